What follows belongs to an exercise in optimizing a design on an open flow for small area and a short achievable clock period; a production flow would make more cautious choices. At most, simulation tests tie the RTL to the original design; equivalence was not proved. The runs stand in the order in which they began. Some may have run side by side, so a run need not build on the results above it, and the first need not be the original design. Not every run is shown, and edits may drop behaviour that the tests do not exercise. For runs 3 to 6, only the layout was checked, not whether the RTL still works. Power and IR drop assume default switching activity.

<file path="design/flow/design.v">
module glb_segment #
(
    parameter H_DISP            = 12'd160       ,    
    parameter V_DISP            = 12'd120            
)
(
    input   wire                clk             ,
    input   wire                rst_n           ,
    input   wire                Y_hsync         ,    
    input   wire                Y_vsync         ,    
    input   wire    [ 7:0]      Y_data          ,    
    input   wire                Y_de            ,    
    output  wire                segment_hsync     ,    
    output  wire                segment_vsync     ,    
    output  reg     [ 7:0]      segment_data      ,    
    output  wire                segment_de             
);
reg     [31:0]      sum_pixel;
wire    [31:0]      divisor = H_DISP*V_DISP;
reg     [ 7:0]      mean_pixel;
reg     [ 7:0]      m1_data,m2_data;
reg     [31:0]      under_sum,over_sum;
reg     [23:0]      under_sum_cnt,over_sum_cnt;
reg     [ 7:0]      threshold;
parameter DLY_CYCLE = 2 ;
reg     [DLY_CYCLE-1:0]      Y_de_d                  ;
reg     [DLY_CYCLE-1:0]      Y_hsync_d               ;
reg     [DLY_CYCLE-1:0]      Y_vsync_d               ;
wire Y_vsync_pedge;
wire Y_vsync_nedge;
always @(posedge clk or negedge rst_n) begin
    if(!rst_n) begin
        Y_de_d    <= {(DLY_CYCLE){1'b0}};
        Y_hsync_d <= {(DLY_CYCLE){1'b0}};
        Y_vsync_d <= {(DLY_CYCLE){1'b0}};
    end
    else begin
        Y_de_d    <= {Y_de_d   [(DLY_CYCLE-2):0],    Y_de};
        Y_hsync_d <= {Y_hsync_d[(DLY_CYCLE-2):0], Y_hsync};
        Y_vsync_d <= {Y_vsync_d[(DLY_CYCLE-2):0], Y_vsync};
    end
end
assign segment_de    = Y_de_d   [0];
assign segment_hsync = Y_hsync_d[0];
assign segment_vsync = Y_vsync_d[0];
assign Y_vsync_pedge = Y_vsync_d[0] & ~Y_vsync_d[1];
assign Y_vsync_nedge = ~Y_vsync_d[0] & Y_vsync_d[1];
reg      [1:0]          frame_cnt         ;   
always @(posedge clk or negedge rst_n) begin
    if(!rst_n)
        frame_cnt <= 2'd0;
    else if(frame_cnt == 2'd3)
        frame_cnt <= frame_cnt;
    else if(Y_vsync_nedge)
        frame_cnt <= frame_cnt  + 1'b1;
end
always @(posedge clk or negedge rst_n) begin
    if(!rst_n) begin
        sum_pixel <= 32'd0;
    end
    else if(Y_vsync_nedge)begin
        sum_pixel <= 32'd0;
    end
    else if(Y_de && (frame_cnt == 2'd1))begin
        sum_pixel <= sum_pixel + Y_data;
    end
end
always @(posedge clk or negedge rst_n) begin
    if(!rst_n) begin
        mean_pixel <= 8'h00;
    end
    else if(Y_vsync_nedge && (frame_cnt == 2'd1))begin  
        mean_pixel <= sum_pixel / divisor;
    end
end
always @(posedge clk or negedge rst_n) begin
    if(!rst_n) begin
        under_sum_cnt <= 24'd0;
        over_sum_cnt  <= 24'd0;
    end
    else if(Y_vsync_nedge) begin
        under_sum_cnt <= 24'd0;
        over_sum_cnt  <= 24'd0;
    end
    else if(Y_de && (frame_cnt == 2'd2))begin
        if (Y_data >= mean_pixel)
            over_sum_cnt  <= over_sum_cnt + 1'b1;
        else
            under_sum_cnt <= under_sum_cnt + 1'b1;
    end
end
always @(posedge clk or negedge rst_n) begin
    if(!rst_n) begin
        under_sum <= 32'd0;
        over_sum  <= 32'd0;
    end
    else if(Y_de && (frame_cnt == 2'd2))begin
        if (Y_data >= mean_pixel)
            over_sum  <= over_sum + Y_data;
        else
            under_sum <= under_sum + Y_data;
    end
end
always @(posedge clk or negedge rst_n) begin
    if(!rst_n) begin
        m1_data <= 8'h00;
    end
    else if(Y_vsync_nedge && (frame_cnt == 2'd2))begin  
        m1_data <= (under_sum_cnt == 24'd0) ? 8'h00 : under_sum / under_sum_cnt;
    end
end
always @(posedge clk or negedge rst_n) begin
    if(!rst_n) begin
        m2_data <= 8'h00;
    end
    else if(Y_vsync_nedge && (frame_cnt == 2'd2))begin  
        m2_data <= (over_sum_cnt == 24'd0) ? 8'h00 : over_sum / over_sum_cnt;
    end
end
always @(posedge clk or negedge rst_n) begin
    if(!rst_n) begin
        threshold <= 8'h00;
    end
    else begin  
        threshold <= ({1'b0, m1_data} + {1'b0, m2_data}) >> 1;
    end
end
always @(posedge clk or negedge rst_n) begin
    if(!rst_n) begin
        segment_data <= 8'h00;
    end
    else if(Y_de && (frame_cnt == 2'd3))begin
        segment_data <= (Y_data > threshold) ? 8'h00 : 8'hff;
    end
end
endmodule
</file>
<file path="design/flow/run.sh">
#!/bin/bash
# synth_recipe.tcl (not shown) runs the flow's synth.tcl, then flattens the netlist and writes it again
# the make line also repeats each setting of config.mk as NAME=value (left out here)
make -C /OpenROAD-flow-scripts/flow DESIGN_CONFIG=/design/flow/config.mk WORK_HOME=/design/flow/orfs CLKGATE_MAP_FILE= SYNTH_SCRIPT=/design/flow/synth_recipe.tcl finish
</file>
<file path="design/flow/config.mk">
export PLATFORM = sky130hd
export DESIGN_NAME = glb_segment
export DESIGN_NICKNAME = glb_segment
export VERILOG_FILES = /design/flow/design.v
export SDC_FILE = /design/flow/constraint.sdc
export NUM_CORES = 4
export LEC_CHECK = 0
export CAP_MARGIN = 20
export CORE_MARGIN = 2
export CORE_UTILIZATION = 45
export PLACE_DENSITY = 0.6
export SLEW_MARGIN = 20
</file>
<file path="design/flow/constraint.sdc">
create_clock -name core_clock -period 120.0 [get_ports {clk}]
set_input_delay 24.0000 -clock core_clock [delete_from_list [all_inputs] [get_ports {clk}]]
set_output_delay 24.0000 -clock core_clock [all_outputs]
set_load 0.01 [all_outputs]
</file>
==> run summary, run 1 <==
- Worst Setup Slack, final: around 6500 ps
- Maximum level of the CTS H-tree: 4
- Final cell utilization of the core: 48.90%
- Peak fanout along the critical path: 47
- Clock latency on the worst-skew pair: 500 ps
- Synth cell count leaders: sky130_fd_sc_hd__ha_1 (1,040), sky130_fd_sc_hd__nor3_1 (840), sky130_fd_sc_hd__o21a_1 (811)
- Placeable Area: 125,600 um2
- Routability congestion estimate: 0.8880
- Total I/O pin count: 24
- Flops & latches, synth: between 150 and 200
- Number of CTS-inserted buffers: 17
- Area growth, synth to finish: 7.830%
- Period utilisation layout: 94.54%
- Share of the synthesized area in the top cell type: between 20% and 30%
- Hold Crit Start: Y_vsync_d[0]
- Prevailing post-synth register cell: sky130_fd_sc_hd__dfrtp_1
- Fraction of final layout cells with drive strength greater than 1: between 10% and 20%
- Max Cap Viol: 0
- DRC errors left: 0
- Area enclosed by the die boundary: 129,400 um2
- Total wire length: 170,600 um
- Most Frequent Cell on Critical Path: sky130_fd_sc_hd__o21a_1
- Via count of the first global-routing pass: 53,160
- Final hold violation count: 0
- Chip Height: approximately 360 um
- Final HPWL from detailed placement: 128,400 um
- Max incr delay on CP: 610 ps
- Cell count after synthesis: 7,624
- Setup Crit Path Kind: reg -> reg
- Worst Setup SP: over_sum_cnt[22]
- Count of hold-fix buffers inserted at cts: 0
- Startpoint type of the worst setup path: flop
- FILL cells: 12,480
- Arrival time reported for the critical path endpoint: between 100,000 and 150,000 ps
- Outcome: finished clean
- Count of flip-flops with a built-in enable after synthesis: 0
- Most frequent cell after synthesis: sky130_fd_sc_hd__ha_1
- Wire length of the first global-routing pass: 274,300 um
- Number of setup violations in the final report: 0
- TritonCTS clock tree: yes
- Final worst path period need: around 110,000 ps
- Worst Path Buf+Inv: 21
- Synth async-reset ratio: 100.0%
- Final number of max-transition violations: 0
- Total nets after synthesis: 8,681
- Initial DRC Count: between 3,000 and 4,000
- GRT Util Overall: between 20% and 30%
- RR Startpoint: over_sum_cnt[22]
- Number of warnings reported in the yosys synthesis log: 1
- Cell count along the critical path: 587
- Number of antenna violations at the first check in global routing: 1
- Setup crit end kind: flop
- Worst hold path cell count: 0
- Crit path to: m2_data[0]
- Count of unique library cells instantiated by Yosys: 137
- Root buffer cell: sky130_fd_sc_hd__clkbuf_16
- Average via count per standard cell: 6.141
- Seq/Total Area, Yosys: 8.041%
- Final nets: 8,647
- # rows: 130
- # diodes: 0
- Reg2Reg Depth: about 590
- Die span in x: about 360 um
- Pin count of the biggest net entering global routing: a little over 80
- Worst slack after detailed placement: -1296 ps
- Length of the first detailed-routing pass in iterations: 5
- Kind of cell adding the most delay to the critical path: compound AO/OA/AOI/OAI gates
- Vias: about 57,000
- Measured slew at the worst slew-check pin: 1067 ps
- Most area-consuming cells after synthesis: sky130_fd_sc_hd__ha_1 (23%), sky130_fd_sc_hd__o21a_1 (11%), sky130_fd_sc_hd__dfrtp_1 (8.0%), sky130_fd_sc_hd__nor3_1 (7.4%), sky130_fd_sc_hd__mux2_2 (6.8%)
- Average size of a mapped cell: 7.470 um2
- Post-synthesis instance area: 56,950 um2
- Worst-case clock skew: approximately 18 ps
- Setup slack on the worst flop-to-flop path: 6550 ps
- Library cell occupying the most area in the post-synthesis netlist: sky130_fd_sc_hd__ha_1
- Path type of the worst min-delay path: reg -> reg
- Clock net sink count: between 150 and 200
- Final antenna-violating net count: 0
- Initial Utilization: between 40 and 50%
- WL per Instance: between 15 and 20 um
- Count of port buffers added during placement: 23
- CTS clock-pin slew for the worst setup and hold paths: 80 ps
- Overflow left after global routing: 0
- Hold EP: Y_vsync_d[1]
- Relative slew slack: 28.79%
- End of the worst register-to-register path: m2_data[0]
- Largest buffer count on any clock path: 2
- Cell with the largest stage delay on the worst path: sky130_fd_sc_hd__or4b_2
- Peak clock frequency supported by timing: about 0.0088 GHz
- WP data required: around 120,000 ps
==> sequential cells by signal, summed over array words and instances (netlist names), 8 cells and up <==
name,flops
m1_data,8
over_sum,32
over_sum_cnt,24
mean_pixel,8
threshold,8
under_sum_cnt,24
under_sum,32
m2_data,8
sum_pixel,32
==> metrics by stage <==
stage	setup TNS [ps]	instance area, um2	hold WS [ps]	cells
floorplan	0	56950	435.1	7624
global placement	0	59020	452.7	9113
detailed placement	-1296	59020	447.6	9113
CTS	0	59710	469.8	9148
global route	-564.5	61410	487.3	9253
finish	0	61410	462.9	9253
==> repair_timing <==
action / 4_1_cts / 5_1_grt
pin swaps: 1 / 65
setup buffers: 1 / 96
gates cloned: 2 / 9
resized for setup: 6 / 227
setup endpoints to repair: 1 / 4
==> logic make-up (layout without fill, tap and decap cells) <==
group | count (synthesis) | count (layout) | synth area share, %
buf+inv | 464 | 436 | 3.249
fa+ha+maj | 1051 | 1051 | 23.12
xor+xnor | 302 | 302 | 4.820
compound gates | 2290 | 2293 | 28.24
flops | 183 | 183 | 8.041
mux | 416 | 416 | 8.145
simple gates | 2918 | 2922 | 24.39
==> metal layers <==
metal  track usage, %  vias up  wire [um]
met5                0        -          0
met3            1.599      223       5481
met4            6.187        0       3765
met2            44.23     1052      81090
met1            33.59    26740      80220
li1                 -    28810          -
==> placed cells by master, fill, tap and decap left out, types with 62 or more instances in the layout <==
cell | Yosys | routed
sky130_fd_sc_hd__dfrtp_1 | 183 | 181
sky130_fd_sc_hd__nand2b_1 | 63 | 63
sky130_fd_sc_hd__nand2_1 | 583 | 582
sky130_fd_sc_hd__o31ai_1 | 294 | 293
sky130_fd_sc_hd__or2_2 | 120 | 120
sky130_fd_sc_hd__nor2b_1 | 66 | 62
sky130_fd_sc_hd__xnor2_1 | 232 | 232
sky130_fd_sc_hd__a21oi_1 | 364 | 343
sky130_fd_sc_hd__ha_1 | 1040 | 1040
sky130_fd_sc_hd__nor2_1 | 759 | 743
sky130_fd_sc_hd__buf_4 | 12 | 181
sky130_fd_sc_hd__nor3_1 | 840 | 834
sky130_fd_sc_hd__nand4_1 | 127 | 127
sky130_fd_sc_hd__o21a_1 | 811 | 811
sky130_fd_sc_hd__o21ai_0 | 270 | 228
sky130_fd_sc_hd__a21o_1 | 157 | 156
sky130_fd_sc_hd__mux2_2 | 343 | 343
sky130_fd_sc_hd__nand3_1 | 108 | 106
sky130_fd_sc_hd__inv_1 | 163 | 163
==> final cells by class <==
type	count	area, um2	area share (%)
Tap cell	1650	2064	3.362
Multi-Input combinational cell	6984	51400	83.70
Timing Repair Buffer	232	2085	3.395
Clock buffer	19	452.9	0.7376
Inverter	172	645.6	1.051
Sequential cell	183	4582	7.461
Clock inverter	13	181.4	0.2954
Power of run 1 is not shown: the default activity estimate is doubtful for this run.
==> run 2: changes to the inputs <==
==> design/flow/design.v (replaced) <==
module glb_segment #
(
    parameter H_DISP            = 12'd160       ,
    parameter V_DISP            = 12'd120
)
(
    input   wire                clk             ,
    input   wire                rst_n           ,
    input   wire                Y_hsync         ,
    input   wire                Y_vsync         ,
    input   wire    [ 7:0]      Y_data          ,
    input   wire                Y_de            ,
    output  wire                segment_hsync     ,
    output  wire                segment_vsync     ,
    output  wire    [ 7:0]      segment_data      ,
    output  wire                segment_de
);
localparam [22:0] NPIX = H_DISP*V_DISP;
reg             vs0, vs1, hs0, de0;
reg     [ 1:0]  fc;
reg             seg;
reg     [ 7:0]  yd;
reg     [ 7:0]  mq;
reg     [22:0]  us, os;
reg     [14:0]  uc, oc;
assign segment_hsync = hs0;
assign segment_vsync = vs0;
assign segment_de    = de0;
assign segment_data  = {8{seg}};
wire nedge = vs1 & ~vs0;
wire f1 = (fc == 2'd1);
wire f2 = (fc == 2'd2);
wire f3 = (fc == 2'd3);
wire dv = f3 & ~mq[3];
wire [ 7:0] p     = yd & {8{de0}};
wire        under = (yd < mq);
wire        uen   = f1 | (f2 & under);
wire        oen   = f2 & ~under;
wire [22:0] ua    = us + (uen ? p : 8'd0);
wire        wrap  = f1 & (ua >= NPIX);
wire [22:0] uacc  = wrap ? ua - NPIX : ua;
wire [22:0] oacc  = os + (oen ? p : 8'd0);
wire [16:0] ut    = {1'b0, us[22:7]} + {2'b01, ~uc};
wire [16:0] ot    = {1'b0, os[22:7]} + {2'b01, ~oc};
wire [22:0] ustep = ut[16] ? {ut[14:0], us[6:0], 1'b1} : {us[21:0], 1'b0};
wire [22:0] ostep = ot[16] ? {ot[14:0], os[6:0], 1'b1} : {os[21:0], 1'b0};
wire [ 8:0] msum  = {1'b0, us[7:0]} + {1'b0, os[7:0]};
wire [ 7:0] thr   = msum[8:1];
always @(posedge clk or negedge rst_n) begin
    if (!rst_n) begin
        vs0 <= 1'b0; vs1 <= 1'b0; hs0 <= 1'b0; de0 <= 1'b0;
    end else begin
        vs0 <= Y_vsync; vs1 <= vs0; hs0 <= Y_hsync; de0 <= Y_de;
    end
end
always @(posedge clk)
    yd <= Y_data;
always @(posedge clk or negedge rst_n) begin
    if (!rst_n)
        fc <= 2'd0;
    else if (nedge & ~f3)
        fc <= fc + 2'd1;
end
always @(posedge clk or negedge rst_n) begin
    if (!rst_n)
        mq <= 8'd0;
    else if (nedge & f2)
        mq <= 8'd0;
    else
        mq <= mq + {7'd0, wrap | dv};
end
always @(posedge clk or negedge rst_n) begin
    if (!rst_n)
        us <= 23'd0;
    else if (nedge & f1)
        us <= 23'd0;
    else if (dv)
        us <= ustep;
    else
        us <= uacc;
end
always @(posedge clk or negedge rst_n) begin
    if (!rst_n)
        os <= 23'd0;
    else if (dv)
        os <= ostep;
    else
        os <= oacc;
end
always @(posedge clk or negedge rst_n) begin
    if (!rst_n) begin
        uc <= 15'h7fff;
        oc <= 15'h7fff;
    end else begin
        uc <= uc + {14'd0, f2 & de0 & under};
        oc <= oc + {14'd0, f2 & de0 & ~under};
    end
end
always @(posedge clk or negedge rst_n) begin
    if (!rst_n)
        seg <= 1'b0;
    else if (Y_de & f3)
        seg <= ~(Y_data > thr);
end
endmodule
==> run summary, run 2 <==
- Xor and xnor area share after synthesis: 11.46% (+6.6 points)
- Sw Share: 46.65%
- CTS clock-pin slew for the worst setup and hold paths: 70 ps (about the same)
- Post-CTS repair timing setup buffer count: 0 (-1)
- Combinational cell fraction of total power: 61.4%
- Kind of cell adding the most delay to the critical path: compound AO/OA/AOI/OAI gates
- Register area: 2475 um2 (-46%)
- Final cell utilization of the core: 50.01% (+1.1 points)
- Worst Setup SP: Y_data[1]
- GRT Util Overall: 20.60% (-4.6 points)
- Path type of the worst min-delay path: reg -> reg
- Switching power of the nets: 0.0001101 W
- Setup slack on the worst flop-to-flop path: 112,890 ps (+106,340 ps)
- Die span in x: 137.6 um (-62%)
- Count of flip-flops with a built-in enable after synthesis: 0 (unchanged)
- Count of hold-fix buffers inserted at cts: 0 (unchanged)
- Most area-consuming cells after synthesis: sky130_fd_sc_hd__dfrtp_1 (19%), sky130_fd_sc_hd__ha_1 (12%), sky130_fd_sc_hd__dfstp_2 (9.8%), sky130_fd_sc_hd__xnor2_1 (8.5%), sky130_fd_sc_hd__nor2_1 (3.9%)
- # rows: 48 (-63%)
- Peak clock frequency supported by timing: 0.03929 GHz (+350%)
- Share of the synthesized area in compound gates (AO/OA/AOI/OAI): 18.33% (-9.9 points)
- Arrival time reported for the critical path endpoint: 25,730 ps (-88,120 ps)
- Number of CTS-inserted buffers: 9 (-8)
- Total wire length: 18,040 um (-89%)
- Initial Utilization: 46.25% (+0.90 points)
- Placeable Area: 17,360 um2 (-86%)
- Final worst path period need: 25,450 ps (-88,000 ps)
- Fraction of power consumed by the clock network: 12.1%
- Number of setup violations in the final report: 0 (unchanged)
- Worst Path Buf+Inv: 1 (-95%)
- Via count of the first global-routing pass: 6,204 (-88%)
- WP data required: 120,270 ps (-130 ps)
- Simple-gate portion of the synthesized area: 19.54% (-4.8 points)
- Proportion of synthesized area in mux cells: 1.418% (-6.7 points)
- Maximum level of the CTS H-tree: 3 (-1)
- Root buffer cell: sky130_fd_sc_hd__clkbuf_16
- Outcome: finished clean
- Wire length of the first global-routing pass: 30,550 um (-89%)
- Initial DRC Count: 373 (-90%)
- Clock latency on the worst-skew pair: 360 ps (-140 ps)
- Cells along the critical path: clkdlybuf4s50_1 > ha_1 > nor2b_1 > o21a_1 > o21ai_0 > nand2b_1 > a21oi_1 > o21ai_0 > a41oi_1
- Sequential share of power: 26.5%
- RR Startpoint: yd[1]
- Peak fanout along the critical path: 2 (-96%)
- Highest-count cells in the layout ignoring fill and taps: sky130_fd_sc_hd__nor2_1 (84), sky130_fd_sc_hd__xnor2_1 (78), sky130_fd_sc_hd__ha_1 (78)
- Largest buffer count on any clock path: 2 (unchanged)
- Overflow left after global routing: 0 (unchanged)
- Synth async-reset ratio: 91.92% (-8.1 points)
- Most Frequent Cell on Critical Path: sky130_fd_sc_hd__o21ai_0
- Seq/Total Area, Yosys: 30.83% (+23 points)
- Post-synthesis instance area: 8028 um2 (-86%)
- Vias: 6,327 (-89%)
- Pin count of the biggest net entering global routing: 60 (-27%)
- Average size of a mapped cell: 8.802 um2 (+18%)
- FILL cells: 1,707 (-86%)
- Count of port buffers added during placement: 23 (unchanged)
- Length of the first detailed-routing pass in iterations: 5 (unchanged)
- Library cell occupying the most area in the post-synthesis netlist: sky130_fd_sc_hd__dfrtp_1
- Leading cell type in the layout, fill and taps excluded: sky130_fd_sc_hd__nor2_1
- Max incr delay on CP: 420 ps (-190 ps)
- Area growth, synth to finish: 8.120%
- TritonCTS clock tree: yes
- Cell count along the critical path: 9 (-98%)
- Chip Height: 137.6 um (-62%)
- Synth cell count leaders: sky130_fd_sc_hd__nor2_1 (84), sky130_fd_sc_hd__ha_1 (78), sky130_fd_sc_hd__xnor2_1 (78)
- Total I/O pin count: 24 (unchanged)
- Startpoint type of the worst setup path: input pin
- Count of unique library cells instantiated by Yosys: 76 (-45%)
- WL per Instance: 15.75 um (-15%)
- Combinational family with the most area after synthesis: simple AND/OR/NAND/NOR gates
- Total nets after synthesis: 1,008 (-88%)
- Number of warnings reported in the yosys synthesis log: 1 (unchanged)
- Flops & latches, synth: 99 (-46%)
- Synthesized-area fraction occupied by adder cells: 13.40% (-9.7 points)
- Final number of max-transition violations: 0 (unchanged)
- Setup repair after global routing missed its margin: no
- Post-cts repair resize count: 0 (-6)
- Clock net sink count: 99 (-46%)
- Routability congestion estimate: 0.8310 (-6.4%)
- Cell with the largest stage delay on the worst path: sky130_fd_sc_hd__clkdlybuf4s50_1
- Relative slew slack: 33.29% (+4.5 points)
- Worst-case clock skew: 10.79 ps (-6.869 ps)
- Final HPWL from detailed placement: 13,660 um (-89%)
- Final antenna-violating net count: 0 (unchanged)
- Prevailing post-synth register cell: sky130_fd_sc_hd__dfrtp_1
- Power density normalized to cell area: approximately 27 nW/um2
- Share of the synthesized area in the top cell type: 19.01% (-3.8 points)
- Measured slew at the worst slew-check pin: 1001 ps (-66.38 ps)
- Fraction of final layout cells with drive strength greater than 1: 8.804% (-3.5 points)
- Setup Crit Path Kind: in -> reg
- Worst ir drop on vdd: 0.01666 mV
- Registers with the most flip-flops: os (23), us (23)
- Reg2Reg Depth: 30 (-95%)
- # diodes: 0 (unchanged)
- Number of antenna violations at the first check in global routing: 0 (-1)
- Cell count after synthesis: 912 (-88%)
- Internal Pwr Total: 0.0001259 W
- DRC errors left: 0 (unchanged)
- Period utilisation layout: 21.21% (-73 points)
- End of the worst register-to-register path: mq[6]
- Accumulated negative setup slack: 0 ps (unchanged)
- Final hold violation count: 0 (unchanged)
- Leakage power summed over all cells: around 3.5 nW
- Area enclosed by the die boundary: 18,920 um2 (-85%)
- Most frequent cell after synthesis: sky130_fd_sc_hd__nor2_1
- Area occupied by multi-input gates: 5155 um2 (-90%)
- Crit path to: seg
- Final nets: 1,011 (-88%)
- Average via count per standard cell: 5.526 (-10%)
- Setup crit end kind: flop
- Max Cap Viol: 0 (unchanged)
run 2: changes by cell type after synthesis, moves of 200 or more:
| cell | delta |
|---|---|
| sky130_fd_sc_hd__ha_1 | -962 |
| sky130_fd_sc_hd__nor3_1 | -820 |
| sky130_fd_sc_hd__o21a_1 | -801 |
| sky130_fd_sc_hd__nor2_1 | -675 |
| sky130_fd_sc_hd__nand2_1 | -528 |
| sky130_fd_sc_hd__mux2_2 | -340 |
| sky130_fd_sc_hd__a21oi_1 | -304 |
| sky130_fd_sc_hd__o31ai_1 | -291 |
| sky130_fd_sc_hd__o21ai_0 | -240 |
| sky130_fd_sc_hd__clkbuf_1 | -200 |
run 2: stage by stage:
| step | setup slack [ps] | area [um2] | power [W] | instances | hold slack [ps] |
|---|---|---|---|---|---|
| after global placement | 94180 | 8398 | 0.0002070 | 1129 | 379.4 |
| after CTS | 94530 | 8680 | 0.0002381 | 1145 | 413.8 |
| final | 94550 | 8680 | 0.0002359 | 1145 | 405.1 |
| after detailed placement | 94170 | 8398 | 0.0002079 | 1129 | 389.1 |
| after global routing | 94390 | 8680 | 0.0002607 | 1145 | 424.0 |
| after floorplan | 94790 | 8028 | 0.0001769 | 912 | 435.1 |
run 2: final cells by class:
class	instances	area share (%)
clock buffers	12	2.840
well taps	225	3.243
inverters	63	2.725
repair buffers	26	2.883
clock inverters	4	0.4036
flip-flops and latches	99	28.51
multi-input cells	716	59.39
run 2: power groups by stage:
stage               sequential [W]  combinational [W]  clock (W)
finish                   0.0000625           0.000145  0.0000285
global route             0.0000644           0.000165  0.0000311
CTS                      0.0000625           0.000146  0.0000295
detailed placement       0.0000631           0.000145          0
global placement         0.0000630           0.000144          0
floorplan                0.0000555           0.000121          0
run 2: kinds of logic after synthesis:
| logic type | after synthesis |
|---|---|
| AOI/OAI and AO/OA | 212 |
| DFF | 99 |
| muxes | 11 |
| adders and majority gates | 83 |
| and+or+nand+nor | 305 |
| buffers and inverters | 97 |
| xor gates and xnor gates | 105 |
run 2: worst min path at each step:
stage,from,to,slack [ps],depth (start not counted)
3_3_place_gp,vs0,vs1,380,0
3_5_place_dp,vs0,vs1,390,0
2_1_floorplan,vs0,vs1,440,0
4_1_cts,vs0,vs1,410,0
6_report,vs0,vs1,410,0
5_1_grt,vs0,vs1,420,0
run 2: layer usage:
| layer | vias up | share of wire [%] | track usage, % |
|---|---|---|---|
| li1 | 3239 | - | - |
| met1 | 2990 | 50 | 28.77 |
| met2 | 79 | 45 | 33.14 |
| met3 | 19 | 2.6 | 2.796 |
| met4 | 0 | 1.8 | 6.300 |
| met5 | - | 0 | 0 |
==> run 3: changes to the inputs <==
--- a/design/flow/design.v
+++ b/design/flow/design.v
@@ -15,13 +15,13 @@
     output  wire    [ 7:0]      segment_data      ,
     output  wire                segment_de
 );
-localparam [22:0] NPIX = H_DISP*V_DISP;
+localparam [14:0] NPIX = H_DISP*V_DISP;
 reg             vs0, vs1, hs0, de0;
 reg     [ 1:0]  fc;
 reg             seg;
 reg     [ 7:0]  yd;
 reg     [ 7:0]  mq;
-reg     [22:0]  us, os;
+reg     [23:0]  us, os;
 reg     [14:0]  uc, oc;
 assign segment_hsync = hs0;
 assign segment_vsync = vs0;
@@ -36,14 +36,17 @@
 wire        under = (yd < mq);
 wire        uen   = f1 | (f2 & under);
 wire        oen   = f2 & ~under;
-wire [22:0] ua    = us + (uen ? p : 8'd0);
-wire        wrap  = f1 & (ua >= NPIX);
-wire [22:0] uacc  = wrap ? ua - NPIX : ua;
-wire [22:0] oacc  = os + (oen ? p : 8'd0);
-wire [16:0] ut    = {1'b0, us[22:7]} + {2'b01, ~uc};
-wire [16:0] ot    = {1'b0, os[22:7]} + {2'b01, ~oc};
-wire [22:0] ustep = ut[16] ? {ut[14:0], us[6:0], 1'b1} : {us[21:0], 1'b0};
-wire [22:0] ostep = ot[16] ? {ot[14:0], os[6:0], 1'b1} : {os[21:0], 1'b0};
+wire        wrap  = f1 & (us[14:8] == NPIX[14:8]);
+wire        uclr  = nedge & f1;
+wire        su    = us[23];
+wire        so    = os[23];
+wire [23:0] ua    = dv ? {us[22:0], 1'b0}
+                       : {us[23:15] & {9{~uclr}}, us[14:8] & {7{~(uclr | wrap)}}, us[7:0] & {8{~uclr}}};
+wire [23:0] ub    = dv ? {~su, uc ^ {15{~su}}, {8{su}}} : {16'd0, uen ? p : 8'd0};
+wire [23:0] usum  = ua + ub + {23'd0, dv & su};
+wire [23:0] oa    = dv ? {os[22:0], 1'b0} : os;
+wire [23:0] ob    = dv ? {~so, oc ^ {15{~so}}, {8{so}}} : {16'd0, oen ? p : 8'd0};
+wire [23:0] osum  = oa + ob + {23'd0, dv & so};
 wire [ 8:0] msum  = {1'b0, us[7:0]} + {1'b0, os[7:0]};
 wire [ 7:0] thr   = msum[8:1];
 always @(posedge clk or negedge rst_n) begin
@@ -70,22 +73,16 @@
         mq <= mq + {7'd0, wrap | dv};
 end
 always @(posedge clk or negedge rst_n) begin
-    if (!rst_n)
-        us <= 23'd0;
-    else if (nedge & f1)
-        us <= 23'd0;
-    else if (dv)
-        us <= ustep;
-    else
-        us <= uacc;
-end
-always @(posedge clk or negedge rst_n) begin
-    if (!rst_n)
-        os <= 23'd0;
-    else if (dv)
-        os <= ostep;
-    else
-        os <= oacc;
+    if (!rst_n) begin
+        us <= 24'd0;
+        os <= 24'd0;
+    end else if (dv) begin
+        us <= {usum[23:1], ~usum[23]};
+        os <= {osum[23:1], ~osum[23]};
+    end else begin
+        us <= usum;
+        os <= osum;
+    end
 end
 always @(posedge clk or negedge rst_n) begin
     if (!rst_n) begin
==> run summary, run 3 <==
- Synth cell count leaders: sky130_fd_sc_hd__nand2_1 (146), sky130_fd_sc_hd__ha_1 (75), sky130_fd_sc_hd__nor2_1 (66)
- Fraction of final layout cells with drive strength greater than 1: 7.488% (-1.3 points)
- Xor and xnor area share after synthesis: 13.59% (+2.1 points)
- Setup repair after global routing missed its margin: no
- Cell count after synthesis: 867 (-4.9%)
- Overflow left after global routing: 0 (unchanged)
- Setup crit end kind: flop
- # diodes: 0 (unchanged)
- Setup Crit Path Kind: in -> reg
- Combinational family with the most area after synthesis: simple AND/OR/NAND/NOR gates
- Routability congestion estimate: 0.8396 (+1.0%)
- Count of hold-fix buffers inserted at cts: 0 (unchanged)
- # rows: 47 (-2.1%)
- Clock net sink count: 101 (+2.0%)
- Maximum level of the CTS H-tree: 3 (unchanged)
- Initial DRC Count: 364 (-2.4%)
- Number of warnings reported in the yosys synthesis log: 1 (unchanged)
- Final HPWL from detailed placement: 11,950 um (-13%)
- Flops & latches, synth: 101 (+2.0%)
- Count of port buffers added during placement: 23 (unchanged)
- Final hold violation count: 0 (unchanged)
- Initial Utilization: 45.58% (-0.67 points)
- Synth async-reset ratio: 92.08% (+0.16 points)
- Largest buffer count on any clock path: 2 (unchanged)
- Seq/Total Area, Yosys: 33.76% (+2.9 points)
- Wire length of the first global-routing pass: 28,090 um (-8.0%)
- Final nets: 956 (-5.4%)
- Average via count per standard cell: 5.356 (-3.1%)
- Non-filler instance count after layout: 1,088 (-5.0%)
- Number of setup violations in the final report: 0 (unchanged)
- Share of the synthesized area in compound gates (AO/OA/AOI/OAI): 16.70% (-1.6 points)
- Area enclosed by the die boundary: 17,670 um2 (-6.6%)
- Final antenna-violating net count: 0 (unchanged)
- Most area-consuming cells after synthesis: sky130_fd_sc_hd__dfrtp_1 (21%), sky130_fd_sc_hd__ha_1 (13%), sky130_fd_sc_hd__dfstp_2 (11%), sky130_fd_sc_hd__nand2_1 (7.3%), sky130_fd_sc_hd__xnor2_1 (7.1%)
- Peak fanout along the critical path: 2 (unchanged)
- Total wire length: 16,340 um (-9.4%)
- Count of unique library cells instantiated by Yosys: 58 (-24%)
- Post-CTS repair timing setup buffer count: 0 (unchanged)
- Placeable Area: 16,410 um2 (-5.5%)
- Peak clock frequency supported by timing: 0.03926 GHz (about the same)
- Highest-count cells in the layout ignoring fill and taps: sky130_fd_sc_hd__nand2_1 (145), sky130_fd_sc_hd__ha_1 (75), sky130_fd_sc_hd__nor2_1 (66)
- Average size of a mapped cell: 8.626 um2 (-2.0%)
- Period utilisation layout: 21.23% (about the same)
- Number of CTS-inserted buffers: 9 (unchanged)
- Most Frequent Cell on Critical Path: sky130_fd_sc_hd__o21ai_0
- Library cell occupying the most area in the post-synthesis netlist: sky130_fd_sc_hd__dfrtp_1
- Max Cap Viol: 0 (unchanged)
- Area growth, synth to finish: 9.202%
- Arrival time reported for the critical path endpoint: 25,750 ps (+20 ps)
- WP data required: 120,280 ps (about the same)
- Die span in x: 132.9 um (-3.4%)
- Prevailing post-synth register cell: sky130_fd_sc_hd__dfrtp_1
- Measured slew at the worst slew-check pin: 976.7 ps (-23.86 ps)
- DRC errors left: 0 (unchanged)
- Leading cell type in the layout, fill and taps excluded: sky130_fd_sc_hd__nand2_1
- Count of flip-flops with a built-in enable after synthesis: 0 (unchanged)
- FILL cells: 1,562 (-8.5%)
- Clock latency on the worst-skew pair: 360 ps (about the same)
- Post-synthesis instance area: 7478 um2 (-6.8%)
- Outcome: finished clean
- Worst Setup Slack, final: 94,530 ps (-18.10 ps)
- Chip Height: 132.9 um (-3.4%)
- Startpoint type of the worst setup path: input pin
- Total I/O pin count: 24 (unchanged)
- Final number of max-transition violations: 0 (unchanged)
- Synthesized-area fraction occupied by adder cells: 13.89% (+0.48 points)
- Cell with the largest stage delay on the worst path: sky130_fd_sc_hd__clkdlybuf4s50_1
- Post-cts repair resize count: 0 (unchanged)
- Share of the synthesized area in the top cell type: 21.08% (+2.1 points)
- Cell Area, Placed: 7821 um2 (-6.9%)
- Number of placed cells counting well taps: 1,072 (-5.0%)
- Proportion of synthesized area in mux cells: 0.2677% (-1.2 points)
- Total nets after synthesis: 960 (-4.8%)
- WL per Instance: 15.02 um (-4.7%)
- GRT Util Overall: 19.73% (-0.87 points)
- Number of antenna violations at the first check in global routing: 0 (unchanged)
- Cells along the critical path: clkdlybuf4s50_1 > ha_1 > nor2b_1 > o21a_1 > o21ai_0 > nand2b_1 > a21oi_1 > o21ai_0 > o31a_1 > a31oi_1
- Final non-filler cell area: 8167 um2 (-5.9%)
- Most frequent cell after synthesis: sky130_fd_sc_hd__nand2_1
- Simple-gate portion of the synthesized area: 17.92% (-1.6 points)
- CTS clock-pin slew for the worst setup and hold paths: 70 ps (about the same)
- Length of the first detailed-routing pass in iterations: 5 (unchanged)
- Registers with the most flip-flops: os (24), us (24)
- Relative slew slack: 34.88% (+1.6 points)
- Path type of the worst min-delay path: reg -> reg
- Worst slack after detailed placement: 94,140 ps (-25.60 ps)
- Root buffer cell: sky130_fd_sc_hd__clkbuf_16
- TritonCTS clock tree: yes
- Vias: 5,827 (-7.9%)
- Worst-case clock skew: 10.17 ps (-0.6131 ps)
- Pin count of the biggest net entering global routing: 75 (+25%)
- Max incr delay on CP: 420 ps (about the same)
- Accumulated negative setup slack: 0 ps (unchanged)
- Via count of the first global-routing pass: 5,602 (-9.7%)
- Final worst path period need: 25,470 ps (+18.10 ps)
run 3: worst paths after layout:
check / startpoint / to / slack (ps) / cells after the start
setup / recovery: Y_data[1] / seg / 94530 / 10
hold / removal: vs0 / vs1 / 410 / 0
setup reg to reg: mq[1] / os[16] / 115120 / 20
hold reg to reg: vs0 / vs1 / 410 / 0
max in group asynchronous: rst_n / us[23] / 95230 / 2
min in group asynchronous: rst_n / mq[3] / 23510 / 1
run 3: layout make-up:
type                    instances  area, um2  share of cell area, %
clock buffers                   9      225.2                  2.758
well taps                     220      275.3                  3.371
inverters                      26      97.59                  1.195
flip-flops and latches        101       2525                  30.92
multi-input cells             699       4673                  57.22
clock inverters                 7      120.1                  1.471
repair buffers                 26      250.2                  3.064
run 3: critical path: cells and delay by family:
kind	cells	cell delay, ps
buf+inv	1	420
simple gates	2	200
compound gates	6	810
fa+ha+maj	1	310
run 3: per-layer routing:
layer	routed length [um]	part of all wire [%]	vias to the layer above	GRT usage, %
met1	8174	50	2757	27.81
met5	0	0	-	0
li1	-	-	2971	-
met4	268	1.6	0	6.810
met3	472	2.9	14	2.375
met2	7426	45	85	31.43
run 3: kinds of logic after synthesis:
| logic type | count (synthesis) |
|---|---|
| xor+xnor | 116 |
| mux | 2 |
| compound gates | 197 |
| buf+inv | 67 |
| flops | 101 |
| fa+ha+maj | 80 |
| simple gates | 304 |
run 3: stage by stage:
step,utilization [%],hold slack [ps]
floorplan,-,435.1
global placement,47.67,380.2
detailed placement,47.67,398.6
CTS,49.78,415.5
global route,49.78,432.4
finish,49.78,412.9
Power of run 3 is not shown: the default activity estimate is doubtful for this run.
==> run 4: changes to the inputs <==
--- a/design/flow/design.v
+++ b/design/flow/design.v
@@ -31,24 +31,24 @@
 wire f1 = (fc == 2'd1);
 wire f2 = (fc == 2'd2);
 wire f3 = (fc == 2'd3);
-wire dv = f3 & ~mq[3];
+wire dv = f3 & ~mq[3];                   
+wire fin = f3 & mq[3] & ~mq[0];          
 wire [ 7:0] p     = yd & {8{de0}};
 wire        under = (yd < mq);
 wire        uen   = f1 | (f2 & under);
 wire        oen   = f2 & ~under;
 wire        wrap  = f1 & (us[14:8] == NPIX[14:8]);
-wire        uclr  = nedge & f1;
+wire        sclr  = nedge & ~fc[1];
 wire        su    = us[23];
 wire        so    = os[23];
 wire [23:0] ua    = dv ? {us[22:0], 1'b0}
-                       : {us[23:15] & {9{~uclr}}, us[14:8] & {7{~(uclr | wrap)}}, us[7:0] & {8{~uclr}}};
-wire [23:0] ub    = dv ? {~su, uc ^ {15{~su}}, {8{su}}} : {16'd0, uen ? p : 8'd0};
+                       : {us[23:15] & {9{~(sclr | fin)}}, us[14:8] & {7{~(sclr | fin | wrap)}}, us[7:0] & {8{~sclr}}};
+wire [23:0] ub    = dv ? {~su, uc ^ {15{su}}, {8{su}}}
+                       : {16'd0, fin ? os[7:0] : uen ? p : 8'd0};
 wire [23:0] usum  = ua + ub + {23'd0, dv & su};
-wire [23:0] oa    = dv ? {os[22:0], 1'b0} : os;
-wire [23:0] ob    = dv ? {~so, oc ^ {15{~so}}, {8{so}}} : {16'd0, oen ? p : 8'd0};
+wire [23:0] oa    = dv ? {os[22:0], 1'b0} : os & {24{~sclr}};
+wire [23:0] ob    = dv ? {~so, oc ^ {15{so}}, {8{so}}} : {16'd0, oen ? p : 8'd0};
 wire [23:0] osum  = oa + ob + {23'd0, dv & so};
-wire [ 8:0] msum  = {1'b0, us[7:0]} + {1'b0, os[7:0]};
-wire [ 7:0] thr   = msum[8:1];
 always @(posedge clk or negedge rst_n) begin
     if (!rst_n) begin
         vs0 <= 1'b0; vs1 <= 1'b0; hs0 <= 1'b0; de0 <= 1'b0;
@@ -70,13 +70,10 @@
     else if (nedge & f2)
         mq <= 8'd0;
     else
-        mq <= mq + {7'd0, wrap | dv};
+        mq <= mq + {7'd0, wrap | dv | fin};
 end
-always @(posedge clk or negedge rst_n) begin
-    if (!rst_n) begin
-        us <= 24'd0;
-        os <= 24'd0;
-    end else if (dv) begin
+always @(posedge clk) begin
+    if (dv) begin
         us <= {usum[23:1], ~usum[23]};
         os <= {osum[23:1], ~osum[23]};
     end else begin
@@ -86,17 +83,17 @@
 end
 always @(posedge clk or negedge rst_n) begin
     if (!rst_n) begin
-        uc <= 15'h7fff;
-        oc <= 15'h7fff;
+        uc <= 15'h0000;
+        oc <= 15'h0000;
     end else begin
-        uc <= uc + {14'd0, f2 & de0 & under};
-        oc <= oc + {14'd0, f2 & de0 & ~under};
+        uc <= uc - {14'd0, f2 & de0 & under};
+        oc <= oc - {14'd0, f2 & de0 & ~under};
     end
 end
 always @(posedge clk or negedge rst_n) begin
     if (!rst_n)
         seg <= 1'b0;
     else if (Y_de & f3)
-        seg <= ~(Y_data > thr);
+        seg <= ~(Y_data > us[8:1]);
 end
 endmodule
==> design/flow/flow/run.sh (new file) <==
#!/bin/bash
# Standard ORFS layout (standard.sh) with two changes:
#  - ports are buffered with buf_2 instead of the default delay buffer;
#  - CTS inserts no dummy loads.
set -euo pipefail
bash standard.sh \
  "BUFFER_PORTS_ARGS=-buffer_cell sky130_fd_sc_hd__buf_2" \
  "CTS_ARGS=-sink_clustering_enable -repair_clock_nets -dont_use_dummy_load" \
  finish > flow_make.log 2>&1
==> design/flow/standard.sh (new file) <==
#!/bin/bash
# synth_recipe.tcl (not shown) runs the flow's synth.tcl, then flattens the netlist and writes it again
# the make line also repeats each setting of config.mk as NAME=value (left out here)
make -C /OpenROAD-flow-scripts/flow DESIGN_CONFIG=/design/flow/config.mk WORK_HOME=/design/flow/orfs CLKGATE_MAP_FILE= SYNTH_SCRIPT=/design/flow/synth_recipe.tcl "${@:-finish}"
removed: design/flow/run.sh
==> run summary, run 4 <==
- Outcome: finished clean
- Root buffer cell: sky130_fd_sc_hd__clkbuf_16
- Post-CTS repair timing setup buffer count: 0 (unchanged)
- RR Startpoint: fc[1]
- Final worst path period need: 25,400 ps (-70.80 ps)
- Pin count of the biggest net entering global routing: 46 (-39%)
- Hold Crit Start: vs0
- Number of setup violations in the final report: 0 (unchanged)
- Setup crit end kind: output port
- Chip Height: 128.9 um (-3.0%)
- Average via count per standard cell: 5.658 (+5.6%)
- Setup slack on the worst flop-to-flop path: 115,520 ps (+400 ps)
- Measured slew at the worst slew-check pin: 733.8 ps (-243.0 ps)
- Die span in x: 128.9 um (-3.0%)
- Path type of the worst min-delay path: reg -> reg
- Placeable Area: 15,200 um2 (-7.3%)
- CTS clock-pin slew for the worst setup and hold paths: 70 ps (about the same)
- Highest-count cells in the layout ignoring fill and taps: sky130_fd_sc_hd__nor2_1 (84), sky130_fd_sc_hd__xnor2_1 (70), sky130_fd_sc_hd__ha_1 (68)
- Vias: 5,607 (-3.8%)
- Hold EP: vs1
- Synth cell count leaders: sky130_fd_sc_hd__nor2_1 (85), sky130_fd_sc_hd__xnor2_1 (70), sky130_fd_sc_hd__ha_1 (68)
- Worst hold path cell count: 0 (unchanged)
- Leading cell type in the layout, fill and taps excluded: sky130_fd_sc_hd__nor2_1
- Relative slew slack: 50.87% (+16 points)
- Area enclosed by the die boundary: 16,610 um2 (-6.0%)
- Setup repair after global routing missed its margin: no
- Registers with the most flip-flops: os (24), us (24)
- Area growth, synth to finish: 6.577%
- Clock net sink count: 101 (unchanged)
- Overflow left after global routing: 0 (unchanged)
- Number of warnings reported in the yosys synthesis log: 1 (unchanged)
- TritonCTS clock tree: yes
- Flops & latches, synth: 101 (unchanged)
- Final hold violation count: 0 (unchanged)
- Accumulated negative setup slack: 0 ps (unchanged)
- # rows: 45 (-4.3%)
- Arrival time reported for the critical path endpoint: 1400 ps (-24,350 ps)
- Final antenna-violating net count: 0 (unchanged)
- Peak clock frequency supported by timing: 0.03937 GHz (+0.28%)
- Cell count after synthesis: 799 (-7.8%)
- End of the worst register-to-register path: us[20]
- Maximum level of the CTS H-tree: 3 (unchanged)
- Max incr delay on CP: 790 ps (+370 ps)
- Worst Setup SP: de0
- Count of flip-flops with a built-in enable after synthesis: 0 (unchanged)
- Final nets: 890 (-6.9%)
- Share of the synthesized area in the top cell type: 16.04% (-5.0 points)
- Number of CTS-inserted buffers: 9 (unchanged)
- Post-synthesis instance area: 7019 um2 (-6.1%)
- Seq/Total Area, Yosys: 32.01% (-1.7 points)
- Post-cts repair resize count: 0 (unchanged)
- Peak fanout along the critical path: 26 (+24)
- Setup Crit Path Kind: reg -> out
- Kind of cell adding the most delay to the critical path: flip-flops
- Fraction of final layout cells with drive strength greater than 1: 6.476% (-1.0 points)
- DRC errors left: 0 (unchanged)
- Number of antenna violations at the first check in global routing: 0 (unchanged)
- Cells along the critical path: buf_2
- Most frequent cell after synthesis: sky130_fd_sc_hd__nor2_1
- Count of hold-fix buffers inserted at cts: 0 (unchanged)
- Total nets after synthesis: 884 (-7.9%)
- Count of port buffers added during placement: 23 (unchanged)
- WL per Instance: 16.01 um (+6.6%)
- WP data required: 96,000 ps (-24,280 ps)
- Wire length of the first global-routing pass: 26,740 um (-4.8%)
- Average size of a mapped cell: 8.785 um2 (+1.8%)
- Total wire length: 15,860 um (-2.9%)
- Period utilisation layout: 21.17% (-0.059 points)
- # diodes: 0 (unchanged)
- Clock latency on the worst-skew pair: 350 ps (about the same)
- Max Cap Viol: 0 (unchanged)
- Final number of max-transition violations: 0 (unchanged)
- Cell with the largest stage delay on the worst path: sky130_fd_sc_hd__dfrtp_1
- Total I/O pin count: 24 (unchanged)
- Non-filler instance count after layout: 991 (-8.9%)
- Most area-consuming cells after synthesis: sky130_fd_sc_hd__dfrtp_1 (16%), sky130_fd_sc_hd__dfxtp_1 (16%), sky130_fd_sc_hd__ha_1 (12%), sky130_fd_sc_hd__xnor2_1 (8.7%), sky130_fd_sc_hd__a22o_1 (4.6%)
- Worst-case clock skew: 18.50 ps (+8.326 ps)
- Largest buffer count on any clock path: 2 (unchanged)
- Via count of the first global-routing pass: 5,592 (-0.18%)
- Startpoint type of the worst setup path: flop
- Number of placed cells counting well taps: 982 (-8.4%)
- Initial Utilization: 46.17% (+0.59 points)
- Worst Path Buf+Inv: 1 (unchanged)
- Initial DRC Count: 271 (-26%)
- Synth async-reset ratio: 44.55% (-48 points)
- Reg2Reg Depth: 16 (-20%)
- Count of unique library cells instantiated by Yosys: 63 (+8.6%)
- GRT Util Overall: 20.07% (+0.34 points)
- Routability congestion estimate: 0.8701 (+3.6%)
- Library cell occupying the most area in the post-synthesis netlist: sky130_fd_sc_hd__dfrtp_1
- Prevailing post-synth register cell: sky130_fd_sc_hd__dfxtp_1
- Final HPWL from detailed placement: 12,170 um (+1.8%)
- Length of the first detailed-routing pass in iterations: 5 (unchanged)
run 4: cell count changes in the layout (fill, tap and decap cells not counted), moves of 20 or more:
cell                              previous run  this run
sky130_fd_sc_hd__nand2_1                   145        48
sky130_fd_sc_hd__o21ai_0                    58        38
sky130_fd_sc_hd__buf_2                       0        22
sky130_fd_sc_hd__dfstp_2                    30         0
sky130_fd_sc_hd__xor2_1                     55        33
sky130_fd_sc_hd__clkdlybuf4s50_1            22         0
sky130_fd_sc_hd__dfxtp_1                     8        56
sky130_fd_sc_hd__a22o_1                      4        37
run 4: metal layers:
metal  vias up  routed length (um)  GRT usage [%]
met5         -                   0              0
met4         0                 279          6.905
met3        17                 363          2.370
met2        66                7497          33.86
met1      2675                7722          26.72
li1       2849                   -              -
run 4: layout make-up:
class,count,area [um2]
Fill cell,1459,7721
Multi-Input combinational cell,625,4468
Sequential cell,101,2247
Tap cell,188,235.2
Clock buffer,9,225.2
Timing Repair Buffer,28,155.1
Inverter,40,150.1
run 4: worst max-delay path by stage:
| stage | cells after the start | end | slack [ps] |
|---|---|---|---|
| 3_5_place_dp | 9 | seg | 94450 |
| 4_1_cts | 1 | segment_de | 94610 |
| 5_1_grt | 1 | segment_de | 94530 |
| 6_report | 1 | segment_de | 94600 |
| 2_1_floorplan | 8 | seg | 94630 |
| 3_3_place_gp | 9 | seg | 94430 |
run 4: cells by family after synthesis:
kind of cell             count (synthesis)  share of synthesized area, %
AO/OA/AOI/OAI                          222                         21.73
adder cells (fa/ha/maj)                 72                         13.26
AND/OR/NAND/NOR                        227                         15.53
multiplexers                             1                        0.1426
flip-flops                             101                         32.01
XOR/XNOR                               103                         12.85
buffers and inverters                   73                         4.474
run 4: metrics by stage:
stage	cell area (um2)	hold WS, ps	util, %	setup slack (ps)
4_1_cts	7478	443.6	49.19	94610
2_1_floorplan	7019	427.2	-	94630
6_report	7481	445.6	49.21	94600
3_3_place_gp	7253	417.7	47.71	94430
3_5_place_dp	7253	430.3	47.71	94450
5_1_grt	7481	448.9	49.21	94530
Power of run 4 is not shown: the default activity estimate is doubtful for this run.
==> run 5: changes to the inputs <==
--- a/design/flow/design.v
+++ b/design/flow/design.v
@@ -16,16 +16,17 @@
     output  wire                segment_de
 );
 localparam [14:0] NPIX = H_DISP*V_DISP;
-reg             vs0, vs1, hs0, de0;
+reg             vs0, vs1, de0;
+reg             hso, vso, deo;                   
 reg     [ 1:0]  fc;
 reg             seg;
 reg     [ 7:0]  yd;
 reg     [ 7:0]  mq;
 reg     [23:0]  us, os;
 reg     [14:0]  uc, oc;
-assign segment_hsync = hs0;
-assign segment_vsync = vs0;
-assign segment_de    = de0;
+assign segment_hsync = hso;
+assign segment_vsync = vso;
+assign segment_de    = deo;
 assign segment_data  = {8{seg}};
 wire nedge = vs1 & ~vs0;
 wire f1 = (fc == 2'd1);
@@ -51,9 +52,11 @@
 wire [23:0] osum  = oa + ob + {23'd0, dv & so};
 always @(posedge clk or negedge rst_n) begin
     if (!rst_n) begin
-        vs0 <= 1'b0; vs1 <= 1'b0; hs0 <= 1'b0; de0 <= 1'b0;
+        vs0 <= 1'b0; vs1 <= 1'b0; de0 <= 1'b0;
+        hso <= 1'b0; vso <= 1'b0; deo <= 1'b0;
     end else begin
-        vs0 <= Y_vsync; vs1 <= vs0; hs0 <= Y_hsync; de0 <= Y_de;
+        vs0 <= Y_vsync; vs1 <= vs0; de0 <= Y_de;
+        hso <= Y_hsync; vso <= Y_vsync; deo <= Y_de;
     end
 end
 always @(posedge clk)
@@ -64,10 +67,8 @@
     else if (nedge & ~f3)
         fc <= fc + 2'd1;
 end
-always @(posedge clk or negedge rst_n) begin
-    if (!rst_n)
-        mq <= 8'd0;
-    else if (nedge & f2)
+always @(posedge clk) begin
+    if (nedge & ~fc[0])
         mq <= 8'd0;
     else
         mq <= mq + {7'd0, wrap | dv | fin};
==> run summary, run 5 <==
- Accumulated negative setup slack: 0 ps (unchanged)
- Post-synthesis instance area: 6914 um2 (-1.5%)
- Average via count per standard cell: 5.656 (about the same)
- Path type of the worst min-delay path: reg -> reg
- Seq/Total Area, Yosys: 31.92% (-0.092 points)
- Measured slew at the worst slew-check pin: 936.0 ps (+202.2 ps)
- Clock latency on the worst-skew pair: 350 ps (about the same)
- Total wire length: 15,120 um (-4.7%)
- Final number of max-transition violations: 0 (unchanged)
- Relative slew slack: 37.52% (-13 points)
- Simple-gate portion of the synthesized area: 15.18% (-0.34 points)
- Registers with the most flip-flops: os (24), us (24)
- Prevailing post-synth register cell: sky130_fd_sc_hd__dfxtp_1
- # rows: 45 (unchanged)
- Via count of the first global-routing pass: 5,209 (-6.8%)
- WP data required: 96,000 ps (about the same)
- Number of CTS-inserted buffers: 9 (unchanged)
- Count of flip-flops with a built-in enable after synthesis: 0 (unchanged)
- Length of the first detailed-routing pass in iterations: 5 (unchanged)
- Final worst path period need: 25,300 ps (-106.4 ps)
- Worst hold path cell count: 0 (unchanged)
- Number of warnings reported in the yosys synthesis log: 1 (unchanged)
- Worst Path Buf+Inv: 1 (unchanged)
- Max Cap Viol: 0 (unchanged)
- Cell count along the critical path: 1 (unchanged)
- Clock net sink count: 101 (unchanged)
- Cells along the critical path: buf_2
- Number of antenna violations at the first check in global routing: 0 (unchanged)
- TritonCTS clock tree: yes
- Chip Height: 128.0 um (-0.73%)
- Share of the synthesized area in compound gates (AO/OA/AOI/OAI): 21.05% (-0.68 points)
- Post-cts repair resize count: 0 (unchanged)
- FILL cells: 1,442 (-1.2%)
- Synth async-reset ratio: 36.63% (-7.9 points)
- Overflow left after global routing: 0 (unchanged)
- DRC errors left: 0 (unchanged)
- Cell with the largest stage delay on the worst path: sky130_fd_sc_hd__dfrtp_1
- Pin count of the biggest net entering global routing: 53 (+15%)
- Proportion of synthesized area in mux cells: 0.2895% (+0.15 points)
- Synthesized-area fraction occupied by adder cells: 13.28% (+0.021 points)
- Placeable Area: 15,090 um2 (-0.74%)
- Library cell occupying the most area in the post-synthesis netlist: sky130_fd_sc_hd__dfxtp_1
- Setup crit end kind: output port
- Average size of a mapped cell: 8.887 um2 (+1.2%)
- # diodes: 0 (unchanged)
- Synth cell count leaders: sky130_fd_sc_hd__xnor2_1 (73), sky130_fd_sc_hd__nor2_1 (68), sky130_fd_sc_hd__ha_1 (67)
- Combinational family with the most area after synthesis: compound AO/OA/AOI/OAI gates
- Max incr delay on CP: 710 ps (-80 ps)
- Startpoint type of the worst setup path: flop
- Arrival time reported for the critical path endpoint: 1300 ps (-100 ps)
- Final hold violation count: 0 (unchanged)
- Setup Crit Path Kind: reg -> out
- Highest-count cells in the layout ignoring fill and taps: sky130_fd_sc_hd__xnor2_1 (73), sky130_fd_sc_hd__nor2_1 (67), sky130_fd_sc_hd__ha_1 (67)
- Peak clock frequency supported by timing: 0.03953 GHz (+0.42%)
- Routability congestion estimate: 0.8234 (-5.4%)
- Flops & latches, synth: 101 (unchanged)
- Largest buffer count on any clock path: 2 (unchanged)
- Xor and xnor area share after synthesis: 13.55% (+0.70 points)
- Count of hold-fix buffers inserted at cts: 0 (unchanged)
- Share of the synthesized area in the top cell type: 18.53% (+2.5 points)
- Kind of cell adding the most delay to the critical path: flip-flops
- Initial Utilization: 45.82% (-0.35 points)
- Final HPWL from detailed placement: 11,250 um (-7.5%)
- Count of port buffers added during placement: 23 (unchanged)
- Final antenna-violating net count: 0 (unchanged)
- Post-CTS repair timing setup buffer count: 0 (unchanged)
- Final nets: 862 (-3.1%)
- Initial DRC Count: 366 (+35%)
- Cell count after synthesis: 778 (-2.6%)
- CTS clock-pin slew for the worst setup and hold paths: 60 ps (about the same)
- Worst-case clock skew: 13.65 ps (-4.851 ps)
- Die span in x: 128.0 um (-0.73%)
- WL per Instance: 15.69 um (-2.0%)
- Most frequent cell after synthesis: sky130_fd_sc_hd__xnor2_1
- Period utilisation layout: 21.08% (-0.089 points)
- GRT Util Overall: 18.95% (-1.1 points)
- Fraction of final layout cells with drive strength greater than 1: 7.088% (+0.61 points)
- Root buffer cell: sky130_fd_sc_hd__clkbuf_16
- Reg2Reg Depth: 16 (unchanged)
- Wire length of the first global-routing pass: 24,920 um (-6.8%)
- Area growth, synth to finish: 6.279%
- Peak fanout along the critical path: 24 (-7.7%)
- Maximum level of the CTS H-tree: 3 (unchanged)
- Area enclosed by the die boundary: 16,370 um2 (-1.5%)
- Setup repair after global routing missed its margin: no
- Most area-consuming cells after synthesis: sky130_fd_sc_hd__dfxtp_1 (19%), sky130_fd_sc_hd__dfrtp_1 (13%), sky130_fd_sc_hd__ha_1 (12%), sky130_fd_sc_hd__xnor2_1 (9.2%), sky130_fd_sc_hd__a22o_1 (4.7%)
- Outcome: finished clean
- Total I/O pin count: 24 (unchanged)
- Count of unique library cells instantiated by Yosys: 57 (-9.5%)
- Vias: 5,452 (-2.8%)
- Number of setup violations in the final report: 0 (unchanged)
- Total nets after synthesis: 862 (-2.5%)
- Leading cell type in the layout, fill and taps excluded: sky130_fd_sc_hd__xnor2_1
[run 5: changes by cell type after synthesis, moves of 6 or more]
cell	before	now
sky130_fd_sc_hd__a211oi_1	7	1
sky130_fd_sc_hd__a31o_2	2	8
sky130_fd_sc_hd__and3_1	11	18
sky130_fd_sc_hd__clkbuf_1	17	27
sky130_fd_sc_hd__dfrtp_1	45	37
sky130_fd_sc_hd__dfxtp_1	56	64
sky130_fd_sc_hd__nand2_1	48	41
sky130_fd_sc_hd__nor2_1	85	68
sky130_fd_sc_hd__o21ai_0	38	23
[run 5: area by class of cell]
| cell class | count | area, um2 | share of cell area, % |
|---|---|---|---|
| multi-input cells | 600 | 4389 | 59.73 |
| inverters | 39 | 146.4 | 1.992 |
| repair buffers | 27 | 145.1 | 1.975 |
| flip-flops and latches | 101 | 2207 | 30.04 |
| clock buffers | 9 | 225.2 | 3.065 |
| well taps | 188 | 235.2 | 3.201 |
[run 5: stage by stage]
step           hold WS [ps]  setup slack, ps  std cells  util [%]  instance area (um2)
2_1_floorplan         427.2            94890        778         -                 6914
3_3_place_gp          372.5            94680        955     47.18                 7119
3_5_place_dp          370.4            94640        955     47.21                 7123
4_1_cts               395.1            94720        964     48.70                 7348
5_1_grt               402.2            94630        964     48.70                 7348
6_report              391.2            94710        964     48.70                 7348
[run 5: worst paths after layout]
path                       startpoint    endpoint  slack, ps
max in group asynchronous       rst_n       uc[0]      95640
min                               vso         vs1        390
max                               de0  segment_de      94710
max reg2reg                     fc[0]       us[0]     115060
min reg2reg                       vso         vs1        390
min in group asynchronous       rst_n         hso      23780
[run 5: logic make-up after synthesis]
kind of cell | Yosys count
multiplexers | 2
AND/OR/NAND/NOR | 215
buffers and inverters | 77
adder cells (fa/ha/maj) | 71
flip-flops | 101
XOR/XNOR | 107
AO/OA/AOI/OAI | 205
[run 5: metal layers]
metal / GRT usage [%] / share of wire, % / vias to the layer above
met5: 0 / 0 / -
met4: 4.654 / 0.88 / 0
met3: 4.257 / 3.2 / 13
met2: 32.05 / 47 / 95
met1: 24.63 / 49 / 2581
li1: - / - / 2763
Power of run 5 is not shown: the default activity estimate is doubtful for this run.
==> run 6: changes to the inputs <==
--- a/design/flow/flow/run.sh
+++ b/design/flow/flow/run.sh
@@ -5,5 +5,5 @@
 set -euo pipefail
 bash standard.sh \
   "BUFFER_PORTS_ARGS=-buffer_cell sky130_fd_sc_hd__buf_2" \
-  "CTS_ARGS=-sink_clustering_enable -repair_clock_nets -dont_use_dummy_load" \
+  "CTS_ARGS=-sink_clustering_enable -repair_clock_nets -dont_use_dummy_load -buf_list sky130_fd_sc_hd__clkbuf_8" \
   finish > flow_make.log 2>&1
==> run summary, run 6 <==
- Routability congestion estimate: 0.8234 (unchanged)
- Initial Utilization: 45.82% (unchanged)
- Final worst path period need: 25,330 ps (+34.20 ps)
- TritonCTS clock tree: yes
- Outcome: finished clean
- Area enclosed by the die boundary: 16,370 um2 (unchanged)
- Worst-case clock skew: 17.90 ps (+4.247 ps)
- Final nets: 862 (unchanged)
- Count of flip-flops with a built-in enable after synthesis: 0 (unchanged)
- Final antenna-violating net count: 0 (unchanged)
- Measured slew at the worst slew-check pin: 925.7 ps (-10.28 ps)
- Area occupied by multi-input gates: 4389 um2 (unchanged)
- DRC errors left: 0 (unchanged)
- Root buffer cell: sky130_fd_sc_hd__clkbuf_8
- M1 wire length: 7280 um (-0.97%)
- Post-CTS repair timing setup buffer count: 0 (unchanged)
- Average size of a mapped cell: 8.887 um2 (unchanged)
- Pin count of the biggest net entering global routing: 53 (unchanged)
- Setup repair after global routing missed its margin: no
- Length of the first detailed-routing pass in iterations: 5 (unchanged)
- Total wire length: 15,100 um (-0.16%)
- Final hold violation count: 0 (unchanged)
- Setup Crit Path Kind: reg -> out
- Worst Path Buf+Inv: 1 (unchanged)
- Max Cap Viol: 0 (unchanged)
- CTS clock-pin slew for the worst setup and hold paths: 90 ps (+30 ps)
- Post-synthesis instance area: 6914 um2 (unchanged)
- Number of CTS-inserted buffers: 9 (unchanged)
- Total I/O pin count: 24 (unchanged)
- Number of placed cells counting well taps: 955 (unchanged)
- Period utilisation layout: 21.11% (+0.028 points)
- Cell with the largest stage delay on the worst path: sky130_fd_sc_hd__dfrtp_1
- Registers with the most flip-flops: os (24), us (24)
- Prevailing post-synth register cell: sky130_fd_sc_hd__dfxtp_1
- Initial DRC Count: 366 (unchanged)
- Cells along the critical path: buf_2
- Peak clock frequency supported by timing: 0.03948 GHz (-0.14%)
- Fraction of final layout cells with drive strength greater than 1: 7.088% (unchanged)
- Path type of the worst min-delay path: reg -> reg
- # diodes: 0 (unchanged)
- Synth cell count leaders: sky130_fd_sc_hd__xnor2_1 (73), sky130_fd_sc_hd__nor2_1 (68), sky130_fd_sc_hd__ha_1 (67)
- Non-filler instance count after layout: 964 (unchanged)
- Synth async-reset ratio: 36.63% (unchanged)
- Leading cell type in the layout, fill and taps excluded: sky130_fd_sc_hd__xnor2_1
- Most area-consuming cells after synthesis: sky130_fd_sc_hd__dfxtp_1 (19%), sky130_fd_sc_hd__dfrtp_1 (13%), sky130_fd_sc_hd__ha_1 (12%), sky130_fd_sc_hd__xnor2_1 (9.2%), sky130_fd_sc_hd__a22o_1 (4.7%)
- Accumulated negative setup slack: 0 ps (unchanged)
- Sum of met3 wire segment lengths after detailed routing: 500 um (+3.7%)
- Most frequent cell after synthesis: sky130_fd_sc_hd__xnor2_1
- WL per Instance: 15.66 um (-0.16%)
- Seq/Total Area, Yosys: 31.92% (unchanged)
- Peak fanout along the critical path: 24 (unchanged)
- Via count of the first global-routing pass: 5,221 (+0.23%)
- Startpoint type of the worst setup path: flop
- Count of hold-fix buffers inserted at cts: 0 (unchanged)
- Die span in x: 128.0 um (unchanged)
- Vias: 5,456 (+0.073%)
- Highest-count cells in the layout ignoring fill and taps: sky130_fd_sc_hd__xnor2_1 (73), sky130_fd_sc_hd__nor2_1 (67), sky130_fd_sc_hd__ha_1 (67)
- Max incr delay on CP: 720 ps (about the same)
- WP data required: 96,000 ps (about the same)
- Total met2 wirelength after detailed routing: 7191 um (+0.49%)
- Flops & latches, synth: 101 (unchanged)
- Area growth, synth to finish: 4.814%
- Clock latency on the worst-skew pair: 390 ps (+40 ps)
- Average via count per standard cell: 5.660 (about the same)
- Highest metal layer used by the detailed router: met4
- Kind of cell adding the most delay to the critical path: flip-flops
- Relative slew slack: 38.20% (+0.69 points)
- Arrival time reported for the critical path endpoint: 1330 ps (+30 ps)
- Number of warnings reported in the yosys synthesis log: 1 (unchanged)
- Count of port buffers added during placement: 23 (unchanged)
- Total nets after synthesis: 862 (unchanged)
- Clock net sink count: 101 (unchanged)
- FILL cells: 1,457 (+1.0%)
- Number of setup violations in the final report: 0 (unchanged)
- Overflow left after global routing: 0 (unchanged)
- Chip Height: 128.0 um (unchanged)
- Placeable Area: 15,090 um2 (unchanged)
- Cell count after synthesis: 778 (unchanged)
- Share of the synthesized area in the top cell type: 18.53% (unchanged)
- Final number of max-transition violations: 0 (unchanged)
- Maximum level of the CTS H-tree: 3 (unchanged)
- # rows: 45 (unchanged)
- Setup crit end kind: output port
- Number of antenna violations at the first check in global routing: 0 (unchanged)
- Wire length of the first global-routing pass: 24,950 um (+0.11%)
- Final HPWL from detailed placement: 11,250 um (unchanged)
- GRT Util Overall: 18.91% (-0.043 points)
- Register area: 2207 um2 (unchanged)
- Post-cts repair resize count: 0 (unchanged)
- Largest buffer count on any clock path: 2 (unchanged)
- Library cell occupying the most area in the post-synthesis netlist: sky130_fd_sc_hd__dfxtp_1
- Count of unique library cells instantiated by Yosys: 57 (unchanged)
==> run 6: cell counts after synthesis <==
No cell type changed its count.
==> run 6: worst reg2reg max path, stage by stage (launching register included) <==
cell and delay, ps:
sky130_fd_sc_hd__dfrtp_1 440, sky130_fd_sc_hd__ha_1 320, sky130_fd_sc_hd__nand2_1 100, sky130_fd_sc_hd__buf_4 430
sky130_fd_sc_hd__nor2_1 100, sky130_fd_sc_hd__nor2_1 710, sky130_fd_sc_hd__nand3_1 160, sky130_fd_sc_hd__o21ai_1 270
sky130_fd_sc_hd__ha_1 280, sky130_fd_sc_hd__nor2b_1 130, sky130_fd_sc_hd__o21a_1 180, sky130_fd_sc_hd__o211ai_1 210
sky130_fd_sc_hd__a31oi_1 160, sky130_fd_sc_hd__nor4_1 700, sky130_fd_sc_hd__o31a_1 300, sky130_fd_sc_hd__xnor2_1 200
sky130_fd_sc_hd__mux2i_1 120
==> run 6: cell type report <==
| cell class | instances | area share (%) |
|---|---|---|
| Inverter | 39 | 2.020 |
| Timing Repair Buffer | 27 | 2.003 |
| Clock buffer | 9 | 1.709 |
| Multi-Input combinational cell | 600 | 60.57 |
| Sequential cell | 101 | 30.46 |
| Tap cell | 188 | 3.246 |
==> run 6: kinds of logic after synthesis <==
family / share of synthesized area [%]
simple gates: 15.18
compound gates: 21.05
xor+xnor: 13.55
flops: 31.92
buf+inv: 4.723
fa+ha+maj: 13.28
mux: 0.2896
==> run 6: per-layer routing <==
layer  vias up  GRT usage, %
met5         -             0
li1       2761             -
met1      2593         24.64
met3        12         4.132
met2        90         32.09
met4         0         4.460
==> run 6: metrics by stage <==
step | instance area, um2 | setup WS [ps] | hold slack [ps] | util [%]
floorplan | 6914 | 94890 | 427.2 | -
global placement | 7119 | 94680 | 372.5 | 47.18
detailed placement | 7123 | 94640 | 370.4 | 47.21
CTS | 7247 | 94670 | 401.4 | 48.03
global route | 7247 | 94580 | 408.5 | 48.03
finish | 7247 | 94670 | 396.9 | 48.03
==> run 6: final timing paths <==
kind                            cells past startpoint  startpoint  slack, ps          to
worst max-delay path                                1         de0      94670  segment_de
min in group asynchronous                           1       rst_n      23740         hso
worst min-delay path                                0         vso        400         vs1
worst min register to register                      0         vso        400         vs1
worst max register to register                     16       fc[1]     115040       us[0]
max in group asynchronous                           1       rst_n      95680       oc[0]
Power of run 6 is not shown: the default activity estimate is doubtful for this run.
==> run 7: changes to the inputs <==
--- a/design/flow/design.v
+++ b/design/flow/design.v
@@ -52,12 +52,14 @@
 wire [23:0] osum  = oa + ob + {23'd0, dv & so};
 always @(posedge clk or negedge rst_n) begin
     if (!rst_n) begin
-        vs0 <= 1'b0; vs1 <= 1'b0; de0 <= 1'b0;
-        hso <= 1'b0; vso <= 1'b0; deo <= 1'b0;
+        hso <= 1'b0; vso <= 1'b0; deo <= 1'b0; vs1 <= 1'b0;
     end else begin
-        vs0 <= Y_vsync; vs1 <= vs0; de0 <= Y_de;
-        hso <= Y_hsync; vso <= Y_vsync; deo <= Y_de;
+        hso <= Y_hsync; vso <= Y_vsync; deo <= Y_de; vs1 <= vso;
     end
+end
+always @(posedge clk) begin
+    vs0 <= Y_vsync;
+    de0 <= Y_de;
 end
 always @(posedge clk)
     yd <= Y_data;
==> design/flow/flow/run.sh (replaced) <==
#!/bin/bash
# Layout flow: the standard synthesis, then the combinational logic of
# its netlist is re-mapped for area by ABC (every flip-flop instance is kept
# as the standard synthesis made it), then the standard ORFS flow from
# floorplan to finish with two changes:
#  - ports are buffered with buf_2 instead of the default delay buffer;
#  - CTS inserts no dummy loads.
# Each tool writes its full output to a log file in this folder (and ORFS
# keeps its per-step logs under orfs/logs).
set -euo pipefail
HERE=$(pwd)
R=$HERE/orfs/results/sky130hd/glb_segment/base
YOSYS=$FLOW_HOME/../tools/install/yosys/bin/yosys
[[ -x $YOSYS ]] || YOSYS=yosys

bash standard.sh synth > log_synth.txt 2>&1

cp $R/1_2_yosys.v $HERE/std_1_2_yosys.v
LIB=$FLOW_HOME/platforms/sky130hd/lib/sky130_fd_sc_hd__tt_025C_1v80.lib \
DONT_USE_CELLS="$(cat $HERE/flow/dontuse.txt)" \
IN_V=$HERE/std_1_2_yosys.v OUT_V=$HERE/resyn_1_2_yosys.v OUT_DIR=$HERE \
ABC_OPTS="-script +strash;&get,-n;&deepsyn,-T,30;&put;dch,-f;amap" \
  $YOSYS -c $HERE/flow/resyn.tcl > log_resyn.txt 2>&1

cp $HERE/resyn_1_2_yosys.v $R/1_2_yosys.v
rm -f $R/1_synth.odb $R/1_synth.sdc

bash standard.sh \
  "BUFFER_PORTS_ARGS=-buffer_cell sky130_fd_sc_hd__buf_2" \
  "CTS_ARGS=-sink_clustering_enable -repair_clock_nets -dont_use_dummy_load" \
  finish > log_finish.txt 2>&1
==> design/flow/flow/dontuse.txt (new file) <==
DONT_USE_CELLS: sky130_fd_sc_hd__probe_p_8 sky130_fd_sc_hd__probec_p_8 sky130_fd_sc_hd__lpflow_bleeder_1 sky130_fd_sc_hd__lpflow_clkbufkapwr_1 sky130_fd_sc_hd__lpflow_clkbufkapwr_16 sky130_fd_sc_hd__lpflow_clkbufkapwr_2 sky130_fd_sc_hd__lpflow_clkbufkapwr_4 sky130_fd_sc_hd__lpflow_clkbufkapwr_8 sky130_fd_sc_hd__lpflow_clkinvkapwr_1 sky130_fd_sc_hd__lpflow_clkinvkapwr_16 sky130_fd_sc_hd__lpflow_clkinvkapwr_2 sky130_fd_sc_hd__lpflow_clkinvkapwr_4 sky130_fd_sc_hd__lpflow_clkinvkapwr_8 sky130_fd_sc_hd__lpflow_decapkapwr_12 sky130_fd_sc_hd__lpflow_decapkapwr_3 sky130_fd_sc_hd__lpflow_decapkapwr_4 sky130_fd_sc_hd__lpflow_decapkapwr_6 sky130_fd_sc_hd__lpflow_decapkapwr_8 sky130_fd_sc_hd__lpflow_inputiso0n_1 sky130_fd_sc_hd__lpflow_inputiso0p_1 sky130_fd_sc_hd__lpflow_inputiso1n_1 sky130_fd_sc_hd__lpflow_inputiso1p_1 sky130_fd_sc_hd__lpflow_inputisolatch_1 sky130_fd_sc_hd__lpflow_isobufsrc_1 sky130_fd_sc_hd__lpflow_isobufsrc_16 sky130_fd_sc_hd__lpflow_isobufsrc_2 sky130_fd_sc_hd__lpflow_isobufsrc_4 sky130_fd_sc_hd__lpflow_isobufsrc_8 sky130_fd_sc_hd__lpflow_isobufsrckapwr_16 sky130_fd_sc_hd__lpflow_lsbuf_lh_hl_isowell_tap_1 sky130_fd_sc_hd__lpflow_lsbuf_lh_hl_isowell_tap_2 sky130_fd_sc_hd__lpflow_lsbuf_lh_hl_isowell_tap_4 sky130_fd_sc_hd__lpflow_lsbuf_lh_isowell_4 sky130_fd_sc_hd__lpflow_lsbuf_lh_isowell_tap_1 sky130_fd_sc_hd__lpflow_lsbuf_lh_isowell_tap_2 sky130_fd_sc_hd__lpflow_lsbuf_lh_isowell_tap_4
==> design/flow/flow/resyn.tcl (new file) <==
# Re-map the combinational logic of the standard synthesis netlist.
# Every flip-flop instance (name, cell type, connections) is kept.
yosys -import
set lib $::env(LIB)
set dontuse {}
foreach c $::env(DONT_USE_CELLS) { lappend dontuse -dont_use $c }
read_liberty -ignore_miss_func $lib
read_verilog -defer $::env(IN_V)
hierarchy -top glb_segment
# keep sequential cells as instances
setattr -mod -set keep_hierarchy 1 {sky130_fd_sc_hd__df*} {sky130_fd_sc_hd__edf*} {sky130_fd_sc_hd__sdf*} {sky130_fd_sc_hd__dl*} {sky130_fd_sc_hd__conb_1}
flatten
opt_clean -purge
tee -o $::env(OUT_DIR)/pre_stat.txt stat
opt -full
abc -liberty $lib {*}$dontuse {*}$::env(ABC_OPTS)
opt_clean -purge
hilomap -singleton -hicell sky130_fd_sc_hd__conb_1 HI -locell sky130_fd_sc_hd__conb_1 LO
insbuf -buf sky130_fd_sc_hd__buf_4 A X
splitnets
opt_clean -purge
blackbox =A:keep_hierarchy
select -module glb_segment
tee -o $::env(OUT_DIR)/post_stat.txt stat -liberty $lib
select -clear
write_verilog -noattr -nohex -nodec -selected $::env(OUT_V)
==> run summary, run 7 <==
- GRT Util Overall: 20.20% (+1.3 points)
- Worst-case clock skew: 17.43 ps (-0.4632 ps)
- Number of warnings reported in the yosys synthesis log: 1 (unchanged)
- Fraction of final layout cells with drive strength greater than 1: 5.337% (-1.8 points)
- Final nets: 727 (-16%)
- Number of antenna violations at the first check in global routing: 0 (unchanged)
- Hold Crit Start: vso
- Reg2Reg Depth: 75 (+59)
- Initial DRC Count: 237 (-35%)
- Max Cap Viol: 0 (unchanged)
- Path type of the worst min-delay path: reg -> reg
- Peak clock frequency supported by timing: 0.03966 GHz (+0.46%)
- Clock latency on the worst-skew pair: 350 ps (-40 ps)
- Area enclosed by the die boundary: 12,330 um2 (-25%)
- Number of CTS-inserted buffers: 9 (unchanged)
- Placeable Area: 11,320 um2 (-25%)
- Worst hold path cell count: 0 (unchanged)
- Measured slew at the worst slew-check pin: 934.2 ps (+8.561 ps)
- Clock net sink count: 103 (+2.0%)
- Number of setup violations in the final report: 0 (unchanged)
- Final number of max-transition violations: 0 (unchanged)
- Post-CTS repair timing setup buffer count: 0 (unchanged)
- Setup repair after global routing missed its margin: no
- Max incr delay on CP: 260 ps (-460 ps)
- RR Startpoint: yd[2]
- Total nets after synthesis: 696 (-19%)
- Cells along the critical path: buf_2 > clkinv_1 > o31ai_1 > a222oi_1 > nor2_1 > a21oi_1 > nor3_1 > a221o_1 > o221ai_1 > o211ai_1 > o21ai_0
- Post-cts repair resize count: 0 (unchanged)
- Setup slack on the worst flop-to-flop path: 108,050 ps (-6990 ps)
- Count of hold-fix buffers inserted at cts: 0 (unchanged)
- Outcome: finished clean
- Startpoint type of the worst setup path: input pin
- DRC errors left: 0 (unchanged)
- Chip Height: 111.0 um (-13%)
- Peak fanout along the critical path: 2 (-92%)
- Count of port buffers added during placement: 23 (unchanged)
- Root buffer cell: sky130_fd_sc_hd__clkbuf_16
- Length of the first detailed-routing pass in iterations: 7 (+2)
- Via count of the first global-routing pass: 4,602 (-12%)
- Final HPWL from detailed placement: 8440 um (-25%)
- CTS clock-pin slew for the worst setup and hold paths: 70 ps (-20 ps)
- Leading cell type in the layout, fill and taps excluded: sky130_fd_sc_hd__nor2_1
- Worst Setup SP: Y_data[0]
- WP data required: 120,230 ps (+24,230 ps)
- Wire length of the first global-routing pass: 20,780 um (-17%)
- Highest-count cells in the layout ignoring fill and taps: sky130_fd_sc_hd__nor2_1 (152), sky130_fd_sc_hd__clkinv_1 (88), sky130_fd_sc_hd__a21oi_1 (77)
- Die span in x: 111.0 um (-13%)
- End of the worst register-to-register path: us[0]
- Final worst path period need: 25,210 ps (-115.7 ps)
- # rows: 39 (-13%)
- WL per Instance: 13.89 um (-11%)
- Hold EP: vs1
- Overflow left after global routing: 0 (unchanged)
- Largest buffer count on any clock path: 2 (unchanged)
- TritonCTS clock tree: yes
- Average size of a mapped cell: 7.548 um2 (-15%)
- Final hold violation count: 0 (unchanged)
- Routability congestion estimate: 0.7806 (-5.2%)
- Area growth, synth to finish: 9.684%
- Period utilisation layout: 21.01% (-0.096 points)
- Setup Crit Path Kind: in -> reg
- Initial Utilization: 45.53% (-0.29 points)
- # diodes: 0 (unchanged)
- Total I/O pin count: 24 (unchanged)
- Cell with the largest stage delay on the worst path: sky130_fd_sc_hd__o31ai_1
- Setup crit end kind: flop
- Registers with the most flip-flops: os (24), us (24)
- Post-synthesis instance area: 5155 um2 (-25%)
- Arrival time reported for the critical path endpoint: 25,440 ps (+24,110 ps)
- Final antenna-violating net count: 0 (unchanged)
- Maximum level of the CTS H-tree: 3 (unchanged)
- Total wire length: 11,870 um (-21%)
- Cell count after synthesis: 683 (-12%)
- Average via count per standard cell: 5.568 (-1.6%)
- Vias: 4,761 (-13%)
- FILL cells: 1,126 (-23%)
- Relative slew slack: 37.49% (-0.72 points)
- Accumulated negative setup slack: 0 ps (unchanged)
- Pin count of the biggest net entering global routing: 40 (-25%)
## run 7: layout make-up
type / count / area (um2) / area share (%)
Clock buffer: 9 / 225.2 / 3.983
Inverter: 88 / 330.3 / 5.842
Multi-Input combinational cell: 484 / 2520 / 44.57
Sequential cell: 103 / 2247 / 39.74
Tap cell: 143 / 178.9 / 3.164
Timing Repair Buffer: 28 / 152.6 / 2.700
## run 7: worst max path at each step
stage          cells past startpoint  slack [ps]  endpoint
2_1_floorplan                      9       94820       seg
3_3_place_gp                      11       94400       seg
3_5_place_dp                      11       94430       seg
4_1_cts                           11       94770       seg
5_1_grt                           11       94620       seg
6_report                          11       94790       seg
## run 7: worst max-delay path, delay by kind of cell
kind,cells,cell delay [ps]
buffers and inverters,2,140
AO/OA/AOI/OAI,7,870
AND/OR/NAND/NOR,2,440
## run 7: routing by layer
metal	vias to the layer above	track usage, %	wire [um]
met5	-	0	0
met4	0	5.679	180
met3	16	4.483	441
met2	67	34.03	5614
met1	2174	26.26	5637
li1	2504	-	-
## run 7: through the flow
| stage | area, um2 | hold slack [ps] | utilization [%] | worst slack, ps | cells |
|---|---|---|---|---|---|
| 3_5_place_dp | 5429 | 361.0 | 47.96 | 94430 | 846 |
| 5_1_grt | 5654 | 397.1 | 49.94 | 94620 | 855 |
| 6_report | 5654 | 377.4 | 49.94 | 94790 | 855 |
| 3_3_place_gp | 5429 | 356.4 | 47.96 | 94400 | 846 |
| 2_1_floorplan | 5155 | 416.0 | - | 94820 | 683 |
| 4_1_cts | 5654 | 377.5 | 49.94 | 94770 | 855 |
Power of run 7 is not shown: the default activity estimate is doubtful for this run.
==> run 8: changes to the inputs <==
--- a/design/flow/design.v
+++ b/design/flow/design.v
@@ -22,7 +22,7 @@
 reg             seg;
 reg     [ 7:0]  yd;
 reg     [ 7:0]  mq;
-reg     [23:0]  us, os;
+reg     [22:0]  us, os;
 reg     [14:0]  uc, oc;
 assign segment_hsync = hso;
 assign segment_vsync = vso;
@@ -40,14 +40,15 @@
 wire        oen   = f2 & ~under;
 wire        wrap  = f1 & (us[14:8] == NPIX[14:8]);
 wire        sclr  = nedge & ~fc[1];
-wire        su    = us[23];
-wire        so    = os[23];
+wire        first = ~mq[2] & ~mq[1] & ~mq[0];
+wire        su    = ~first & ~us[0];
+wire        so    = ~first & ~os[0];
 wire [23:0] ua    = dv ? {us[22:0], 1'b0}
-                       : {us[23:15] & {9{~(sclr | fin)}}, us[14:8] & {7{~(sclr | fin | wrap)}}, us[7:0] & {8{~sclr}}};
+                       : {1'b0, us[22:15] & {8{~(sclr | fin)}}, us[14:8] & {7{~(sclr | fin | wrap)}}, us[7:0] & {8{~sclr}}};
 wire [23:0] ub    = dv ? {~su, uc ^ {15{su}}, {8{su}}}
                        : {16'd0, fin ? os[7:0] : uen ? p : 8'd0};
 wire [23:0] usum  = ua + ub + {23'd0, dv & su};
-wire [23:0] oa    = dv ? {os[22:0], 1'b0} : os & {24{~sclr}};
+wire [23:0] oa    = dv ? {os[22:0], 1'b0} : {1'b0, os & {23{~sclr}}};
 wire [23:0] ob    = dv ? {~so, oc ^ {15{so}}, {8{so}}} : {16'd0, oen ? p : 8'd0};
 wire [23:0] osum  = oa + ob + {23'd0, dv & so};
 always @(posedge clk or negedge rst_n) begin
@@ -77,11 +78,11 @@
 end
 always @(posedge clk) begin
     if (dv) begin
-        us <= {usum[23:1], ~usum[23]};
-        os <= {osum[23:1], ~osum[23]};
+        us <= {usum[22:1], ~usum[23]};
+        os <= {osum[22:1], ~osum[23]};
     end else begin
-        us <= usum;
-        os <= osum;
+        us <= usum[22:0];
+        os <= osum[22:0];
     end
 end
 always @(posedge clk or negedge rst_n) begin
--- a/design/flow/flow/run.sh
+++ b/design/flow/flow/run.sh
@@ -4,7 +4,7 @@
 # as the standard synthesis made it), then the standard ORFS flow from
 # floorplan to finish with two changes:
 #  - ports are buffered with buf_2 instead of the default delay buffer;
-#  - CTS inserts no dummy loads.
+#  - CTS inserts no dummy loads and uses clkbuf_8 buffers.
 # Each tool writes its full output to a log file in this folder (and ORFS
 # keeps its per-step logs under orfs/logs).
 set -euo pipefail
@@ -27,5 +27,5 @@
 
 bash standard.sh \
   "BUFFER_PORTS_ARGS=-buffer_cell sky130_fd_sc_hd__buf_2" \
-  "CTS_ARGS=-sink_clustering_enable -repair_clock_nets -dont_use_dummy_load" \
+  "CTS_ARGS=-sink_clustering_enable -repair_clock_nets -dont_use_dummy_load -buf_list sky130_fd_sc_hd__clkbuf_8" \
   finish > log_finish.txt 2>&1
==> run summary, run 8 <==
- Maximum level of the CTS H-tree: 3 (unchanged)
- Clock latency on the worst-skew pair: 380 ps (+30 ps)
- Initial DRC Count: 231 (-2.5%)
- Vias: 4,727 (-0.71%)
- Die span in x: 110.9 um (-0.10%)
- Post-CTS repair timing setup buffer count: 0 (unchanged)
- Setup repair after global routing missed its margin: no
- Leading cell type in the layout, fill and taps excluded: sky130_fd_sc_hd__clkinv_1
- Worst Setup SP: Y_data[2]
- Count of hold-fix buffers inserted at cts: 0 (unchanged)
- GRT Util Overall: 18.78% (-1.4 points)
- Fraction of final layout cells with drive strength greater than 1: 4.871% (-0.47 points)
- Accumulated negative setup slack: 0 ps (unchanged)
- Routability congestion estimate: 0.7909 (+1.3%)
- Reg2Reg Depth: 51 (-32%)
- DRC errors left: 0 (unchanged)
- Setup slack on the worst flop-to-flop path: 111,570 ps (+3520 ps)
- Worst-case clock skew: 19.19 ps (+1.753 ps)
- Startpoint type of the worst setup path: input pin
- Cell with the largest stage delay on the worst path: sky130_fd_sc_hd__a221oi_1
- Final number of max-transition violations: 0 (unchanged)
- Clock net sink count: 101 (-1.9%)
- End of the worst register-to-register path: os[0]
- Post-cts repair resize count: 0 (unchanged)
- Root buffer cell: sky130_fd_sc_hd__clkbuf_8
- Via count of the first global-routing pass: 4,359 (-5.3%)
- Worst hold path cell count: 0 (unchanged)
- Worst Path Buf+Inv: 1 (-1)
- Outcome: finished clean
- Wire length of the first global-routing pass: 19,190 um (-7.7%)
- TritonCTS clock tree: yes
- FILL cells: 1,124 (-0.18%)
- Peak fanout along the critical path: 3 (+1)
- Number of CTS-inserted buffers: 9 (unchanged)
- Largest buffer count on any clock path: 2 (unchanged)
- Cell count after synthesis: 712 (+4.2%)
- Overflow left after global routing: 0 (unchanged)
- Final worst path period need: 25,170 ps (-47.10 ps)
- Placeable Area: 11,270 um2 (-0.43%)
- Final non-filler cell area: 5530 um2 (-2.2%)
- Setup crit end kind: flop
- Number of setup violations in the final report: 0 (unchanged)
- WP data required: 120,320 ps (+90 ps)
- Arrival time reported for the critical path endpoint: 25,480 ps (+40 ps)
- Highest-count cells in the layout ignoring fill and taps: sky130_fd_sc_hd__clkinv_1 (130), sky130_fd_sc_hd__nor2_1 (109), sky130_fd_sc_hd__o21ai_0 (94)
- Final nets: 754 (+3.7%)
- WL per Instance: 12.59 um (-9.3%)
- Number of placed cells counting well taps: 873 (+3.2%)
- Number of antenna violations at the first check in global routing: 1 (+1)
- Non-filler instance count after layout: 883 (+3.3%)
- Length of the first detailed-routing pass in iterations: 5 (-2)
- Area occupied by multi-input gates: 2392 um2 (-5.1%)
- Most Frequent Cell on Critical Path: sky130_fd_sc_hd__nor2_1
- Registers with the most flip-flops: os (23), us (23)
- Average via count per standard cell: 5.353 (-3.9%)
- Total I/O pin count: 24 (unchanged)
- Path type of the worst min-delay path: reg -> reg
- Post-synthesis instance area: 5144 um2 (-0.22%)
- Final HPWL from detailed placement: 7997 um (-5.2%)
- Pin count of the biggest net entering global routing: 46 (+15%)
- Average size of a mapped cell: 7.224 um2 (-4.3%)
- # rows: 39 (unchanged)
- Area enclosed by the die boundary: 12,300 um2 (-0.21%)
- Register area: 2207 um2 (-1.8%)
- Kind of cell adding the most delay to the critical path: compound AO/OA/AOI/OAI gates
- Max incr delay on CP: 220 ps (-40 ps)
- Relative slew slack: 41.60% (+4.1 points)
- Final antenna-violating net count: 0 (unchanged)
- Measured slew at the worst slew-check pin: 875.9 ps (-58.30 ps)
- Count of port buffers added during placement: 23 (unchanged)
- Hold EP: vs1
- Cells along the critical path: buf_2 > o22ai_1 > nor2_1 > a21oi_1 > a21oi_1 > a221oi_1 > nor3_1 > a221oi_1 > nor2_1 > nor2_1 > a21o_1
- Max Cap Viol: 0 (unchanged)
- Total wire length: 11,120 um (-6.4%)
- Number of warnings reported in the yosys synthesis log: 1 (unchanged)
- Cell Area, Placed: 5404 um2 (-0.46%)
- Chip Height: 110.9 um (-0.10%)
- Area growth, synth to finish: 7.516%
- Initial Utilization: 45.63% (+0.097 points)
- Period utilisation layout: 20.97% (-0.039 points)
- Hold Crit Start: vso
- Final hold violation count: 0 (unchanged)
- RR Startpoint: fc[1]
- Peak clock frequency supported by timing: 0.03974 GHz (+0.19%)
- Setup Crit Path Kind: in -> reg
- Total nets after synthesis: 725 (+4.2%)
- CTS clock-pin slew for the worst setup and hold paths: 90 ps (+20 ps)
## run 8: layer usage
metal	wire length, um	GRT usage (%)
met3	329	3.718
met2	4880	29.57
met1	5718	25.37
met4	175	7.750
met5	12	0
## run 8: final cells by class
cell class | instances | area share [%]
Multi-Input combinational cell | 473 | 43.26
Sequential cell | 101 | 39.91
Inverter | 130 | 8.824
Tap cell | 143 | 3.235
Timing Repair Buffer | 26 | 2.489
Clock buffer | 9 | 2.240
Antenna cell | 1 | 0.04525
## run 8: worst register-to-register path: cells and delay by family, from the launching register on
kind                   cells  cell delay [ps]
and+or+nand+nor           23             2960
AOI/OAI and AO/OA         23             3790
DFF                        1              470
buffers and inverters      5             1070
## run 8: metrics by stage
step                      utilization [%]  worst slack [ps]  hold slack (ps)
after detailed placement            47.94             94510            362.9
after global routing                49.04             94710            391.3
after global placement              47.94             94520            363.1
after CTS                           49.04             94890            384.7
final                               49.06             94830            379.6
after floorplan                         -             94850            416.0
## run 8: worst max-delay path by stage
stage / end / slack [ps] / cells past startpoint
after floorplan: seg / 94850 / 10
after global placement: seg / 94520 / 11
after detailed placement: seg / 94510 / 11
after CTS: seg / 94890 / 11
after global routing: seg / 94710 / 11
final: seg / 94830 / 11
Power of run 8 is not shown: the default activity estimate is doubtful for this run.
==> run 9: changes to the inputs <==
--- a/design/flow/design.v
+++ b/design/flow/design.v
@@ -85,8 +85,8 @@
         os <= osum[22:0];
     end
 end
-always @(posedge clk or negedge rst_n) begin
-    if (!rst_n) begin
+always @(posedge clk) begin
+    if (sclr) begin
         uc <= 15'h0000;
         oc <= 15'h0000;
     end else begin
==> design/flow/flow/run.sh (replaced) <==
#!/bin/bash
# Layout flow: the standard synthesis, then the combinational logic of
# its netlist is re-mapped for area by ABC (every flip-flop instance is kept
# as the standard synthesis made it; three ABC runs with different seeds,
# the smallest result is used), then the standard ORFS flow from floorplan
# to finish with two changes:
#  - ports are buffered with PORT_BUF instead of the default delay buffer;
#  - CTS inserts no dummy loads and uses clkbuf_8 buffers.
# Each tool writes its full output to a log file in this folder (and ORFS
# keeps its per-step logs under orfs/logs).
set -euo pipefail
HERE=$(pwd)
R=$HERE/orfs/results/sky130hd/glb_segment/base
YOSYS=$FLOW_HOME/../tools/install/yosys/bin/yosys
[[ -x $YOSYS ]] || YOSYS=yosys
PORT_BUF=sky130_fd_sc_hd__buf_2

bash standard.sh synth > log_synth.txt 2>&1

cp $R/1_2_yosys.v $HERE/std_1_2_yosys.v
export LIB=$FLOW_HOME/platforms/sky130hd/lib/sky130_fd_sc_hd__tt_025C_1v80.lib
export DONT_USE_CELLS="$(cat $HERE/flow/dontuse.txt)"
export IN_V=$HERE/std_1_2_yosys.v
for s in 1 2 3; do
  mkdir -p $HERE/resyn_$s
  ( OUT_V=$HERE/resyn_$s/1_2_yosys.v OUT_DIR=$HERE/resyn_$s \
    ABC_OPTS="-script +strash;&get,-n;&deepsyn,-T,40,-S,$s;&put;dch,-f;amap" \
    $YOSYS -c $HERE/flow/resyn.tcl > $HERE/resyn_$s/log_resyn.txt 2>&1 || true ) &
done
wait
best=""; besta=""
for s in 1 2 3; do
  f=$HERE/resyn_$s/post_stat.txt
  [[ -s $HERE/resyn_$s/1_2_yosys.v && -f $f ]] || continue
  a=$(awk '/Chip area/ {print $NF}' $f)
  if [[ -z "$besta" ]] || awk -v a=$a -v b=$besta 'BEGIN{exit !(a<b)}'; then best=$s; besta=$a; fi
done
echo "resyn choice: ${best:-none} area ${besta:-n/a}" > log_resyn_choice.txt
if [[ -n "$best" ]]; then
  cp $HERE/resyn_$best/1_2_yosys.v $R/1_2_yosys.v
  rm -f $R/1_synth.odb $R/1_synth.sdc
fi

bash standard.sh \
  "BUFFER_PORTS_ARGS=-buffer_cell $PORT_BUF" \
  "CTS_ARGS=-sink_clustering_enable -repair_clock_nets -dont_use_dummy_load -buf_list sky130_fd_sc_hd__clkbuf_8" \
  finish > log_finish.txt 2>&1
==> run summary, run 9 <==
- Wire length of the first global-routing pass: 19,380 um (+1.0%)
- Worst Path Buf+Inv: 1 (unchanged)
- Cell count after synthesis: 736 (+3.4%)
- Highest-count cells in the layout ignoring fill and taps: sky130_fd_sc_hd__nor2_1 (152), sky130_fd_sc_hd__nand2_1 (95), sky130_fd_sc_hd__o21ai_0 (95)
- Setup crit end kind: output port
- RR Startpoint: fc[0]
- Length of the first detailed-routing pass in iterations: 4 (-1)
- # rows: 38 (-2.6%)
- Peak clock frequency supported by timing: 0.04004 GHz (+0.77%)
- Overflow left after global routing: 0 (unchanged)
- Startpoint type of the worst setup path: flop
- Setup repair after global routing missed its margin: no
- Relative slew slack: 45.50% (+3.9 points)
- Total nets after synthesis: 749 (+3.3%)
- Final nets: 782 (+3.7%)
- Pin count of the biggest net entering global routing: 36 (-22%)
- Worst Setup SP: seg
- Accumulated negative setup slack: 0 ps (unchanged)
- Period utilisation layout: 20.81% (-0.16 points)
- Count of hold-fix buffers inserted at cts: 0 (unchanged)
- WL per Instance: 12.35 um (-1.9%)
- Setup Crit Path Kind: reg -> out
- Path type of the worst min-delay path: reg -> reg
- Cells along the critical path: buf_2
- Vias: 4,759 (+0.68%)
- Reg2Reg Depth: 57 (+12%)
- Initial DRC Count: 259 (+12%)
- Via count of the first global-routing pass: 4,363 (+0.092%)
- Largest buffer count on any clock path: 2 (unchanged)
- Count of port buffers added during placement: 23 (unchanged)
- Placeable Area: 10,980 um2 (-2.6%)
- Number of setup violations in the final report: 0 (unchanged)
- Worst-case clock skew: 15.08 ps (-4.108 ps)
- Final worst path period need: 24,980 ps (-191.3 ps)
- Hold EP: vs1
- Post-synthesis instance area: 5119 um2 (-0.49%)
- Leading cell type in the layout, fill and taps excluded: sky130_fd_sc_hd__nor2_1
- Post-CTS repair timing setup buffer count: 0 (unchanged)
- Initial Utilization: 46.61% (+0.97 points)
- CTS clock-pin slew for the worst setup and hold paths: 80 ps (about the same)
- Maximum level of the CTS H-tree: 3 (unchanged)
- Max Cap Viol: 0 (unchanged)
- Chip Height: 110.7 um (-0.24%)
- Routability congestion estimate: 0.8230 (+4.1%)
- Worst hold path cell count: 0 (unchanged)
- Root buffer cell: sky130_fd_sc_hd__clkbuf_8
- DRC errors left: 0 (unchanged)
- Final number of max-transition violations: 0 (unchanged)
- Final non-filler cell area: 5530 um2 (unchanged)
- Final cell utilization of the core: 50.35% (+1.3 points)
- Max incr delay on CP: 440 ps (+220 ps)
- End of the worst register-to-register path: os[0]
- Final HPWL from detailed placement: 8305 um (+3.9%)
- Registers with the most flip-flops: os (23), us (23)
- GRT Util Overall: 18.87% (+0.090 points)
- Final hold violation count: 0 (unchanged)
- Cell Area, Placed: 5406 um2 (about the same)
- Hold Crit Start: vso
- Measured slew at the worst slew-check pin: 815.5 ps (-60.47 ps)
- Number of warnings reported in the yosys synthesis log: 1 (unchanged)
- Peak fanout along the critical path: 9 (+6)
- Die span in x: 110.7 um (-0.24%)
- Kind of cell adding the most delay to the critical path: flip-flops
- Total I/O pin count: 24 (unchanged)
- Arrival time reported for the critical path endpoint: 980 ps (-24,500 ps)
- Area enclosed by the die boundary: 12,240 um2 (-0.48%)
- Number of CTS-inserted buffers: 9 (unchanged)
- Cell with the largest stage delay on the worst path: sky130_fd_sc_hd__dfrtp_1
- Outcome: finished clean
- TritonCTS clock tree: yes
- WP data required: 96,000 ps (-24,320 ps)
- Total wire length: 11,200 um (+0.73%)
- Fraction of final layout cells with drive strength greater than 1: 5.346% (+0.47 points)
- Setup slack on the worst flop-to-flop path: 110,250 ps (-1320 ps)
- Average via count per standard cell: 5.247 (-2.0%)
- Average size of a mapped cell: 6.955 um2 (-3.7%)
- Clock net sink count: 101 (unchanged)
- # diodes: 0 (-1)
- Final antenna-violating net count: 0 (unchanged)
- Number of antenna violations at the first check in global routing: 0 (-1)
- Area growth, synth to finish: 8.042%
- Post-cts repair resize count: 0 (unchanged)
- Clock latency on the worst-skew pair: 370 ps (about the same)
-- run 9: layout make-up --
cell class	count	area, um2
fill	1128	5453
multi-input combinational	539	2676
sequential	101	2057
inverter	88	330.3
tap	140	175.2
timing repair buffer	30	167.7
clock buffer	9	123.9
-- run 9: per-stage QoR --
stage	setup WS (ps)	cells	hold WS (ps)
3_3_place_gp	94840	898	358.6
6_report	95020	907	397.2
5_1_grt	94930	907	416.9
3_5_place_dp	94820	898	379.6
4_1_cts	94990	907	404.8
2_1_floorplan	95040	736	416.0
-- run 9: worst max-delay path by stage --
stage	to	depth (start not counted)
after global placement	seg	8
after global routing	segment_data[7]	1
final	segment_data[2]	1
after CTS	segment_data[0]	1
after detailed placement	seg	8
after floorplan	seg	7
-- run 9: per-layer routing --
layer | part of all wire, % | GRT usage [%] | up-vias
met2 | 46 | 32.56 | 42
met5 | 0 | 0 | -
li1 | - | - | 2615
met4 | 0.86 | 4.333 | 0
met3 | 3.2 | 4.757 | 7
met1 | 50 | 23.78 | 2095
Power of run 9 is not shown: the default activity estimate is doubtful for this run.
==> run 10: changes to the inputs <==
--- a/design/flow/flow/run.sh
+++ b/design/flow/flow/run.sh
@@ -44,4 +44,5 @@
 bash standard.sh \
   "BUFFER_PORTS_ARGS=-buffer_cell $PORT_BUF" \
   "CTS_ARGS=-sink_clustering_enable -repair_clock_nets -dont_use_dummy_load -buf_list sky130_fd_sc_hd__clkbuf_8" \
+  "SETUP_SLACK_MARGIN=95.2" \
   finish > log_finish.txt 2>&1
==> run summary, run 10 <==
- Post-synthesis instance area: 5119 um2 (unchanged)
- Clock latency on the worst-skew pair: 380 ps (about the same)
- Average via count per standard cell: 5.282 (+0.66%)
- Die span in x: 110.7 um (unchanged)
- Number of warnings reported in the yosys synthesis log: 1 (unchanged)
- Area enclosed by the die boundary: 12,240 um2 (unchanged)
- WL per Instance: 12.40 um (+0.42%)
- Measured slew at the worst slew-check pin: 806.0 ps (-9.432 ps)
- Peak clock frequency supported by timing: 0.04006 GHz (about the same)
- Final nets: 784 (+0.26%)
- Kind of cell adding the most delay to the critical path: flip-flops
- Worst Path Buf+Inv: 1 (unchanged)
- Registers with the most flip-flops: os (23), us (23)
- WP data required: 96,000 ps (about the same)
- Peak fanout along the critical path: 9 (unchanged)
- Setup crit end kind: output port
- Setup repair after global routing missed its margin: yes
- CTS clock-pin slew for the worst setup and hold paths: 80 ps (about the same)
- Final antenna-violating net count: 0 (unchanged)
- # diodes: 0 (unchanged)
- Worst Setup Slack, final: 95,030 ps (+9.900 ps)
- Final worst path period need: 24,970 ps (-9.900 ps)
- Via count of the first global-routing pass: 4,429 (+1.5%)
- Total wire length: 11,270 um (+0.64%)
- Number of CTS-inserted buffers: 9 (unchanged)
- Initial Utilization: 46.61% (unchanged)
- TritonCTS clock tree: yes
- Worst slack after detailed placement: 94,810 ps (-8.400 ps)
- Average size of a mapped cell: 6.955 um2 (unchanged)
- Max Cap Viol: 0 (unchanged)
- Fraction of final layout cells with drive strength greater than 1: 5.852% (+0.51 points)
- Area growth, synth to finish: 8.458%
- Final hold violation count: 0 (unchanged)
- Clock net sink count: 101 (unchanged)
- Overflow left after global routing: 0 (unchanged)
- Placeable Area: 10,980 um2 (unchanged)
- Accumulated negative setup slack: 0 ps (unchanged)
- Largest buffer count on any clock path: 2 (unchanged)
- Total I/O pin count: 24 (unchanged)
- Cell count after synthesis: 736 (unchanged)
- Setup Crit Path Kind: reg -> out
- Number of setup violations in the final report: 0 (unchanged)
- Period utilisation layout: 20.80% (about the same)
- Number of antenna violations at the first check in global routing: 0 (unchanged)
- Root buffer cell: sky130_fd_sc_hd__clkbuf_8
- Cell with the largest stage delay on the worst path: sky130_fd_sc_hd__dfrtp_2
- Length of the first detailed-routing pass in iterations: 5 (+1)
- Final number of max-transition violations: 0 (unchanged)
- Initial DRC Count: 268 (+3.5%)
- Cells along the critical path: buf_2
- Worst-case clock skew: 10.62 ps (-4.456 ps)
- # rows: 38 (unchanged)
- Chip Height: 110.7 um (unchanged)
- Leading cell type in the layout, fill and taps excluded: sky130_fd_sc_hd__nor2_1
- Count of hold-fix buffers inserted at cts: 0 (unchanged)
- Count of port buffers added during placement: 23 (unchanged)
- Final HPWL from detailed placement: 8233 um (-0.88%)
- Vias: 4,801 (+0.88%)
- Maximum level of the CTS H-tree: 3 (unchanged)
- Outcome: finished clean
- Pin count of the biggest net entering global routing: 36 (unchanged)
- Path type of the worst min-delay path: reg -> reg
- Arrival time reported for the critical path endpoint: 970 ps (about the same)
- Startpoint type of the worst setup path: flop
- GRT Util Overall: 18.99% (+0.12 points)
- Max incr delay on CP: 440 ps (about the same)
- Relative slew slack: 46.13% (+0.63 points)
- Hold Worst Slack: 487.9 ps (+90.64 ps)
- DRC errors left: 0 (unchanged)
- Total nets after synthesis: 749 (unchanged)
- Highest-count cells in the layout ignoring fill and taps: sky130_fd_sc_hd__nor2_1 (152), sky130_fd_sc_hd__nand2_1 (95), sky130_fd_sc_hd__o21ai_0 (95)
- Routability congestion estimate: 0.8147 (-1.0%)
- Wire length of the first global-routing pass: 19,260 um (-0.64%)
- Final cell utilization of the core: 50.55% (+0.19 points)
[run 10: routing by layer]
layer | routed length (um) | track usage, %
met4 | 188 | 5.583
met1 | 5438 | 23.59
met3 | 349 | 4.921
met5 | 0 | 0
met2 | 5292 | 32.47
[run 10: layout make-up]
cell class                 count  area, um2
multi-input combinational    539       2681
tap                          140      175.2
clock buffer                   9      123.9
timing repair buffer          32      182.7
fill                        1124       5431
sequential                   101       2058
inverter                      88      330.3
[run 10: path summary, 6_finish.rpt]
check	startpoint	endpoint	slack, ps	cells past startpoint
max	seg	segment_data[0]	95030	1
min in group asynchronous	rst_n	deo	23440	1
min reg2reg	vso	vs1	490	1
max in group asynchronous	rst_n	seg	96390	1
max reg2reg	fc[0]	os[0]	110240	57
min	vso	vs1	490	1
[run 10: per-stage QoR]
stage	cell area [um2]	std cells
final	5552	909
after global routing	5552	909
after CTS	5539	908
after detailed placement	5406	898
after global placement	5406	898
after floorplan	5119	736
[run 10: repair_timing]
action                                  CTS  global route
endpoints found under the setup margin   11            12
buffers inserted                          1             1
gates resized for setup                   1             1
cloned                                    0             0
Power of run 10 is not shown: the default activity estimate is doubtful for this run.
==> run 11: changes to the inputs <==
--- a/design/flow/flow/run.sh
+++ b/design/flow/flow/run.sh
@@ -13,7 +13,7 @@
 R=$HERE/orfs/results/sky130hd/glb_segment/base
 YOSYS=$FLOW_HOME/../tools/install/yosys/bin/yosys
 [[ -x $YOSYS ]] || YOSYS=yosys
-PORT_BUF=sky130_fd_sc_hd__buf_2
+PORT_BUF=sky130_fd_sc_hd__buf_1
 
 bash standard.sh synth > log_synth.txt 2>&1
 
==> run summary, run 11 <==
- Leading cell type in the layout, fill and taps excluded: sky130_fd_sc_hd__nor2_1
- Total I/O pin count: 24 (unchanged)
- Cell count after synthesis: 736 (unchanged)
- Number of antenna violations at the first check in global routing: 0 (unchanged)
- FILL cells: 1,113 (-0.98%)
- Cells along the critical path: buf_1
- Maximum level of the CTS H-tree: 3 (unchanged)
- Area growth, synth to finish: 8.164%
- # diodes: 0 (unchanged)
- Peak clock frequency supported by timing: 0.04001 GHz (-0.12%)
- CTS clock-pin slew for the worst setup and hold paths: 100 ps (+20 ps)
- Final nets: 783 (-0.13%)
- Period utilisation layout: 20.83% (+0.024 points)
- Post-synthesis instance area: 5119 um2 (unchanged)
- Number of warnings reported in the yosys synthesis log: 1 (unchanged)
- Final hold violation count: 0 (unchanged)
- Overflow left after global routing: 0 (unchanged)
- Wire length of the first global-routing pass: 19,200 um (-0.29%)
- TritonCTS clock tree: yes
- Total wire length: 11,210 um (-0.50%)
- Worst-case clock skew: 29.42 ps (+18.80 ps)
- Max incr delay on CP: 470 ps (+30 ps)
- WP data required: 96,000 ps (about the same)
- Peak fanout along the critical path: 9 (unchanged)
- Length of the first detailed-routing pass in iterations: 4 (-1)
- Area enclosed by the die boundary: 12,240 um2 (unchanged)
- Average via count per standard cell: 5.230 (-0.97%)
- Final HPWL from detailed placement: 8189 um (-0.53%)
- # rows: 38 (unchanged)
- Clock latency on the worst-skew pair: 390 ps (about the same)
- Highest-count cells in the layout ignoring fill and taps: sky130_fd_sc_hd__nor2_1 (152), sky130_fd_sc_hd__nand2_1 (95), sky130_fd_sc_hd__o21ai_0 (95)
- GRT Util Overall: 18.97% (-0.019 points)
- Root buffer cell: sky130_fd_sc_hd__clkbuf_8
- Die span in x: 110.7 um (unchanged)
- Fraction of final layout cells with drive strength greater than 1: 3.516% (-2.3 points)
- Kind of cell adding the most delay to the critical path: flip-flops
- Placeable Area: 10,980 um2 (unchanged)
- Measured slew at the worst slew-check pin: 795.7 ps (-10.32 ps)
- Relative slew slack: 46.82% (+0.69 points)
- Total nets after synthesis: 749 (unchanged)
- Outcome: finished clean
- Pin count of the biggest net entering global routing: 36 (unchanged)
- Chip Height: 110.7 um (unchanged)
- Final worst path period need: 24,990 ps (+29.30 ps)
- Arrival time reported for the critical path endpoint: 990 ps (+20 ps)
- Initial Utilization: 46.61% (unchanged)
- Initial DRC Count: 295 (+10%)
- Setup crit end kind: output port
- Hold Worst Slack: 413.6 ps (-74.27 ps)
- Clock net sink count: 101 (unchanged)
- Startpoint type of the worst setup path: flop
- Worst Path Buf+Inv: 1 (unchanged)
- Registers with the most flip-flops: os (23), us (23)
- Via count of the first global-routing pass: 4,336 (-2.1%)
- Largest buffer count on any clock path: 2 (unchanged)
- Cell with the largest stage delay on the worst path: sky130_fd_sc_hd__dfrtp_2
- Path type of the worst min-delay path: reg -> reg
- Final number of max-transition violations: 0 (unchanged)
- Setup Crit Path Kind: reg -> out
- Setup repair after global routing missed its margin: yes
- Max Cap Viol: 0 (unchanged)
- WL per Instance: 12.35 um (-0.39%)
- Accumulated negative setup slack: 0 ps (unchanged)
- Average size of a mapped cell: 6.955 um2 (unchanged)
- Routability congestion estimate: 0.8287 (+1.7%)
- Count of port buffers added during placement: 23 (unchanged)
- Number of setup violations in the final report: 0 (unchanged)
- DRC errors left: 0 (unchanged)
- Number of CTS-inserted buffers: 9 (unchanged)
- Vias: 4,749 (-1.1%)
- Final antenna-violating net count: 0 (unchanged)
## run 11: final timing paths
kind	from	to	slack [ps]	cells after the start
setup reg to reg	yd[1]	os[0]	110500	61
min in group asynchronous	rst_n	vso	23490	1
max in group asynchronous	rst_n	seg	96210	1
hold / removal	vso	vs1	410	0
setup / recovery	seg	segment_data[1]	95010	1
hold reg to reg	vso	vs1	410	0
## run 11: repair_timing
item | in CTS | in global routing
gates cloned | 0 | 0
resized for setup | 1 | 8
setup buffers | 1 | 0
hold endpoints to repair | 0 | 0
endpoints found under the setup margin | 11 | 12
hold buffers | 0 | 0
pin swaps | 0 | 4
## run 11: through the flow
stage          instance area [um2]  setup WS, ps  cells  util (%)
2_1_floorplan                 5119         95040    736         -
3_3_place_gp                  5378         94860    898     48.96
3_5_place_dp                  5378         94820    898     48.96
4_1_cts                       5510         94990    908     50.17
5_1_grt                       5537         94940    908     50.41
6_report                      5537         95010    908     50.41
## run 11: routing by layer
layer	wire length [um]	GRT usage, %
met2	5108	32.02
met5	0	0
met4	244	6.917
met1	5456	23.13
met3	403	5.303
## run 11: area by class of cell
type | count | area [um2] | share of cell area (%)
flip-flops and latches | 101 | 2058 | 37.18
repair buffers | 31 | 157.7 | 2.847
inverters | 88 | 330.3 | 5.966
well taps | 140 | 175.2 | 3.164
clock buffers | 9 | 123.9 | 2.237
multi-input cells | 539 | 2691 | 48.61
Power of run 11 is not shown: the default activity estimate is doubtful for this run.
==> run 12: changes to the inputs <==
--- a/design/flow/flow/run.sh
+++ b/design/flow/flow/run.sh
@@ -1,8 +1,8 @@
 #!/bin/bash
 # Layout flow: the standard synthesis, then the combinational logic of
 # its netlist is re-mapped for area by ABC (every flip-flop instance is kept
-# as the standard synthesis made it; three ABC runs with different seeds,
-# the smallest result is used), then the standard ORFS flow from floorplan
+# as the standard synthesis made it, but the mask register gets a stronger
+# drive; three ABC runs with different seeds, the smallest result is used), then the standard ORFS flow from floorplan
 # to finish with two changes:
 #  - ports are buffered with PORT_BUF instead of the default delay buffer;
 #  - CTS inserts no dummy loads and uses clkbuf_8 buffers.
@@ -21,10 +21,16 @@
 export LIB=$FLOW_HOME/platforms/sky130hd/lib/sky130_fd_sc_hd__tt_025C_1v80.lib
 export DONT_USE_CELLS="$(cat $HERE/flow/dontuse.txt)"
 export IN_V=$HERE/std_1_2_yosys.v
+export FF_RESIZE="seg* sky130_fd_sc_hd__dfrtp_4 hso* sky130_fd_sc_hd__dfrtp_2 vso* sky130_fd_sc_hd__dfrtp_2 deo* sky130_fd_sc_hd__dfrtp_2"
+SCRIPTS=(
+  "+strash;&get,-n;&deepsyn,-T,40,-S,1;&put;dch,-f;amap"
+  "+strash;&get,-n;&deepsyn,-T,30,-S,1;&put;dch,-f;amap;strash;&get,-n;&deepsyn,-T,30,-S,2;&put;dch,-f;amap"
+  "+strash;&get,-n;&deepsyn,-T,30,-S,3;&put;dch,-f;amap;strash;&get,-n;&deepsyn,-T,30,-S,5;&put;dch,-f;amap"
+)
 for s in 1 2 3; do
   mkdir -p $HERE/resyn_$s
   ( OUT_V=$HERE/resyn_$s/1_2_yosys.v OUT_DIR=$HERE/resyn_$s \
-    ABC_OPTS="-script +strash;&get,-n;&deepsyn,-T,40,-S,$s;&put;dch,-f;amap" \
+    ABC_OPTS="-script ${SCRIPTS[$((s-1))]}" \
     $YOSYS -c $HERE/flow/resyn.tcl > $HERE/resyn_$s/log_resyn.txt 2>&1 || true ) &
 done
 wait
@@ -44,5 +50,4 @@
 bash standard.sh \
   "BUFFER_PORTS_ARGS=-buffer_cell $PORT_BUF" \
   "CTS_ARGS=-sink_clustering_enable -repair_clock_nets -dont_use_dummy_load -buf_list sky130_fd_sc_hd__clkbuf_8" \
-  "SETUP_SLACK_MARGIN=95.2" \
   finish > log_finish.txt 2>&1
--- a/design/flow/flow/resyn.tcl
+++ b/design/flow/flow/resyn.tcl
@@ -15,6 +15,10 @@
 opt -full
 abc -liberty $lib {*}$dontuse {*}$::env(ABC_OPTS)
 opt_clean -purge
+# drive strength of chosen flip-flops (same cell type, stronger output)
+if {[info exists ::env(FF_RESIZE)]} {
+  foreach {pat cell} $::env(FF_RESIZE) { chtype -set $cell c:$pat }
+}
 hilomap -singleton -hicell sky130_fd_sc_hd__conb_1 HI -locell sky130_fd_sc_hd__conb_1 LO
 insbuf -buf sky130_fd_sc_hd__buf_4 A X
 splitnets
==> run summary, run 12 <==
- Post-synthesis instance area: 5107 um2 (-0.22%)
- Worst Setup SP: Y_data[1]
- Via count of the first global-routing pass: 4,351 (+0.35%)
- Peak fanout along the critical path: 3 (-6)
- FILL cells: 1,127 (+1.3%)
- Initial DRC Count: 275 (-6.8%)
- End of the worst register-to-register path: os[0]
- Total I/O pin count: 24 (unchanged)
- Root buffer cell: sky130_fd_sc_hd__clkbuf_8
- Die span in x: 110.5 um (-0.10%)
- RR Startpoint: yd[2]
- Final hold violation count: 0 (unchanged)
- Final cell utilization of the core: 50.25% (-0.16 points)
- WP data required: 120,300 ps (+24,300 ps)
- Setup crit end kind: flop
- Highest-count cells in the layout ignoring fill and taps: sky130_fd_sc_hd__nor2_1 (151), sky130_fd_sc_hd__a21oi_1 (97), sky130_fd_sc_hd__dfxtp_1 (94)
- Registers with the most flip-flops: os (23), us (23)
- Wire length of the first global-routing pass: 19,460 um (+1.3%)
- # diodes: 0 (unchanged)
- Count of port buffers added during placement: 23 (unchanged)
- Cell count after synthesis: 721 (-2.0%)
- Final antenna-violating net count: 0 (unchanged)
- Crit path to: seg
- Largest buffer count on any clock path: 2 (unchanged)
- Routability congestion estimate: 0.8083 (-2.5%)
- Hold Worst Slack: 391.7 ps (-21.91 ps)
- DRC errors left: 0 (unchanged)
- Final nets: 767 (-2.0%)
- Number of CTS-inserted buffers: 9 (unchanged)
- Area enclosed by the die boundary: 12,220 um2 (-0.21%)
- Length of the first detailed-routing pass in iterations: 5 (+1)
- Reg2Reg Depth: 61 (unchanged)
- Clock latency on the worst-skew pair: 380 ps (about the same)
- Final non-filler cell area: 5495 um2 (-0.75%)
- Cell Area, Placed: 5371 um2 (-0.12%)
- Total nets after synthesis: 734 (-2.0%)
- Post-CTS repair timing setup buffer count: 0 (-1)
- Register area: 2064 um2 (+0.30%)
- Period utilisation layout: 21.11% (+0.29 points)
- Clock net sink count: 101 (unchanged)
- Average size of a mapped cell: 7.084 um2 (+1.9%)
- Startpoint type of the worst setup path: input pin
- Fraction of final layout cells with drive strength greater than 1: 3.059% (-0.46 points)
- Total wire length: 11,200 um (-0.16%)
- Final HPWL from detailed placement: 8031 um (-1.9%)
- Path type of the worst min-delay path: reg -> reg
- Number of warnings reported in the yosys synthesis log: 1 (unchanged)
- Max Cap Viol: 0 (unchanged)
- WL per Instance: 12.55 um (+1.6%)
- Area occupied by multi-input gates: 2678 um2 (-0.51%)
- Relative slew slack: 48.91% (+2.1 points)
- Setup repair after global routing missed its margin: no
- Overflow left after global routing: 0 (unchanged)
- Accumulated negative setup slack: 0 ps (unchanged)
- TritonCTS clock tree: yes
- Final worst path period need: 25,340 ps (+343.3 ps)
- Placeable Area: 10,940 um2 (-0.43%)
- Initial Utilization: 46.70% (+0.10 points)
- Area growth, synth to finish: 7.594%
- Leading cell type in the layout, fill and taps excluded: sky130_fd_sc_hd__nor2_1
- Arrival time reported for the critical path endpoint: 25,630 ps (+24,640 ps)
- Setup slack on the worst flop-to-flop path: 110,070 ps (-430 ps)
- Worst-case clock skew: 25.76 ps (-3.669 ps)
- Post-cts repair resize count: 0 (-1)
- Count of hold-fix buffers inserted at cts: 0 (unchanged)
- Peak clock frequency supported by timing: 0.03947 GHz (-1.4%)
- Setup Crit Path Kind: in -> reg
- Final number of max-transition violations: 0 (unchanged)
- Chip Height: 110.5 um (-0.10%)
- Average via count per standard cell: 5.380 (+2.9%)
- Pin count of the biggest net entering global routing: 46 (+28%)
- Maximum level of the CTS H-tree: 3 (unchanged)
- # rows: 38 (unchanged)
- Measured slew at the worst slew-check pin: 760.5 ps (-35.23 ps)
- Vias: 4,799 (+1.1%)
- Number of setup violations in the final report: 0 (unchanged)
- CTS clock-pin slew for the worst setup and hold paths: 100 ps (about the same)
- Number of antenna violations at the first check in global routing: 0 (unchanged)
- GRT Util Overall: 18.98% (about the same)
- Outcome: finished clean
[run 12: cell count changes in the layout (fill, tap and decap cells not counted), sizes merged, moves of 3 or more]
cell	previous run	this run
clkbuf	12	9
a21oi	64	97
o21ai	95	76
nand2	95	71
a32o	7	16
nand3	2	5
clkinv	88	84
a22oi	4	0
o21a	12	15
a211oi	9	5
a21o	4	1
o221ai	10	6
[run 12: layout make-up]
cell class              instances  area share [%]
clock buffers                   9           2.254
well taps                     140           3.188
multi-input cells             528           48.72
flip-flops and latches        101           37.57
inverters                      84           5.738
repair buffers                 30           2.527
[run 12: layer usage]
metal  track usage (%)  up-vias  part of all wire (%)
li1                  -     2598                     -
met1             23.79     2094                    48
met2             32.72       90                    47
met3             3.787       17                   3.9
met4             6.167        0                   1.7
met5                 0        -                     0
[run 12: how the worst min path moves through the flow]
stage	startpoint	end	slack, ps	depth (start not counted)
2_1_floorplan	vso	vs1	400	0
3_3_place_gp	vso	vs1	370	0
3_5_place_dp	vso	vs1	370	0
4_1_cts	vso	vs1	390	0
5_1_grt	vso	vs1	400	0
6_report	vso	vs1	390	0
[run 12: per-stage QoR]
step                setup slack (ps)  std cells
floorplan                      94660        721
global placement               94320        883
detailed placement             94320        883
CTS                            94710        892
global route                   94500        892
finish                         94660        892
[run 12: worst max-delay path: stages]
cell and delay (ps):
sky130_fd_sc_hd__buf_1 90, sky130_fd_sc_hd__or2_0 210, sky130_fd_sc_hd__a222oi_1 290, sky130_fd_sc_hd__nor3_1 110, sky130_fd_sc_hd__a221oi_1 290, sky130_fd_sc_hd__nor3_1 120
sky130_fd_sc_hd__a221o_1 270, sky130_fd_sc_hd__o221ai_1 70, sky130_fd_sc_hd__o211ai_1 100, sky130_fd_sc_hd__o21ai_0 80
Power of run 12 is not shown: the default activity estimate is doubtful for this run.
==> run 13: changes to the inputs <==
--- a/design/flow/flow/run.sh
+++ b/design/flow/flow/run.sh
@@ -21,7 +21,7 @@
 export LIB=$FLOW_HOME/platforms/sky130hd/lib/sky130_fd_sc_hd__tt_025C_1v80.lib
 export DONT_USE_CELLS="$(cat $HERE/flow/dontuse.txt)"
 export IN_V=$HERE/std_1_2_yosys.v
-export FF_RESIZE="seg* sky130_fd_sc_hd__dfrtp_4 hso* sky130_fd_sc_hd__dfrtp_2 vso* sky130_fd_sc_hd__dfrtp_2 deo* sky130_fd_sc_hd__dfrtp_2"
+export FF_RESIZE="seg* sky130_fd_sc_hd__dfrtp_4"
 SCRIPTS=(
   "+strash;&get,-n;&deepsyn,-T,40,-S,1;&put;dch,-f;amap"
   "+strash;&get,-n;&deepsyn,-T,30,-S,1;&put;dch,-f;amap;strash;&get,-n;&deepsyn,-T,30,-S,2;&put;dch,-f;amap"
==> run summary, run 13 <==
- Highest metal layer used by the detailed router: met4
- Leading cell type in the layout, fill and taps excluded: sky130_fd_sc_hd__nor2_1
- RR Startpoint: yd[1]
- Worst Setup SP: Y_data[1]
- # rows: 38 (unchanged)
- Kind of cell adding the most delay to the critical path: compound AO/OA/AOI/OAI gates
- Initial Utilization: 46.67% (about the same)
- Area enclosed by the die boundary: 12,210 um2 (about the same)
- Outcome: finished clean
- Fraction of final layout cells with drive strength greater than 1: 2.660% (-0.40 points)
- Post-cts repair resize count: 0 (unchanged)
- Setup Crit Path Kind: in -> reg
- Max Cap Viol: 0 (unchanged)
- Maximum level of the CTS H-tree: 3 (unchanged)
- Worst-case clock skew: 20.62 ps (-5.141 ps)
- Worst Path Buf+Inv: 1 (unchanged)
- M1 wire length: 5291 um (-1.3%)
- Area growth, synth to finish: 7.600% (about the same)
- Final number of max-transition violations: 0 (unchanged)
- Final hold violation count: 0 (unchanged)
- Average via count per standard cell: 5.392 (+0.23%)
- Post-CTS repair timing setup buffer count: 0 (unchanged)
- Setup repair after global routing missed its margin: no
- Pin count of the biggest net entering global routing: 46 (unchanged)
- Total wire length: 11,480 um (+2.5%)
- Average size of a mapped cell: 7.079 um2 (about the same)
- Area occupied by multi-input gates: 2678 um2 (unchanged)
- Total I/O pin count: 24 (unchanged)
- Peak clock frequency supported by timing: 0.03937 GHz (-0.26%)
- Period utilisation layout: 21.17% (+0.054 points)
- Number of CTS-inserted buffers: 9 (unchanged)
- FILL cells: 1,120 (-0.62%)
- Sum of met3 wire segment lengths after detailed routing: 548 um (+26%)
- Number of antenna violations at the first check in global routing: 0 (unchanged)
- Total nets after synthesis: 734 (unchanged)
- Peak fanout along the critical path: 3 (unchanged)
- Wire length of the first global-routing pass: 19,960 um (+2.6%)
- Total met2 wirelength after detailed routing: 5552 um (+6.5%)
- # diodes: 0 (unchanged)
- Hold Crit Start: vso
- Register area: 2061 um2 (-0.18%)
- WP data required: 120,290 ps (about the same)
- TritonCTS clock tree: yes
- Via count of the first global-routing pass: 4,512 (+3.7%)
- Most Frequent Cell on Critical Path: sky130_fd_sc_hd__nor3_1
- Final worst path period need: 25,400 ps (+64.90 ps)
- Routability congestion estimate: 0.8121 (+0.47%)
- Count of hold-fix buffers inserted at cts: 0 (unchanged)
- Setup crit end kind: flop
- Arrival time reported for the critical path endpoint: 25,700 ps (+70 ps)
- Cells along the critical path: buf_1 > or2_0 > a222oi_1 > nor3_1 > a221oi_1 > nor3_1 > a221o_1 > o221ai_1 > o211ai_1 > o21ai_0
- Placeable Area: 10,940 um2 (unchanged)
- Final cell utilization of the core: 50.22% (about the same)
- Cell with the largest stage delay on the worst path: sky130_fd_sc_hd__a221oi_1
- Post-synthesis instance area: 5104 um2 (about the same)
- Final HPWL from detailed placement: 8133 um (+1.3%)
- Measured slew at the worst slew-check pin: 773.0 ps (+12.51 ps)
- Path type of the worst min-delay path: reg -> reg
- Cell count after synthesis: 721 (unchanged)
- Count of port buffers added during placement: 23 (unchanged)
- Initial DRC Count: 246 (-11%)
- Vias: 4,810 (+0.23%)
- CTS clock-pin slew for the worst setup and hold paths: 80 ps (-20 ps)
- DRC errors left: 0 (unchanged)
- Clock latency on the worst-skew pair: 380 ps (about the same)
- Length of the first detailed-routing pass in iterations: 4 (-1)
- Die span in x: 110.5 um (about the same)
- Highest-count cells in the layout ignoring fill and taps: sky130_fd_sc_hd__nor2_1 (151), sky130_fd_sc_hd__a21oi_1 (97), sky130_fd_sc_hd__dfxtp_1 (94)
- Largest buffer count on any clock path: 2 (unchanged)
- Final antenna-violating net count: 0 (unchanged)
- Clock net sink count: 101 (unchanged)
- Relative slew slack: 48.07% (-0.84 points)
- Startpoint type of the worst setup path: input pin
- Root buffer cell: sky130_fd_sc_hd__clkbuf_8
- Chip Height: 110.5 um (about the same)
- WL per Instance: 12.87 um (+2.5%)
- Registers with the most flip-flops: os (23), us (23)
- Overflow left after global routing: 0 (unchanged)
- Number of setup violations in the final report: 0 (unchanged)
- Accumulated negative setup slack: 0 ps (unchanged)
- Max incr delay on CP: 340 ps (+50 ps)
- GRT Util Overall: 19.61% (+0.62 points)
- Final nets: 767 (unchanged)
- Number of warnings reported in the yosys synthesis log: 1 (unchanged)
## run 13: through the flow
| stage | setup slack [ps] | instances | hold slack, ps | area (um2) |
|---|---|---|---|---|
| floorplan | 94660 | 721 | 416.0 | 5104 |
| global placement | 94310 | 883 | 360.9 | 5368 |
| detailed placement | 94250 | 883 | 360.9 | 5368 |
| CTS | 94640 | 892 | 380.2 | 5492 |
| global route | 94450 | 892 | 394.1 | 5492 |
| finish | 94600 | 892 | 377.4 | 5492 |
## run 13: worst paths after layout
path / end / slack [ps] / cells after the start
worst max-delay path: seg / 94600 / 10
worst min-delay path: vs1 / 380 / 0
worst max register to register: os[0] / 109940 / 61
worst min register to register: vs1 / 380 / 0
max in group asynchronous: seg / 96190 / 1
min in group asynchronous: seg / 23510 / 1
## run 13: layer usage
layer	vias up	global-route usage, %
li1	2591	-
met2	82	34.15
met1	2131	23.87
met5	-	0
met3	6	5.379
met4	0	5.167
## run 13: layout make-up
class	instances	area share (%)
clock buffer	9	2.256
inverter	84	5.742
multi-input combinational	528	48.76
sequential	101	37.53
tap	140	3.190
timing repair buffer	30	2.529
Power of run 13 is not shown: the default activity estimate is doubtful for this run.
==> run 14: changes to the inputs <==
--- a/design/flow/flow/run.sh
+++ b/design/flow/flow/run.sh
@@ -1,8 +1,8 @@
 #!/bin/bash
 # Layout flow: the standard synthesis, then the combinational logic of
 # its netlist is re-mapped for area by ABC (every flip-flop instance is kept
-# as the standard synthesis made it, but the mask register gets a stronger
-# drive; three ABC runs with different seeds, the smallest result is used), then the standard ORFS flow from floorplan
+# as the standard synthesis made it; three ABC runs with different seeds,
+# the smallest result is used), then the standard ORFS flow from floorplan
 # to finish with two changes:
 #  - ports are buffered with PORT_BUF instead of the default delay buffer;
 #  - CTS inserts no dummy loads and uses clkbuf_8 buffers.
@@ -21,16 +21,10 @@
 export LIB=$FLOW_HOME/platforms/sky130hd/lib/sky130_fd_sc_hd__tt_025C_1v80.lib
 export DONT_USE_CELLS="$(cat $HERE/flow/dontuse.txt)"
 export IN_V=$HERE/std_1_2_yosys.v
-export FF_RESIZE="seg* sky130_fd_sc_hd__dfrtp_4"
-SCRIPTS=(
-  "+strash;&get,-n;&deepsyn,-T,40,-S,1;&put;dch,-f;amap"
-  "+strash;&get,-n;&deepsyn,-T,30,-S,1;&put;dch,-f;amap;strash;&get,-n;&deepsyn,-T,30,-S,2;&put;dch,-f;amap"
-  "+strash;&get,-n;&deepsyn,-T,30,-S,3;&put;dch,-f;amap;strash;&get,-n;&deepsyn,-T,30,-S,5;&put;dch,-f;amap"
-)
 for s in 1 2 3; do
   mkdir -p $HERE/resyn_$s
   ( OUT_V=$HERE/resyn_$s/1_2_yosys.v OUT_DIR=$HERE/resyn_$s \
-    ABC_OPTS="-script ${SCRIPTS[$((s-1))]}" \
+    ABC_OPTS="-script +strash;&get,-n;&deepsyn,-T,40,-S,$s;&put;dch,-f;amap" \
     $YOSYS -c $HERE/flow/resyn.tcl > $HERE/resyn_$s/log_resyn.txt 2>&1 || true ) &
 done
 wait
--- a/design/flow/flow/resyn.tcl
+++ b/design/flow/flow/resyn.tcl
@@ -15,10 +15,6 @@
 opt -full
 abc -liberty $lib {*}$dontuse {*}$::env(ABC_OPTS)
 opt_clean -purge
-# drive strength of chosen flip-flops (same cell type, stronger output)
-if {[info exists ::env(FF_RESIZE)]} {
-  foreach {pat cell} $::env(FF_RESIZE) { chtype -set $cell c:$pat }
-}
 hilomap -singleton -hicell sky130_fd_sc_hd__conb_1 HI -locell sky130_fd_sc_hd__conb_1 LO
 insbuf -buf sky130_fd_sc_hd__buf_4 A X
 splitnets
==> run summary, run 14 <==
- Outcome: finished clean
- Worst Setup Slack, final: 94,960 ps (+362.7 ps)
- Registers with the most flip-flops: os (23), us (23)
- Die span in x: 110.7 um (+0.14%)
- Maximum level of the CTS H-tree: 3 (unchanged)
- Final worst path period need: 25,040 ps (-362.7 ps)
- Final HPWL from detailed placement: 8165 um (+0.39%)
- # rows: 38 (unchanged)
- TritonCTS clock tree: yes
- Arrival time reported for the critical path endpoint: 1040 ps (-24,660 ps)
- Register area: 2057 um2 (-0.18%)
- Root buffer cell: sky130_fd_sc_hd__clkbuf_8
- Pin count of the biggest net entering global routing: 36 (-22%)
- Worst-case clock skew: 21.59 ps (+0.9762 ps)
- Routability congestion estimate: 0.8292 (+2.1%)
- Final antenna-violating net count: 0 (unchanged)
- CTS clock-pin slew for the worst setup and hold paths: 90 ps (about the same)
- Clock latency on the worst-skew pair: 380 ps (about the same)
- Cell with the largest stage delay on the worst path: sky130_fd_sc_hd__dfrtp_1
- Leading cell type in the layout, fill and taps excluded: sky130_fd_sc_hd__nor2_1
- Peak clock frequency supported by timing: 0.03994 GHz (+1.4%)
- Placeable Area: 10,980 um2 (+0.43%)
- Total wire length: 11,150 um (-2.9%)
- Count of port buffers added during placement: 23 (unchanged)
- Initial Utilization: 46.61% (-0.065 points)
- Post-CTS repair timing setup buffer count: 0 (unchanged)
- Highest metal layer used by the detailed router: met4
- Max Cap Viol: 0 (unchanged)
- Final cell utilization of the core: 50.09% (-0.13 points)
- Count of hold-fix buffers inserted at cts: 0 (unchanged)
- Area growth, synth to finish: 7.480%
- Setup repair after global routing missed its margin: no
- Wire length of the first global-routing pass: 19,080 um (-4.4%)
- Final number of max-transition violations: 0 (unchanged)
- Cell count after synthesis: 736 (+2.1%)
- Cells along the critical path: buf_1
- Total I/O pin count: 24 (unchanged)
- Post-cts repair resize count: 0 (unchanged)
- Number of setup violations in the final report: 0 (unchanged)
- Via count of the first global-routing pass: 4,367 (-3.2%)
- Setup Crit Path Kind: reg -> out
- Period utilisation layout: 20.87% (-0.30 points)
- Total met2 wirelength after detailed routing: 5070 um (-8.7%)
- Average via count per standard cell: 5.198 (-3.6%)
- Post-synthesis instance area: 5119 um2 (+0.29%)
- Average size of a mapped cell: 6.955 um2 (-1.7%)
- M1 wire length: 5496 um (+3.9%)
- Chip Height: 110.7 um (+0.14%)
- Final hold violation count: 0 (unchanged)
- Largest buffer count on any clock path: 2 (unchanged)
- DRC errors left: 0 (unchanged)
- Sum of met3 wire segment lengths after detailed routing: 267 um (-51%)
- Startpoint type of the worst setup path: flop
- Area enclosed by the die boundary: 12,240 um2 (+0.28%)
- Setup crit end kind: output port
- Highest-count cells in the layout ignoring fill and taps: sky130_fd_sc_hd__nor2_1 (152), sky130_fd_sc_hd__nand2_1 (95), sky130_fd_sc_hd__o21ai_0 (95)
- WP data required: 96,000 ps (-24,290 ps)
- Kind of cell adding the most delay to the critical path: flip-flops
- Worst Path Buf+Inv: 1 (unchanged)
- # diodes: 0 (unchanged)
- Number of CTS-inserted buffers: 9 (unchanged)
- FILL cells: 1,110 (-0.89%)
- Measured slew at the worst slew-check pin: 815.3 ps (+42.28 ps)
- Initial DRC Count: 169 (-31%)
- Length of the first detailed-routing pass in iterations: 4 (unchanged)
- GRT Util Overall: 18.75% (-0.85 points)
- Area occupied by multi-input gates: 2676 um2 (about the same)
- Number of warnings reported in the yosys synthesis log: 1 (unchanged)
- Fraction of final layout cells with drive strength greater than 1: 2.347% (-0.31 points)
- Worst slack after detailed placement: 94,800 ps (+549.2 ps)
- Peak fanout along the critical path: 9 (+6)
- Hold Worst Slack: 398.8 ps (+21.43 ps)
- Max incr delay on CP: 480 ps (+140 ps)
- Path type of the worst min-delay path: reg -> reg
- Clock net sink count: 101 (unchanged)
- Number of antenna violations at the first check in global routing: 0 (unchanged)
- Relative slew slack: 45.52% (-2.6 points)
- Overflow left after global routing: 0 (unchanged)
- Total nets after synthesis: 749 (+2.0%)
- Vias: 4,715 (-2.0%)
- WL per Instance: 12.29 um (-4.5%)
- Accumulated negative setup slack: 0 ps (unchanged)
- Final nets: 782 (+2.0%)
## run 14: final timing paths
check                       from               to  slack [ps]  cells after the start
min in group asynchronous  rst_n              vso       23500                      1
setup / recovery             seg  segment_data[3]       94960                      1
setup reg to reg           fc[0]            os[0]      110610                     58
hold reg to reg              vso              vs1         400                      0
max in group asynchronous  rst_n              seg       96230                      1
hold / removal               vso              vs1         400                      0
## run 14: worst reg2reg max path: cells and delay by family (launching register included)
family,cells,cell delay (ps)
AO/OA/AOI/OAI,25,4730
AND/OR/NAND/NOR,26,2600
XOR/XNOR,1,160
flip-flops,1,460
buffers and inverters,6,1360
## run 14: metrics by stage
| step | std cells | instance area, um2 |
|---|---|---|
| after floorplan | 736 | 5119 |
| after global placement | 898 | 5378 |
| after detailed placement | 898 | 5378 |
| after CTS | 907 | 5502 |
| after global routing | 907 | 5502 |
| final | 907 | 5502 |
## run 14: final cells by class
class                      instances  area share [%]
sequential                       101           37.39
tap                              140           3.184
clock buffer                       9           2.252
timing repair buffer              30           2.524
multi-input combinational        539           48.65
inverter                          88           6.004
## run 14: layer usage
layer  global-route usage (%)  vias to the layer above
met2                    32.43                       48
met1                    22.61                     2029
met3                    3.882                       20
met4                    7.917                        0
met5                        0                        -
li1                         -                     2618
Power of run 14 is not shown: the default activity estimate is doubtful for this run.

[afterwards: timing with drivers on the ports]
The flow's constraints put no driver on any port. The routed layouts listed below were extracted and timed again, unchanged, in two steps.
Step 1 sets driving cells, clkbuf_16 on the clock port and buf_2 on the other inputs (assumed; they add their load-dependent delay and slew).
Step 2 adds t to the input delays and takes it off the output delays; t is the mean of the earliest and latest rising clock arrival at the registers after step 1. Input paths then give back, and output paths get back, about the clock's delay inside the block.
a / b / c = ideal / step 1 / step 2; a / b = the first two.
run | t, ns | setup WS [ns] | hold WS [ns]
run 1 | 0.554 | 6.546 / 6.546 / 6.546 | 0.463 / 0.463 / 0.463
run 2 | 0.394 | 94.546 / 94.540 / 94.173 | 0.405 / 0.405 / 0.405
run 3 | 0.403 | 94.528 / 94.540 / 94.145 | 0.413 / 0.413 / 0.413
run 4 | 0.382 | 94.599 / 94.561 / 94.435 | 0.446 / 0.446 / 0.446
run 5 | 0.386 | 94.705 / 94.664 / 94.619 | 0.391 / 0.391 / 0.391
run 6 | 0.415 | 94.671 / 94.635 / 94.625 | 0.397 / 0.397 / 0.397
run 7 | 0.378 | 94.786 / 94.802 / 94.424 | 0.377 / 0.377 / 0.377
run 8 | 0.402 | 94.834 / 94.828 / 94.425 | 0.380 / 0.380 / 0.380
run 9 | 0.399 | 95.025 / 94.992 / 94.818 | 0.397 / 0.397 / 0.397
run 10 | 0.414 | 95.035 / 94.995 / 94.830 | 0.488 / 0.488 / 0.488
run 11 | 0.407 | 95.005 / 94.971 / 94.831 | 0.414 / 0.414 / 0.414
run 12 | 0.397 | 94.662 / 94.674 / 94.277 | 0.392 / 0.392 / 0.392
run 13 | 0.399 | 94.597 / 94.609 / 94.210 | 0.377 / 0.377 / 0.377
run 14 | 0.406 | 94.960 / 94.926 / 94.814 | 0.399 / 0.399 / 0.399
After both steps setup and hold are still met in every run listed. The setup slack of run 8, which loses most, moves by -0.006 ns with the drivers and by -0.409 ns with both steps.
